Context: an optimization exercise on an open-source flow, tuned for small area, a short achievable clock period and few clock cycles per item. The choices shown serve that exercise and are no tape-out recipe. Only simulation tests tie the RTL to the original design; equivalence was not proved. Order is by start time. A run may have started before the one above it ended, and the first run may already hold edits. The series may have gaps, and a smaller design here may also do less where the tests do not look. No driver is modelled on the clock port, so clocking that relies on it looks cheaper here than on a real chip. Power and IR drop assume default switching activity.

==> design.v <==
module lut #(
    parameter int ENTRIES = 16,
    parameter int ENTRY_WIDTH = 10
)(
    output logic [ENTRIES*ENTRY_WIDTH-1:0] o_values   
);
    localparam logic [ENTRIES*ENTRY_WIDTH-1:0] LUT_INIT = {
        10'b0000000001,
        10'b0000000110,
        10'b0000001101,
        10'b0000010110,
        10'b0000100011,
        10'b0000110010,
        10'b0001000011,
        10'b0001010010,
        10'b0001001000,
        10'b0001000000,
        10'b0001000001,
        10'b0001000011,
        10'b0000110010,
        10'b0000101000,
        10'b0000010101,
        10'b0000000011
    };
    assign o_values = LUT_INIT;
endmodule
module lse_add #(
    parameter int WIDTH          = 24,
    parameter int LUT_PRECISION  = 10,
    parameter int FRAC_BITS      = 10   
)(
    input  logic                         i_clk,
    input  logic                         i_rst,
    input  logic                         i_enable,
    input  logic [WIDTH-1:0]             i_operand_a,
    input  logic [WIDTH-1:0]             i_operand_b,
    input  logic [16*LUT_PRECISION-1:0]  i_clut_values,   
    input  logic [1:0]                   i_pe_mode,
    output logic [WIDTH-1:0]             o_result,
    output logic                         o_valid_out
);
    localparam logic [WIDTH-1:0] NEG_INF_VAL   = {1'b1, {(WIDTH-1){1'b0}}};
    localparam logic [WIDTH-1:0] POS_SAT_VAL   = {1'b0, {(WIDTH-1){1'b1}}};
    localparam int                INT_BITS     = WIDTH - FRAC_BITS;
    localparam int                CLUT_SIZE    = 16;
    localparam int                CLUT_ADDR_BITS  = 4;
    localparam int                CLUT_ADDR_SHIFT = (FRAC_BITS > CLUT_ADDR_BITS)
                                                    ? (FRAC_BITS - CLUT_ADDR_BITS)
                                                    : 0;
    logic [WIDTH-1:0] result_next;
    logic signed [WIDTH-1:0] x, y;
    logic signed [WIDTH:0] sub;
    logic signed [INT_BITS-1:0] I_yx;
    logic [FRAC_BITS-1:0] F_yx;
    logic [WIDTH-1:0] one_plus_frac;
    logic [WIDTH-1:0] f_tilde;
    logic [5:0] shift_amount;
    logic [FRAC_BITS-1:0] frac_part;
    logic [CLUT_ADDR_BITS:0] rounded_index;
    logic [CLUT_ADDR_BITS-1:0] clut_index;
    logic signed [LUT_PRECISION-1:0] clut_correction;
    logic signed [WIDTH:0] temp_result;
    logic signed [WIDTH:0] clut_extension;
    logic signed [WIDTH:0] x_ext;
    logic signed [WIDTH:0] f_tilde_ext;
    always_comb begin : lse_add_comb
        result_next = '0;
        x = '0;
        y = '0;
        sub = '0;
        I_yx = '0;
        F_yx = '0;
        one_plus_frac = '0;
        f_tilde = '0;
        shift_amount = '0;
        frac_part = '0;
        rounded_index = '0;
        clut_index = '0;
        clut_correction = '0;
        temp_result = '0;
        clut_extension = '0;
        x_ext = '0;
        f_tilde_ext = '0;
        unique case (i_pe_mode)
            2'b00: begin
                if (i_operand_a == NEG_INF_VAL || i_operand_b == NEG_INF_VAL) begin
                    if (i_operand_a == NEG_INF_VAL && i_operand_b == NEG_INF_VAL) begin
                        result_next = NEG_INF_VAL;
                    end else if (i_operand_a == NEG_INF_VAL) begin
                        result_next = i_operand_b;
                    end else begin
                        result_next = i_operand_a;
                    end
                end else begin
                    if ($signed(i_operand_a) >= $signed(i_operand_b)) begin
                        x = $signed(i_operand_a);
                        y = $signed(i_operand_b);
                    end else begin
                        x = $signed(i_operand_b);
                        y = $signed(i_operand_a);
                    end
                    sub = $signed({y[WIDTH-1], y}) - $signed({x[WIDTH-1], x});
                    I_yx = sub[WIDTH:FRAC_BITS];
                    F_yx = sub[FRAC_BITS-1:0];
                    one_plus_frac = {{(INT_BITS-1){1'b0}}, 1'b1, F_yx};
                    shift_amount = (-I_yx < 6'd24) ? -I_yx[5:0] : 6'd24;
                    f_tilde      = one_plus_frac >> shift_amount;
                    frac_part = f_tilde[FRAC_BITS-1:0];
                    if (CLUT_ADDR_SHIFT > 0) begin
                        rounded_index = (frac_part + (1 << (CLUT_ADDR_SHIFT-1))) >> CLUT_ADDR_SHIFT;
                    end else begin
                        rounded_index = {1'b0, frac_part[CLUT_ADDR_BITS-1:0]};
                    end
                    if (rounded_index[CLUT_ADDR_BITS]) begin
                        clut_index = {CLUT_ADDR_BITS{1'b1}};
                    end else begin
                        clut_index = rounded_index[CLUT_ADDR_BITS-1:0];
                    end
                    clut_correction = i_clut_values[clut_index*LUT_PRECISION +: LUT_PRECISION];
                    clut_extension = $signed({{(WIDTH-LUT_PRECISION+1){clut_correction[LUT_PRECISION-1]}}, clut_correction});
                    x_ext        = $signed({x[WIDTH-1], x});
                    f_tilde_ext  = $signed({1'b0, f_tilde});
                    temp_result  = x_ext + f_tilde_ext + clut_extension;
                    if (temp_result > $signed({1'b0, POS_SAT_VAL})) begin
                        result_next = POS_SAT_VAL;
                    end else begin
                        result_next = temp_result[WIDTH-1:0];
                    end
                end
            end
            default: begin
                result_next = i_operand_a + i_operand_b;
            end
        endcase
    end
    always_ff @(posedge i_clk) begin : lse_add_sync
        if (i_rst) begin
            o_result    <= '0;
            o_valid_out <= 1'b0;
        end else if (i_enable) begin
            o_result    <= result_next;
            o_valid_out <= 1'b1;
        end else begin
            o_valid_out <= 1'b0;
        end
    end
endmodule
module lse_add_pe (
    input  logic        i_clk,
    input  logic        i_rst,
    input  logic        i_enable,
    input  logic [1:0]  i_pe_mode,
    input  logic [23:0] i_operand_a,
    input  logic [23:0] i_operand_b,
    output logic [23:0] o_result,
    output logic        o_valid_out
);
    logic [16*10-1:0] clut_values;
    lut #(
        .ENTRIES(16),
        .ENTRY_WIDTH(10)
    ) u_lut (
        .o_values(clut_values)
    );
    lse_add #(
        .WIDTH(24),
        .LUT_PRECISION(10),
        .FRAC_BITS(10)
    ) u_add (
        .i_clk(i_clk),
        .i_rst(i_rst),
        .i_enable(i_enable),
        .i_operand_a(i_operand_a),
        .i_operand_b(i_operand_b),
        .i_clut_values(clut_values),
        .i_pe_mode(i_pe_mode),
        .o_result(o_result),
        .o_valid_out(o_valid_out)
    );
endmodule
==> run.sh <==
#!/bin/bash
# synth_recipe.tcl (not shown) runs the flow's synth.tcl, then flattens the netlist and writes it again
# the make line also repeats each setting of config.mk as NAME=value (left out here)
make -C /OpenROAD-flow-scripts/flow DESIGN_CONFIG=/design/flow/config.mk WORK_HOME=/design/flow/orfs CLKGATE_MAP_FILE= SYNTH_SCRIPT=/design/flow/synth_recipe.tcl finish
==> config.mk <==
export PLATFORM = sky130hd
export DESIGN_NAME = lse_add_pe
export DESIGN_NICKNAME = lse_add_pe
export VERILOG_FILES = /design/flow/design.v
export SDC_FILE = /design/flow/constraint.sdc
export NUM_CORES = 4
export LEC_CHECK = 0
export CAP_MARGIN = 20
export CORE_MARGIN = 2
export CORE_UTILIZATION = 40
export SLEW_MARGIN = 20
==> constraint.sdc <==
create_clock -name core_clock -period 13.0 [get_ports {i_clk}]
set_input_delay 2.6000 -clock core_clock [delete_from_list [all_inputs] [get_ports {i_clk}]]
set_output_delay 2.6000 -clock core_clock [all_outputs]
set_load 0.01 [all_outputs]
==> summary.md, run 1 <==
| Metric | Value |
|---|---|
| Status | no timing/DRC/antenna violations |
| Sw Pwr | 438 uW |
| R2R depth | 2 |
| Hold EP | u_add.o_result[20]$_SDFFE_PP0P_ |
| Count leader, synth | nor2_1 |
| Sequential Power Share | 0.097 |
| Initial antenna violation count | 0 |
| Maxcap violations | 0 |
| Max VDD drop | 77.9 uV |
| # fillers | 1,943 |
| Worst hold path depth | 2 |
| Buffers on Ports | 77 |
| # IOs | 78 |
| Int Pwr | 473 uW |
| Post-DRT Antenna Nets | 0 |
| Synth Flop Type | dfxtp_1 |
| Global placement routability congestion | 1.01 |
| Total CTS buffers | 3 |
| Leak | 5.31 nW |
| Crit path kind | input port to flop |
| Max-slew headroom | 0.380 |
| Min Tclk post-route | 12.58 ns |
| Via count | 10,700 |
| Worst path max stage delay | 0.57 ns |
| Startpoint Class | input port |
| Synth Cell Area | 0.00828 mm^2 |
| Area of the multi-input gates | 0.00774 mm^2 |
| Clk latency of the worst-skew pair | 0.26 ns |
| Period utilisation layout | 0.968 |
| First-pass GRT wire length | 54,000 um |
| Largest net degree at the start of global routing | 40 |
| Max H-tree Level | 1 |
| Clock Sinks | 25 |
| Clock Skew | 0 ns |
| Power share of the clock group | 0.076 |
| Clk root buf | clkbuf_16 |
| Synth area leaders | ha_1 (11%), dfxtp_1 (6.0%), nor2_1 (5.8%) |
| Comb power frac | 0.828 |
| Top cells by count, synth | nor2_1 (128), nand2_1 (102), a21oi_1 (95), inv_1 (78), ha_1 (70) |
| Site row count | 52 |
| Grt ovf | 0 |
| Core Region | 0.0203 mm^2 |
| Area Overhead vs Synth | 47.2% |
| Synth Instances | 1,195 |
| Post-synth cell types | 115 |
| Seq/Total Area, Yosys | 0.0604 |
| PwrDens | 74.7 mW/mm^2 |
| Flop2flop setup slack | 12.23 ns |
| Hold path start | u_add.o_result[20]$_SDFFE_PP0P_ |
| Die Span Y | 148 um |
| Final core utilization | 0.600 |
| Final Max Tran Viols | 0 |
| Yosys top cell area share | 0.106 |
| Initial Util | 0.408 |
| Number of global-route vias before repair | 9,941 |
| CTS tree | done |
| Final Power | 911 uW |
| Synth warnings | 1 |
| Pre-Repair DR Iteration Count | 7 |
| Worst reg2reg path startpoint | u_add.o_result[12]$_SDFFE_PP0P_ |
| CP dominant cell by count | buf_4 |
| Post-DR vias/cell | 5.96 |
| Initial DRC count | 913 |
| Routed WL | 35,900 um |
| Reg clk slew, reported paths | 0.06 ns |
| Final Hold Viols | 0 |
| Critical path endpoint category | flop |
| FF+latch count, synth | 25 |
| DIE WIDTH | 148 um |
| Ys async rst share | 0 |
| Req. time, crit path | 13.11 ns |
| Number of flops mapped to enable cells by yosys | 0 |
| FMAX | 0.0795 GHz |
| CP Data Arrival Time | 12.69 ns |
| Routed WL per cell | 19.9 um |
| Slowest cell on the critical path | o41ai_1 |
| Syn_area_per_cell | 6.93 um^2 |
| Post-DP HPWL | 29,000 um |
| Mapped Nets | 1,327 |
| Reg-to-reg endpoint | u_add.o_result[12]$_SDFFE_PP0P_ |
| Post-route DRC | 0 |
| Total track usage | 0.309 |
| Fraction of layout cells with a size suffix above 1 | 0.312 |
| FF/Latch Area | 500 um^2 |
| Actual slew at the worst max-slew pin | 0.927 ns |
| # diodes | 0 |
| Hold Path Class | flop to flop |
| Final net count | 1,666 |
| Hold buffer count at cts | 0 |
| Leading area contributor after synthesis | ha_1 |
| CP max FO | 6 |
| Final setup violation count | 0 |
| Die area | 0.0219 mm^2 |
| Maximum root-to-sink buffer count | 2 |
| Sw frac | 0.480 |
[cell usage in the layout, fill, tap and decap left out, types with 18 or more instances in the layout]
master and count:
nand2_1 100, o21ai_0 52, nor2_1 123, nand4_1 18
xnor2_1 40, dfxtp_1 25, inv_1 75, nand3_1 41
nor2b_1 21, ha_1 59, nor3_1 27, buf_4 314
a21oi_1 89, nor4_1 18, clkdlybuf4s50_1 75
[state kept, by name, summed over array words and instances, names as in the netlist]
signal and count:
u_add.o_result 24, u_add.o_valid_out 1
[routing by layer]
layer | wire length, um | global-route usage | share of wire
met1 | 16000 | 0.437 | 0.45
met2 | 16100 | 0.500 | 0.45
met3 | 2780 | 0.0287 | 0.077
met4 | 1060 | 0.0886 | 0.030
met5 | 0 | 0 | 0
[worst max-delay path, delay by kind of cell]
kind,cells,cell delay (ns)
xor gates and xnor gates,1,0.28
AOI/OAI and AO/OA,23,4.00
and+or+nand+nor,14,1.97
buffers and inverters,14,2.31
adders and majority gates,5,1.53
[power groups by stage]
stage / Sequential [mW] / Clock [mW] / Combinational (mW)
2_1_floorplan: 0.0934 / 0 / 0.375
3_3_place_gp: 0.0897 / 0 / 0.669
3_5_place_dp: 0.0899 / 0 / 0.671
4_1_cts: 0.0883 / 0.0699 / 0.686
5_1_grt: 0.0891 / 0.0746 / 0.807
6_report: 0.0882 / 0.0688 / 0.754
[kinds of logic (layout without fill, tap and decap cells)]
logic type / count (synthesis) / in the layout / synth area share
buf+inv: 147 / 484 / 0.0792
simple gates: 470 / 470 / 0.298
fa+ha+maj: 79 / 79 / 0.128
flops: 25 / 25 / 0.0604
mux: 19 / 19 / 0.0246
xor+xnor: 53 / 53 / 0.0561
compound gates: 402 / 403 / 0.354
[area by class of cell]
type / instances / area share
tap: 270 / 0.0277
sequential: 25 / 0.0411
timing repair buffer: 397 / 0.264
multi-input combinational: 1024 / 0.635
inverter: 83 / 0.0258
clock buffer: 3 / 0.00616
clock inverter: 1 / 0.000411
[per-stage QoR]
| stage | worst slack, ns | TNS [ns] | instances | instance area (um^2) | hold slack (ns) |
|---|---|---|---|---|---|
| final | 0.416 | 0 | 1803 | 12200 | 0.463 |
| after CTS | 0.00437 | 0 | 1790 | 11600 | 0.464 |
| after global routing | -0.0883 | -0.949 | 1803 | 12200 | 0.487 |
| after global placement | -0.469 | -8.08 | 1781 | 11400 | 0.450 |
| after floorplan | 0.00265 | 0 | 1195 | 8320 | 0.486 |
| after detailed placement | -0.666 | -12.99 | 1781 | 11400 | 0.456 |
[how the worst max path moves through the flow]
stage               slack, ns                               to            start  depth (start not counted)
floorplan               0.003  u_add.o_result[15]$_SDFFE_PP0P_  i_operand_b[21]                         61
detailed placement      -0.67  u_add.o_result[13]$_SDFFE_PP0P_   i_operand_b[4]                         53
CTS                     0.004  u_add.o_result[13]$_SDFFE_PP0P_   i_operand_b[6]                         55
global placement        -0.47  u_add.o_result[20]$_SDFFE_PP0P_   i_operand_b[4]                         53
finish                   0.42   u_add.o_result[0]$_SDFFE_PP0P_   i_operand_b[1]                         57
global route            -0.09  u_add.o_result[13]$_SDFFE_PP0P_   i_operand_b[5]                         56
[timing repair]
action / 4_1_cts / 5_1_grt
gates resized for setup: 25 / 100
gates cloned: 0 / 2
hold endpoints to repair: 0 / 0
endpoints found under the setup margin: 24 / 24
setup buffers: 5 / 11
pin swaps: 15 / 62
Testbench counts, summed over its fixed seeds: cycles 8,008, items 8,000.
==> run 2: changes to the inputs <==
==> design.v (replaced) <==
module lut (
    input  logic [4:0] i_frac_hi,
    output logic [6:0] o_value
);
    always_comb begin
        unique case (i_frac_hi)
            5'd0:                 o_value = 7'd3;    
            5'd1,  5'd2:          o_value = 7'd21;   
            5'd3,  5'd4:          o_value = 7'd40;   
            5'd5,  5'd6:          o_value = 7'd50;   
            5'd7,  5'd8:          o_value = 7'd67;   
            5'd9,  5'd10:         o_value = 7'd65;   
            5'd11, 5'd12:         o_value = 7'd64;   
            5'd13, 5'd14:         o_value = 7'd72;   
            5'd15, 5'd16:         o_value = 7'd82;   
            5'd17, 5'd18:         o_value = 7'd67;   
            5'd19, 5'd20:         o_value = 7'd50;   
            5'd21, 5'd22:         o_value = 7'd35;   
            5'd23, 5'd24:         o_value = 7'd22;   
            5'd25, 5'd26:         o_value = 7'd13;   
            5'd27, 5'd28:         o_value = 7'd6;    
            default:              o_value = 7'd1;    
        endcase
    end
endmodule
module lse_diff (
    input  logic [23:0] i_operand_a,
    input  logic [23:0] i_operand_bx,    
    input  logic        i_lse,           
    output logic [23:0] o_xs,            
    output logic [9:0]  o_frac,          
    output logic [3:0]  o_h_lo,          
    output logic        o_h_zero,        
    output logic        o_h_ones,        
    output logic        o_lo_nz,         
    output logic        o_ge             
);
    logic [24:0] s;
    logic [9:0]  lo_or;
    always_comb begin
        s = {i_operand_a[23], i_operand_a}
          + {i_operand_bx[23], i_operand_bx}
          + {24'd0, i_lse};
        o_ge = ~s[24];
        o_xs = !i_lse ? s[23:0] : (o_ge ? i_operand_a : ~i_operand_bx);
        lo_or[0] = 1'b0;
        for (int i = 1; i < 10; i++) lo_or[i] = lo_or[i-1] | s[i-1];
        o_frac = s[9:0] ^ ({10{o_ge}} & lo_or);
        o_h_lo   = s[13:10];
        o_h_zero = (s[23:14] == 10'd0);
        o_h_ones = (&s[23:14]);
        o_lo_nz  = |s[9:0];
    end
endmodule
module lse_corr (
    input  logic [9:0]  i_frac,
    input  logic [3:0]  i_h_lo,
    input  logic        i_h_zero,
    input  logic        i_h_ones,
    input  logic        i_lo_nz,
    input  logic        i_ge,
    input  logic        i_kill,          
    output logic [10:0] o_f,             
    output logic [6:0]  o_corr           
);
    logic [4:0]  sh_ge, sh_lt;
    logic        rng_ge, rng_lt;
    logic [3:0]  shift;
    logic [10:0] f;
    logic [6:0]  tab;
    lut u_lut (.i_frac_hi(f[9:5]), .o_value(tab));
    always_comb begin
        sh_ge  = {1'b0, i_h_lo} + {4'd0, i_lo_nz};
        sh_lt  = 5'd16 - {1'b0, i_h_lo};
        rng_ge = (i_h_zero && (sh_ge <= 5'd10)) || (i_h_ones && (&i_h_lo) && i_lo_nz);
        rng_lt = (i_h_ones && (i_h_lo != 4'd0) && (sh_lt <= 5'd10)) || (i_h_zero && (i_h_lo == 4'd0));
        shift  = i_ge ? (rng_ge ? sh_ge[3:0] : 4'hF)
                      : (rng_lt ? sh_lt[3:0] : 4'hF);
        f      = {1'b1, i_frac} >> shift;
        o_f    = i_kill ? 11'd0 : f;
        o_corr = i_kill ? 7'd0 : tab;
    end
endmodule
module lse_sum (
    input  logic [23:0] i_xs,
    input  logic [10:0] i_f,
    input  logic [6:0]  i_corr,
    output logic [23:0] o_result
);
    logic [11:0] fk, ck, cs_s, cs_c;
    logic [12:0] low;
    logic [11:0] hi;
    logic        sat;
    always_comb begin
        fk   = {1'b0, i_f};
        ck   = {5'd0, i_corr};
        cs_s = i_xs[11:0] ^ fk ^ ck;
        cs_c = (i_xs[11:0] & fk) | (i_xs[11:0] & ck) | (fk & ck);
        low  = {1'b0, cs_s} + {cs_c, 1'b0};
        hi   = low[12] ? i_xs[23:12] + 12'd1 : i_xs[23:12];
        sat  = ~i_xs[23] & (&i_xs[22:12]) & low[12];
        o_result = sat ? 24'h7FFFFF : {hi, low[11:0]};
    end
endmodule
module lse_add (
    input  logic [23:0] i_operand_a,
    input  logic [23:0] i_operand_b,
    input  logic [1:0]  i_pe_mode,
    output logic [23:0] o_result
);
    localparam logic [23:0] NEG_INF_VAL = 24'h800000;
    logic        lse, kill, h_zero, h_ones, lo_nz, ge;
    logic [23:0] bx, xs;
    logic [9:0]  frac;
    logic [3:0]  h_lo;
    logic [10:0] f;
    logic [6:0]  corr;
    always_comb begin
        lse  = (i_pe_mode == 2'b00);
        bx   = lse ? ~i_operand_b : i_operand_b;
        kill = !lse || (i_operand_a == NEG_INF_VAL) || (i_operand_b == NEG_INF_VAL);
    end
    lse_diff u_diff (
        .i_operand_a(i_operand_a), .i_operand_bx(bx), .i_lse(lse),
        .o_xs(xs), .o_frac(frac), .o_h_lo(h_lo), .o_h_zero(h_zero),
        .o_h_ones(h_ones), .o_lo_nz(lo_nz), .o_ge(ge)
    );
    lse_corr u_corr (
        .i_frac(frac), .i_h_lo(h_lo), .i_h_zero(h_zero),
        .i_h_ones(h_ones), .i_lo_nz(lo_nz), .i_ge(ge), .i_kill(kill),
        .o_f(f), .o_corr(corr)
    );
    lse_sum u_sum (
        .i_xs(xs), .i_f(f), .i_corr(corr),
        .o_result(o_result)
    );
endmodule
module lse_add_pe (
    input  logic        i_clk,
    input  logic        i_rst,
    input  logic        i_enable,
    input  logic [1:0]  i_pe_mode,
    input  logic [23:0] i_operand_a,
    input  logic [23:0] i_operand_b,
    output logic [23:0] o_result,
    output logic        o_valid_out
);
    localparam logic [23:0] NEG_INF_VAL = 24'h800000;
    logic        lse_d;
    logic [23:0] a_q, bx_q;
    logic        lse_q, kill1_q, v1_q;
    logic [23:0] xs_d, xs_q;
    logic [9:0]  frac_d, frac_q;
    logic [3:0]  h_lo_d, h_lo_q;
    logic        h_zero_d, h_zero_q, h_ones_d, h_ones_q;
    logic        lo_nz_d, lo_nz_q, ge_d, ge_q;
    logic        kill2_q, v2_q;
    logic [23:0] xs3_q;
    logic [10:0] f_d, f_q;
    logic [6:0]  corr_d, corr_q;
    logic        v3_q;
    logic [23:0] result_d;
    assign lse_d = (i_pe_mode == 2'b00);
    lse_diff u_diff (
        .i_operand_a(a_q), .i_operand_bx(bx_q), .i_lse(lse_q),
        .o_xs(xs_d), .o_frac(frac_d), .o_h_lo(h_lo_d), .o_h_zero(h_zero_d),
        .o_h_ones(h_ones_d), .o_lo_nz(lo_nz_d), .o_ge(ge_d)
    );
    lse_corr u_corr (
        .i_frac(frac_q), .i_h_lo(h_lo_q), .i_h_zero(h_zero_q),
        .i_h_ones(h_ones_q), .i_lo_nz(lo_nz_q), .i_ge(ge_q), .i_kill(kill2_q),
        .o_f(f_d), .o_corr(corr_d)
    );
    lse_sum u_sum (
        .i_xs(xs3_q), .i_f(f_q), .i_corr(corr_q),
        .o_result(result_d)
    );
    always_ff @(posedge i_clk) begin
        if (i_rst) begin
            v1_q        <= 1'b0;
            v2_q        <= 1'b0;
            v3_q        <= 1'b0;
            o_valid_out <= 1'b0;
        end else begin
            v1_q        <= i_enable;
            v2_q        <= v1_q;
            v3_q        <= v2_q;
            o_valid_out <= v3_q;
        end
        a_q      <= i_operand_a;
        bx_q     <= lse_d ? ~i_operand_b : i_operand_b;
        lse_q    <= lse_d;
        kill1_q  <= !lse_d || (i_operand_a == NEG_INF_VAL) || (i_operand_b == NEG_INF_VAL);
        xs_q     <= xs_d;
        frac_q   <= frac_d;
        h_lo_q   <= h_lo_d;
        h_zero_q <= h_zero_d;
        h_ones_q <= h_ones_d;
        lo_nz_q  <= lo_nz_d;
        ge_q     <= ge_d;
        kill2_q  <= kill1_q;
        xs3_q    <= xs_q;
        f_q      <= f_d;
        corr_q   <= corr_d;
        o_result <= result_d;
    end
endmodule
==> flow/run.sh (new file) <==
#!/bin/bash
# Layout flow: the standard flow (standard.sh) with its synthesis unchanged.
# Changes to the layout steps only:
#  - timing repair aims for setup slack well past the clock period, so that the
#    achieved period (clock period less worst slack) shrinks;
#  - the port buffers are buf_1 cells (repair resizes the ones on critical paths).
# Each step's output goes to its own log here; ORFS keeps per-stage logs under orfs/logs/.
set -euo pipefail
bash standard.sh synth > synth.log 2>&1
bash standard.sh SETUP_SLACK_MARGIN=9.5 \
  'BUFFER_PORTS_ARGS=-buffer_cell sky130_fd_sc_hd__buf_1' finish > layout.log 2>&1
==> standard.sh (new file) <==
#!/bin/bash
# synth_recipe.tcl (not shown) runs the flow's synth.tcl, then flattens the netlist and writes it again
# the make line also repeats each setting of config.mk as NAME=value (left out here)
make -C /OpenROAD-flow-scripts/flow DESIGN_CONFIG=/design/flow/config.mk WORK_HOME=/design/flow/orfs CLKGATE_MAP_FILE= SYNTH_SCRIPT=/design/flow/synth_recipe.tcl "${@:-finish}"
--- a/config.mk
+++ b/config.mk
@@ -7,5 +7,6 @@
 export LEC_CHECK = 0
 export CAP_MARGIN = 20
 export CORE_MARGIN = 2
-export CORE_UTILIZATION = 40
+export CORE_UTILIZATION = 65
+export CTS_BUF_LIST = sky130_fd_sc_hd__clkbuf_8
 export SLEW_MARGIN = 20
removed: run.sh
==> run 2 against run 1 <==
  * Global-route usage down 1.6 points
  * Critical path depth down 56
  * Wire length down 48%
  * Combinational power down 39%
  * Final area down 26%
  * Via count down 40%
  * Die area down 41%
  * Sequential cell count up 138
  * Power up 66%
  * Non-clock buffer count down 296
  * Worst hold slack worse by 0.14 ns
  * Critical endpoint is now o_result[19]
  * Largest power group is now registers
  * Highest routed layer unchanged
==> summary.md, run 2 <==
| Metric | Value |
|---|---|
| CP Data Arrival Time | 0.90 ns |
| FF+latch count, synth | 163 |
| Seq/Total Area, Yosys | 0.416 |
| Routed WL per cell | 17.6 um |
| Post-placement setup slack | 8.93 ns |
| Global placement routability congestion | 0.946 |
| Maximum root-to-sink buffer count | 2 |
| Max H-tree Level | 4 |
| Post-synth cell types | 72 |
| Delay-heaviest family, CP | flip-flops |
| Top cells by count, synth | dfxtp_1 (163), nand3_1 (59), nor2_1 (50), ha_1 (48), nand2_1 (42) |
| Startpoint Class | flop |
| Count leader, synth | dfxtp_1 |
| Reg clk slew, reported paths | 0.09 ns |
| CP Buf/Inv Count | 1 |
| Actual slew at the worst max-slew pin | 0.740 ns |
| Max VDD drop | 140 uV |
| Cell Chain, Critical Path | buf_2 |
| Pre-Repair DR Iteration Count | 7 |
| Number of global-route vias before repair | 6,093 |
| Total track usage | 0.293 |
| Core Region | 0.0119 mm^2 |
| Leak | 3.84 nW |
| Synth Instances | 824 |
| Clock Sinks | 163 |
| Mapped Nets | 935 |
| Most common cell after layout, fill and taps aside | dfxtp_1 |
| First-pass GRT wire length | 29,600 um |
| # IOs | 78 |
| Area Overhead vs Synth | 15.0% |
| Clk root buf | clkbuf_8 |
| FMAX | 0.286 GHz |
| # diodes | 0 |
| Syn_area_per_cell | 9.52 um^2 |
| Final net count | 1,018 |
| Setup Total Neg Slack | 0 ns |
| Slowest cell on the critical path | dfxtp_1 |
| CP max FO | 1 |
| Synth warnings | 5 |
| PwrDens | 168 mW/mm^2 |
| Final Power | 1.51 mW |
| Met1 Use GR | 0.368 |
| Hold path start | xs_q[23]$_DFF_P_ |
| Period utilisation layout | 0.269 |
| Final setup violation count | 0 |
| Worst path max stage delay | 0.32 ns |
| Commonest non-fill, non-tap cells in the layout | dfxtp_1 (150), nand3_1 (59), buf_1 (52) |
| Crit path kind | flop to output port |
| GR peak layer | met2 |
| Ys async rst share | 0 |
| Synth Cell Area | 0.00785 mm^2 |
| Die area | 0.0130 mm^2 |
| Via count | 6,497 |
| Fraction of layout cells with a size suffix above 1 | 0.159 |
| Yosys top cell area share | 0.416 |
| Synth Flop Type | dfxtp_1 |
| Clk latency of the worst-skew pair | 0.45 ns |
| # fillers | 856 |
| Initial DRC count | 578 |
| Maxcap violations | 0 |
| Hold Path Class | flop to flop |
| Clock Skew | 0.0115 ns |
| Hold buffer count at cts | 0 |
| Hold_ws | 0.323 ns |
| Status | no timing/DRC/antenna violations |
| Buffers on Ports | 77 |
| RSZ-0062 raised after global routing | true |
| Critical path endpoint category | output port |
| Site row count | 40 |
| Crit path from | o_result[19]$_SDFF_PP1_ |
| Req. time, crit path | 10.40 ns |
| Number of flops mapped to enable cells by yosys | 0 |
| DIE WIDTH | 114 um |
| Total CTS buffers | 17 |
| Post-route DRC | 0 |
| Die Span Y | 114 um |
| GR Util met3 | 0.0563 |
| Leading area contributor after synthesis | dfxtp_1 |
| Initial antenna violation count | 0 |
| Worst reg2reg path startpoint | h_lo_q[3]$_DFF_P_ |
| Grt ovf | 0 |
| Met2 usage | 0.498 |
| Max-slew headroom | 0.500 |
| Final Max Tran Viols | 0 |
| Min Tclk post-route | 3.50 ns |
| Final Hold Viols | 0 |
| Largest net degree at the start of global routing | 50 |
| Post-DP HPWL | 13,800 um |
| Post-DRT Antenna Nets | 0 |
| Routed WL | 18,800 um |
| Initial Util | 0.659 |
| Post-DR vias/cell | 6.09 |
| PnR worst setup slack | 9.50 ns |
| CTS tree | done |
| Synth area leaders | dfxtp_1 (42%), ha_1 (7.7%), xor2_1 (3.9%) |
[run 2: timing repair]
action,4_1_cts,5_1_grt
pin swaps,5,5
endpoints found under the setup margin,69,88
setup buffers,9,11
gates cloned,0,0
resized for setup,42,46
endpoints found under the hold margin,0,0
[run 2: kinds of logic (layout without fill, tap and decap cells)]
logic type / after synthesis / count (layout) / synth area share
xor+xnor: 64 / 64 / 0.0714
buf+inv: 66 / 162 / 0.0367
compound gates: 194 / 194 / 0.171
flops: 163 / 163 / 0.416
mux: 27 / 27 / 0.0362
simple gates: 252 / 252 / 0.167
fa+ha+maj: 58 / 58 / 0.102
[run 2: final timing paths]
path	endpoint	slack (ns)	cells after the start
setup reg to reg	corr_q[6]$_SDFF_PP0_	9.54	13
hold / removal	xs3_q[23]$_DFF_P_	0.32	0
setup / recovery	o_result[19]	9.50	1
hold reg to reg	xs3_q[23]$_DFF_P_	0.32	0
[run 2: layout make-up]
class / count / area [um^2] / share of cell area
repair buffers: 101 / 583 / 0.0646
inverters: 29 / 109 / 0.0121
flip-flops and latches: 163 / 3280 / 0.364
clock buffers: 18 / 248 / 0.0275
clock inverters: 14 / 151 / 0.0168
multi-input cells: 595 / 4470 / 0.495
well taps: 147 / 184 / 0.0204
[run 2: power breakdown]
part           internal [mW]  switching [mW]  total (mW)
registers              0.606          0.0827       0.689
clock network          0.178           0.185       0.364
logic                  0.210           0.252       0.462
[run 2: per-layer routing]
metal  part of all wire  wire length (um)
met3              0.059              1110
met4              0.030               561
met2               0.49              9190
met1               0.42              7940
met5                  0                 0
[run 2: metrics by stage]
step	utilization	cells	instance area [um^2]
finish	0.757	1067	9020
global placement	0.687	1015	8180
detailed placement	0.687	1015	8180
CTS	0.736	1056	8760
floorplan	-	824	7850
global route	0.757	1067	9020
Testbench counts for the RTL of run 2, summed over its fixed seeds: cycles 8,032, items 8,000.
==> run 3: changes to the inputs <==
--- a/config.mk
+++ b/config.mk
@@ -5,6 +5,7 @@
 export SDC_FILE = /design/flow/constraint.sdc
 export NUM_CORES = 4
 export LEC_CHECK = 0
+export ABC_AREA = 1
 export CAP_MARGIN = 20
 export CORE_MARGIN = 2
 export CORE_UTILIZATION = 65
==> run 3 against run 2 <==
  * Still clean on timing, DRC and antenna
  * Sequential power is 4.2% lower
  * Clock skew is 0.00068 ns higher
  * Register-to-register slack better by 0.16 ns
  * Non-clock buffer count is 22 lower
  * Clock power is 2% higher
  * Fmax is 0.38% higher
  * Via count is 1.5% lower
  * Synthesized cell count is 17% higher
  * Cell count is 13% higher
  * Worst hold slack better by 0.0078 ns
  * Worst setup slack better by 0.013 ns
  * Synthesized area is 1.4% higher
==> summary.md, run 3 <==
| Metric | Value |
|---|---|
| Top cells by count, synth | nand2_1 (201), dfxtp_1 (163), inv_1 (85), nor2_1 (64), xor2_1 (51) |
| Comb power frac | 0.271 |
| Synth warnings | 5 |
| Sequential Power Share | 0.466 |
| Ys async rst share | 0 |
| Maximum root-to-sink buffer count | 2 |
| Count leader, synth | nand2_1 |
| Actual slew at the worst max-slew pin | 0.497 ns |
| Leak | 4.11 nW |
| Post-route DRC | 0 |
| Final net count | 1,153 |
| Number of flops mapped to enable cells by yosys | 0 |
| Max-slew headroom | 0.665 |
| Simple-Gate Fraction of Synth Area | 0.248 |
| Total track usage | 0.258 |
| Period utilisation layout | 0.268 |
| Clock Sinks | 163 |
| Main combinational cell family by area after synthesis | simple AND/OR/NAND/NOR gates |
| Post-DRT Antenna Nets | 0 |
| Max H-tree Level | 4 |
| # IOs | 78 |
| Cell Chain, Critical Path | buf_6 |
| Clk latency of the worst-skew pair | 0.46 ns |
| Post-synth cell types | 52 |
| Mapped Nets | 1,073 |
| Total CTS buffers | 17 |
| DIE WIDTH | 115 um |
| Post-DR vias/cell | 5.32 |
| Min Tclk post-route | 3.49 ns |
| # diodes | 0 |
| Final Hold Viols | 0 |
| Req. time, crit path | 10.40 ns |
| Die Span Y | 115 um |
| Via count | 6,400 |
| Initial antenna violation count | 0 |
| Int Pwr | 938 uW |
| Synth Cell Area | 0.00796 mm^2 |
| Largest net degree at the start of global routing | 54 |
| Buffers on Ports | 77 |
| Post-DP HPWL | 12,800 um |
| Startpoint Class | flop |
| Max VDD drop | 88.8 uV |
| Routed WL per cell | 13.4 um |
| CP Buf/Inv Count | 1 |
| Syn_area_per_cell | 8.27 um^2 |
| Proportion of synthesized area in mux cells | 0 |
| Clock Skew | 0.0122 ns |
| Clk root buf | clkbuf_8 |
| Number of global-route vias before repair | 5,799 |
| Flop2flop setup slack | 9.70 ns |
| Slowest cell on the critical path | dfxtp_2 |
| Synth area leaders | dfxtp_1 (41%), nand2_1 (9.5%), ha_1 (7.5%) |
| # fillers | 983 |
| Leading area contributor after synthesis | dfxtp_1 |
| Commonest non-fill, non-tap cells in the layout | nand2_1 (201), dfxtp_1 (156), inv_1 (85) |
| Final Max Tran Viols | 0 |
| Final setup violation count | 0 |
| Routed WL | 16,100 um |
| First-pass GRT wire length | 26,500 um |
| Site row count | 40 |
| CP max FO | 1 |
| Core Region | 0.0120 mm^2 |
| Hold Path Class | flop to flop |
| Die area | 0.0131 mm^2 |
| Seq/Total Area, Yosys | 0.410 |
| Sw frac | 0.338 |
| Pre-Repair DR Iteration Count | 5 |
| Synthesized-area fraction occupied by adder cells | 0.101 |
| Initial Util | 0.665 |
| RSZ-0062 raised after global routing | true |
| CP Data Arrival Time | 0.89 ns |
| Setup Total Neg Slack | 0 ns |
| FMAX | 0.287 GHz |
| Status | no timing/DRC/antenna violations |
| Power share of the clock group | 0.263 |
| Reg clk slew, reported paths | 0.09 ns |
| Initial DRC count | 389 |
| Maxcap violations | 0 |
| Worst path max stage delay | 0.33 ns |
| Sw Pwr | 479 uW |
| Synth Instances | 962 |
| Post CTS Setup Buffer Count | 0 |
| Crit path kind | flop to output port |
| Yosys top cell area share | 0.410 |
| Fraction of layout cells with a size suffix above 1 | 0.123 |
| Critical path endpoint category | output port |
| Final Power | 1.42 mW |
| Global placement routability congestion | 0.936 |
| Compound-Gate Fraction of Synth Area | 0.111 |
| Synth Area in XOR/XNOR | 0.0690 |
| PwrDens | 160 mW/mm^2 |
| Area Overhead vs Synth | 11.1% |
| Most common cell after layout, fill and taps aside | nand2_1 |
| FF+latch count, synth | 163 |
| Synth Flop Type | dfxtp_1 |
| CTS tree | done |
| Delay-heaviest family, CP | flip-flops |
| Grt ovf | 0 |
run 3: path summary, 6_finish.rpt:
path	startpoint	to	depth (start not counted)
worst max register to register	lse_q$_DFF_P_	xs_q[9]$_DFF_P_	15
worst min register to register	xs_q[18]$_DFF_P_	xs3_q[18]$_DFF_P_	0
worst min-delay path	xs_q[18]$_DFF_P_	xs3_q[18]$_DFF_P_	0
worst max-delay path	o_result[4]$_SDFF_PP1_	o_result[4]	1
run 3: cell families after synthesis:
logic type / count (synthesis)
buffers and inverters: 113
AOI/OAI and AO/OA: 152
and+or+nand+nor: 415
adders and majority gates: 58
xor gates and xnor gates: 61
DFF: 163
run 3: area by class of cell:
cell class                      instances  area [um^2]  share of cell area
Multi-Input combinational cell        686         4220               0.478
Inverter                               95          362              0.0409
Clock buffer                           18          248              0.0280
Timing Repair Buffer                   79          379              0.0429
Tap cell                              147          184              0.0208
Sequential cell                       163         3270               0.370
Clock inverter                         14          170              0.0193
run 3: repair_timing:
item | in CTS | in global routing
gates resized for setup | 25 | 17
endpoints found under the setup margin | 25 | 37
gates cloned | 0 | 0
hold buffers | 0 | 0
run 3: layer usage:
metal / track usage / part of all wire / up-vias
li1: - / - / 3361
met1: 0.346 / 0.47 / 2853
met2: 0.411 / 0.46 / 162
met3: 0.0498 / 0.050 / 24
met4: 0.103 / 0.020 / 0
met5: 0 / 0 / -
run 3: through the flow:
stage               cells  hold WS, ns  cell area (um^2)   util  setup slack (ns)
detailed placement   1170        0.312              8330  0.696              9.42
global placement     1170        0.311              8330  0.696              9.40
CTS                  1202        0.333              8770  0.734              9.48
finish               1202        0.331              8840  0.739              9.51
floorplan             962        0.310              7960      -              9.55
global route         1202        0.337              8840  0.739              9.46
run 3: power groups by stage:
stage | Clock, mW | Combinational, mW | Sequential, mW
CTS | 0.380 | 0.373 | 0.655
global route | 0.403 | 0.438 | 0.671
detailed placement | 0 | 0.364 | 0.668
floorplan | 0 | 0.279 | 0.662
finish | 0.373 | 0.385 | 0.660
global placement | 0 | 0.359 | 0.665
==> run 4: changes to the inputs <==
--- a/design.v
+++ b/design.v
@@ -148,7 +148,7 @@
     localparam logic [23:0] NEG_INF_VAL = 24'h800000;
     logic        lse_d;
     logic [23:0] a_q, bx_q;
-    logic        lse_q, kill1_q, v1_q;
+    logic        lse_q, v1_q;
     logic [23:0] xs_d, xs_q;
     logic [9:0]  frac_d, frac_q;
     logic [3:0]  h_lo_d, h_lo_q;
@@ -190,7 +190,6 @@
         a_q      <= i_operand_a;
         bx_q     <= lse_d ? ~i_operand_b : i_operand_b;
         lse_q    <= lse_d;
-        kill1_q  <= !lse_d || (i_operand_a == NEG_INF_VAL) || (i_operand_b == NEG_INF_VAL);
         xs_q     <= xs_d;
         frac_q   <= frac_d;
         h_lo_q   <= h_lo_d;
@@ -198,7 +197,7 @@
         h_ones_q <= h_ones_d;
         lo_nz_q  <= lo_nz_d;
         ge_q     <= ge_d;
-        kill2_q  <= kill1_q;
+        kill2_q  <= !lse_q || (a_q == NEG_INF_VAL) || (bx_q == ~NEG_INF_VAL);
         xs3_q    <= xs_q;
         f_q      <= f_d;
         corr_q   <= corr_d;
==> flow/run.sh (replaced) <==
#!/bin/bash
# Layout flow: the standard flow (standard.sh) with its synthesis unchanged.
# Changes to the layout steps only:
#  - clock tree: flow/clock_tree.tcl builds a balanced two-level tree (port ->
#    2 clkbuf_16 -> 8 clkbuf_16 -> flip-flops) in place of TritonCTS's tree;
#  - timing repair aims for setup slack well past the clock period, so that the
#    achieved period (clock period less worst slack) shrinks;
#  - the port buffers are buf_1 cells (repair resizes the ones on critical paths).
# Each step's output goes to its own log here; ORFS keeps per-stage logs under orfs/logs/.
set -euo pipefail
here=$(pwd)
bash standard.sh synth > synth.log 2>&1
bash standard.sh SETUP_SLACK_MARGIN=9.75 \
  'BUFFER_PORTS_ARGS=-buffer_cell sky130_fd_sc_hd__buf_1' \
  "PRE_CTS_TCL=$here/flow/clock_tree.tcl" finish > layout.log 2>&1
==> flow/clock_tree.tcl (new file) <==
# Clock tree built by hand before ORFS's CTS step (sourced as PRE_CTS_TCL).
#
# Two buffer levels: the clock port drives two sky130_fd_sc_hd__clkbuf_16 roots;
# each root drives four clkbuf_16 leaves; each leaf drives the clock pins of one
# eighth of the flip-flops. The flip-flops are split by placement into eight
# clusters of equal size (bisection by x, then y, then x); every buffer sits at
# the centre of what it drives. All flip-flops are two equal buffer levels away
# from the port, so the tree is balanced, and its insertion delay is smaller than
# that of TritonCTS's deeper tree. The nets are left out of TritonCTS, which would
# otherwise add further levels; detailed placement later legalizes the buffers.
set block [ord::get_db_block]
set clknet [$block findNet i_clk]
set bufm [[ord::get_db] findMaster sky130_fd_sc_hd__clkbuf_16]

proc bisect {items idx} {
  set s [lsort -integer -index $idx $items]
  set h [expr {[llength $s] / 2}]
  return [list [lrange $s 0 [expr {$h - 1}]] [lrange $s $h end]]
}

proc centre {items} {
  set sx 0
  set sy 0
  foreach s $items {
    incr sx [lindex $s 1]
    incr sy [lindex $s 2]
  }
  return [list [expr {$sx / [llength $items]}] [expr {$sy / [llength $items]}]]
}

# a buffer named name at pos, driven by innet; returns the net it drives
proc add_buf {block master name innet pos} {
  set buf [odb::dbInst_create $block $master $name]
  set net [odb::dbNet_create $block "${name}_net"]
  $net setSigType CLOCK
  [$buf findITerm A] connect $innet
  [$buf findITerm X] connect $net
  $buf setLocation [lindex $pos 0] [lindex $pos 1]
  $buf setPlacementStatus PLACED
  return $net
}

set sinks {}
foreach it [$clknet getITerms] {
  lassign [[$it getInst] getLocation] x y
  lappend sinks [list $it $x $y]
}
puts "clock_tree.tcl: [llength $sinks] clock sinks"

set skip [list i_clk]
set r 0
foreach half [bisect $sinks 1] {
  set rnet [add_buf $block $bufm "clkbuf_root_$r" $clknet [centre $half]]
  lappend skip [$rnet getName]
  set l 0
  foreach q [bisect $half 2] {
    foreach g [bisect $q 1] {
      set lnet [add_buf $block $bufm "clkbuf_leaf_${r}_$l" $rnet [centre $g]]
      lappend skip [$lnet getName]
      foreach s $g {
        set it [lindex $s 0]
        $it disconnect
        $it connect $lnet
      }
      puts "clock_tree.tcl: clkbuf_leaf_${r}_$l drives [llength $g] sinks"
      incr l
    }
  }
  incr r
}

set_cts_config -skip_nets $skip
==> run 4 against run 3 <==
  * Worst hold slack lost 0.0022 ns
  * Power shrank 4.9%
  * Sequential share of layout area shrank 0.54 points
==> summary.md, run 4 <==
| Metric | Value |
|---|---|
| Clock Skew | 0.0199 ns |
| CP Buf/Inv Count | 1 |
| Fraction of layout cells with a size suffix above 1 | 0.113 |
| Maxcap violations | 0 |
| Slowest cell on the critical path | dfxtp_2 |
| Area of all placed cells without fillers | 0.00892 mm^2 |
| Final setup violation count | 0 |
| Routed WL | 17,600 um |
| Post-DP HPWL | 13,500 um |
| Core Region | 0.0120 mm^2 |
| Hold Path Class | flop to flop |
| Leading area contributor after synthesis | dfxtp_1 |
| Total track usage | 0.267 |
| Via count | 6,727 |
| Syn_area_per_cell | 8.06 um^2 |
| Synth Cell Area | 0.00801 mm^2 |
| Die area | 0.0132 mm^2 |
| Hold_ws | 0.329 ns |
| PwrDens | 151 mW/mm^2 |
| Min Tclk post-route | 3.34 ns |
| Die Span Y | 115 um |
| Crit path kind | flop to output port |
| Grt ovf | 0 |
| Max-slew headroom | 0.615 |
| Post-route DRC | 0 |
| Ys async rst share | 0 |
| # IOs | 78 |
| Number of global-route vias before repair | 6,134 |
| Final Max Tran Viols | 0 |
| Power share of the clock group | 0.207 |
| Sw Pwr | 444 uW |
| Final Hold Viols | 0 |
| Post-synth cell types | 50 |
| Leak | 4.14 nW |
| Sequential Power Share | 0.492 |
| Yosys top cell area share | 0.405 |
| Site row count | 40 |
| Sw frac | 0.329 |
| Reg clk slew, reported paths | 0.07 ns |
| RSZ-0062 raised after global routing | true |
| # fillers | 945 |
| Initial Util | 0.667 |
| Synth warnings | 5 |
| Startpoint Class | flop |
| Post-placement setup slack | 9.34 ns |
| Post-DR vias/cell | 5.52 |
| Commonest non-fill, non-tap cells in the layout | nand2_1 (194), dfxtp_1 (152), inv_1 (98) |
| Clk latency of the worst-skew pair | 0.32 ns |
| CP max FO | 1 |
| Critical path endpoint category | output port |
| Period utilisation layout | 0.257 |
| R2R depth | 13 |
| Worst path max stage delay | 0.32 ns |
| Buffers on Ports | 77 |
| Post-DRT Antenna Nets | 0 |
| Count leader, synth | nand2_1 |
| Synth Flop Type | dfxtp_1 |
| FF+latch count, synth | 162 |
| Routed WL per cell | 14.5 um |
| Pre-Repair DR Iteration Count | 5 |
| Area of the multi-input gates | 0.00430 mm^2 |
| Largest net degree at the start of global routing | 46 |
| First-pass GRT wire length | 28,900 um |
| Status | no timing/DRC/antenna violations |
| Comb power frac | 0.301 |
| Delay-heaviest family, CP | flip-flops |
| Cell Chain, Critical Path | buf_6 |
| Final Power | 1.35 mW |
| Top cells by count, synth | nand2_1 (195), dfxtp_1 (162), inv_1 (98), nand3_1 (75), nor2_1 (67) |
| Req. time, crit path | 10.40 ns |
| CP Data Arrival Time | 0.74 ns |
| Mapped Nets | 1,105 |
| CP Depth | 1 |
| Global placement routability congestion | 1.04 |
| FF/Latch Area | 0.00326 mm^2 |
| Most common cell after layout, fill and taps aside | nand2_1 |
| PnR worst setup slack | 9.66 ns |
| Hold buffer count at cts | 0 |
| Initial DRC count | 538 |
| Worst hold path depth | 0 |
| Int Pwr | 903 uW |
| Area Overhead vs Synth | 11.4% |
| Final net count | 1,183 |
| Synth Instances | 994 |
| Number of flops mapped to enable cells by yosys | 0 |
| Area post-placement | 0.00838 mm^2 |
| Synth area leaders | dfxtp_1 (40%), nand2_1 (9.1%), ha_1 (7.5%) |
| FMAX | 0.300 GHz |
| Setup Total Neg Slack | 0 ns |
| Max VDD drop | 136 uV |
| Seq/Total Area, Yosys | 0.405 |
| DIE WIDTH | 115 um |
| Actual slew at the worst max-slew pin | 0.577 ns |
| Initial antenna violation count | 2 |
==> run 4: changes by cell type in the layout (fill, tap and decap cells not counted), moves of 12 or more <==
cell      previous run  this run
o211ai_1            19         3
nand3_1             50        75
inv_1               85        98
clkbuf_8            18         0
nand4_1             12        24
o21ai_1             25        13
a21oi_1             37        56
==> run 4: metrics by stage <==
stage          std cells  utilization
2_1_floorplan        994            -
3_3_place_gp        1198        0.698
3_5_place_dp        1198        0.698
4_1_cts             1213        0.726
5_1_grt             1217        0.742
6_report            1219        0.743
==> run 4: metal layers <==
| layer | part of all wire | global-route usage | vias up |
|---|---|---|---|
| met5 | 0 | 0 | - |
| met2 | 0.47 | 0.467 | 252 |
| met4 | 0.024 | 0.0562 | 0 |
| met1 | 0.44 | 0.360 | 3014 |
| met3 | 0.066 | 0.0279 | 27 |
| li1 | - | - | 3434 |
==> run 4: cell families after synthesis <==
group	after synthesis	share of synthesized area
and+or+nand+nor	432	0.255
DFF	162	0.405
AOI/OAI and AO/OA	153	0.107
buffers and inverters	129	0.0667
xor gates and xnor gates	60	0.0656
adders and majority gates	58	0.100
==> run 4: final timing paths <==
path,start,end,slack (ns)
hold / removal,xs_q[23]$_DFF_P_,xs3_q[23]$_DFF_P_,0.33
setup reg to reg,lse_q$_DFF_P_,xs_q[12]$_DFF_P_,9.93
setup / recovery,o_result[1]$_SDFF_PP1_,o_result[1],9.66
hold reg to reg,xs_q[23]$_DFF_P_,xs3_q[23]$_DFF_P_,0.33
==> run 4: area by class of cell <==
type	count	area share
multi-input combinational	704	0.482
sequential	162	0.365
timing repair buffer	88	0.0592
inverter	106	0.0449
buffer	10	0.0281
tap	147	0.0206
antenna	2	0.000561
==> run 4: power groups by stage <==
stage / Clock, mW / Sequential, mW / Combinational (mW)
after floorplan: 0 / 0.661 / 0.280
after global placement: 0 / 0.667 / 0.367
after detailed placement: 0 / 0.670 / 0.372
after CTS: 0.229 / 0.671 / 0.380
after global routing: 0.304 / 0.676 / 0.459
final: 0.279 / 0.663 / 0.405
==> run 4: repair_timing <==
| action | CTS | global route |
|---|---|---|
| gates cloned | 1 | 0 |
| pin swaps | 2 | 2 |
| setup endpoints to repair | 48 | 57 |
| setup buffers | 4 | 4 |
| gates resized for setup | 7 | 82 |
Testbench counts for the RTL of run 4, summed over its fixed seeds: cycles 8,032, items 8,000.
==> run 5: changes to the inputs <==
--- a/flow/run.sh
+++ b/flow/run.sh
@@ -10,6 +10,6 @@
 set -euo pipefail
 here=$(pwd)
 bash standard.sh synth > synth.log 2>&1
-bash standard.sh SETUP_SLACK_MARGIN=9.75 \
+bash standard.sh SETUP_SLACK_MARGIN=9.68 \
   'BUFFER_PORTS_ARGS=-buffer_cell sky130_fd_sc_hd__buf_1' \
   "PRE_CTS_TCL=$here/flow/clock_tree.tcl" finish > layout.log 2>&1
==> run 5 against run 4 <==
  * Critical path depth did not move
  * First-iteration DRC count fell by 8.4%
  * Worst hold slack barely moved
  * Die area did not move
  * Final area fell by 0.73%
  * Critical path type unchanged
  * Largest power group unchanged
  * Still clean
  * Synthesized area did not move
  * Wire length fell by 1.5%
  * Register-to-register slack got worse by 0.05 ns
  * Clock skew rose by 0.0031 ns
  * Worst setup slack barely moved
==> summary.md, run 5 <==
| Metric | Value |
|---|---|
| Hold_ws | 0.329 ns |
| Slowest cell on the critical path | dfxtp_2 |
| Post-placement setup slack | 9.34 ns |
| Area of all placed cells without fillers | 0.00886 mm^2 |
| PwrDens | 152 mW/mm^2 |
| Cell Chain, Critical Path | buf_6 |
| Req. time, crit path | 10.40 ns |
| Die Span Y | 115 um |
| Final Power | 1.35 mW |
| Yosys top cell area share | 0.405 |
| Post-route DRC | 0 |
| Buffers on Ports | 77 |
| RSZ-0062 raised after global routing | true |
| FF+latch count, synth | 162 |
| Initial antenna violation count | 2 |
| Status | no timing/DRC/antenna violations |
| Reg clk slew, reported paths | 0.07 ns |
| Area Overhead vs Synth | 10.6% |
| FMAX | 0.300 GHz |
| Leading area contributor after synthesis | dfxtp_1 |
| Final Max Tran Viols | 0 |
| Site row count | 40 |
| CP max FO | 1 |
| Mapped Nets | 1,105 |
| Synth area leaders | dfxtp_1 (40%), nand2_1 (9.1%), ha_1 (7.5%) |
| Final setup violation count | 0 |
| Final net count | 1,179 |
| Delay-heaviest family, CP | flip-flops |
| Ys async rst share | 0 |
| Max VDD drop | 135 uV |
| Startpoint Class | flop |
| Synth Cell Area | 0.00801 mm^2 |
| Min Tclk post-route | 3.33 ns |
| Most common cell after layout, fill and taps aside | nand2_1 |
| Actual slew at the worst max-slew pin | 0.577 ns |
| Number of global-route vias before repair | 6,120 |
| Clock Skew | 0.0231 ns |
| Count leader, synth | nand2_1 |
| Core Region | 0.0120 mm^2 |
| Routed WL | 17,400 um |
| Synth Flop Type | dfxtp_1 |
| Final Hold Viols | 0 |
| Synth warnings | 5 |
| Seq/Total Area, Yosys | 0.405 |
| Critical path endpoint category | output port |
| Routed WL per cell | 14.3 um |
| First-pass GRT wire length | 28,800 um |
| Commonest non-fill, non-tap cells in the layout | nand2_1 (195), dfxtp_1 (152), inv_1 (98) |
| Largest net degree at the start of global routing | 46 |
| PnR worst setup slack | 9.67 ns |
| Area post-placement | 0.00838 mm^2 |
| Leak | 4.10 nW |
| Crit path kind | flop to output port |
| Number of flops mapped to enable cells by yosys | 0 |
| Max-slew headroom | 0.615 |
| Post-DP HPWL | 13,500 um |
| Fraction of layout cells with a size suffix above 1 | 0.108 |
| CP Buf/Inv Count | 1 |
| Post-synth cell types | 50 |
| Period utilisation layout | 0.257 |
| Grt ovf | 0 |
| Setup Total Neg Slack | 0 ns |
| Post-DRT Antenna Nets | 0 |
| Pre-Repair DR Iteration Count | 5 |
| Clk latency of the worst-skew pair | 0.32 ns |
| CP Data Arrival Time | 0.73 ns |
| Synth Instances | 994 |
| Worst path max stage delay | 0.32 ns |
| Global placement routability congestion | 1.04 |
| Maxcap violations | 0 |
| Top cells by count, synth | nand2_1 (195), dfxtp_1 (162), inv_1 (98), nand3_1 (75), nor2_1 (67) |
| Initial DRC count | 493 |
| Post-DR vias/cell | 5.49 |
| Syn_area_per_cell | 8.06 um^2 |
| Die area | 0.0132 mm^2 |
| Initial Util | 0.667 |
| Total track usage | 0.266 |
| DIE WIDTH | 115 um |
| Hold buffer count at cts | 0 |
| Via count | 6,673 |
| Hold Path Class | flop to flop |
| # IOs | 78 |
-- run 5: cell counts after synthesis --
No cell type changed its count.
-- run 5: kinds of logic (layout without fill, tap and decap cells) --
family                     after synthesis  in the layout  share of synthesized area
and+or+nand+nor                        432            433                      0.255
buffers and inverters                  129            200                     0.0667
adders and majority gates               58             58                      0.100
xor gates and xnor gates                60             60                     0.0656
other                                    0              2                          0
DFF                                    162            162                      0.405
AOI/OAI and AO/OA                      153            153                      0.107
-- run 5: final cells by class --
class	count	area, um^2
multi-input combinational	704	4270
sequential	162	3260
fill	954	3160
timing repair buffer	84	487
inverter	106	400
buffer	10	250
tap	147	184
antenna	2	5.00
-- run 5: what timing repair did --
| item | in CTS | in global routing |
|---|---|---|
| setup buffers | 4 | 0 |
| pin swaps | 2 | 0 |
| gates cloned | 1 | 0 |
| gates resized for setup | 4 | 77 |
| endpoints found under the setup margin | 40 | 57 |
| hold endpoints to repair | 0 | 0 |
-- run 5: report_power, final --
part | total (mW) | switching, mW | leakage, nW | internal (mW)
combinational | 0.404 | 0.241 | 2.62 | 0.163
clock | 0.279 | 0.141 | 0.123 | 0.138
sequential | 0.663 | 0.0607 | 1.36 | 0.602
total | 1.35 | 0.443 | 4.10 | 0.903
-- run 5: final timing paths --
check	startpoint	end	slack (ns)	depth (start not counted)
worst max-delay path	o_result[1]$_SDFF_PP1_	o_result[1]	9.67	1
worst min-delay path	xs_q[23]$_DFF_P_	xs3_q[23]$_DFF_P_	0.33	0
worst max register to register	lse_q$_DFF_P_	xs_q[12]$_DFF_P_	9.88	13
worst min register to register	xs_q[23]$_DFF_P_	xs3_q[23]$_DFF_P_	0.33	0
-- run 5: worst register-to-register path, stage by stage, from the launching register on --
cell and delay [ns]:
dfxtp_1 0.30, buf_4 0.25, fa_2 0.48, fa_1 0.41, inv_1 0.11, o21ai_2 0.09
nand2_1 0.08, nand2_1 0.14, nand3_1 0.13, nand4_1 0.26, buf_6 0.30, nand3_1 0.12
nand2_1 0.05, o22ai_1 0.28
-- run 5: layer usage --
layer,share of wire,track usage,up-vias
met4,0.022,0.0514,0
met5,0,0,-
li1,-,-,3420
met1,0.44,0.359,2987
met2,0.47,0.468,236
met3,0.065,0.0248,30
-- run 5: stage by stage --
step	std cells	utilization
finish	1215	0.737
global route	1213	0.737
CTS	1213	0.726
detailed placement	1198	0.698
global placement	1198	0.698
floorplan	994	-
==> run 6: changes to the inputs <==
--- a/flow/run.sh
+++ b/flow/run.sh
@@ -10,6 +10,6 @@
 set -euo pipefail
 here=$(pwd)
 bash standard.sh synth > synth.log 2>&1
-bash standard.sh SETUP_SLACK_MARGIN=9.68 \
+bash standard.sh SETUP_SLACK_MARGIN=9.6 \
   'BUFFER_PORTS_ARGS=-buffer_cell sky130_fd_sc_hd__buf_1' \
   "PRE_CTS_TCL=$here/flow/clock_tree.tcl" finish > layout.log 2>&1
==> run 6 against run 5 <==
  * Critical path type unchanged
  * Power shrank 1.9%
  * Sequential share of layout area up 0.64 points
  * Sequential cell count did not move
  * Still clean
  * Critical endpoint is now o_result[18]
  * Synthesized area stayed put
  * Largest cell class unchanged
  * Worst hold slack worse by 0.0029 ns
==> summary.md, run 6 <==
| Metric | Value |
|---|---|
| Synth Flop Type | dfxtp_1 |
| Period utilisation layout | 0.258 |
| PwrDens | 152 mW/mm^2 |
| Area Overhead vs Synth | 8.28% |
| Initial antenna violation count | 0 |
| Status | no timing/DRC/antenna violations |
| FMAX | 0.298 GHz |
| Crit path from | o_result[18]$_SDFF_PP1_ |
| Post-DR vias/cell | 5.47 |
| Initial DRC count | 513 |
| Synth area leaders | dfxtp_1 (40%), nand2_1 (9.1%), ha_1 (7.5%) |
| Yosys top cell area share | 0.405 |
| Maxcap violations | 0 |
| Crit path kind | flop to output port |
| Count leader, synth | nand2_1 |
| Setup Total Neg Slack | 0 ns |
| Power share of the clock group | 0.209 |
| Clk latency of the worst-skew pair | 0.31 ns |
| Critical path endpoint category | output port |
| Post-DP HPWL | 13,500 um |
| Grt ovf | 0 |
| Actual slew at the worst max-slew pin | 0.561 ns |
| Seq/Total Area, Yosys | 0.405 |
| Final Hold Viols | 0 |
| Sequential Power Share | 0.498 |
| CP Buf/Inv Count | 1 |
| Sw frac | 0.331 |
| Core Region | 0.0120 mm^2 |
| Hold path start | xs_q[13]$_DFF_P_ |
| Post-route DRC | 0 |
| Leak | 4.01 nW |
| Req. time, crit path | 10.40 ns |
| Post-placement setup slack | 9.58 ns |
| Clock Skew | 0.0173 ns |
| PnR worst setup slack | 9.64 ns |
| Max VDD drop | 131 uV |
| # diodes | 0 |
| Syn_area_per_cell | 8.06 um^2 |
| Fraction of layout cells with a size suffix above 1 | 0.0791 |
| Max-slew headroom | 0.625 |
| Ys async rst share | 0 |
| Reg clk slew, reported paths | 0.07 ns |
| RSZ-0062 raised after global routing | false |
| Number of global-route vias before repair | 6,135 |
| Cell Chain, Critical Path | buf_1 |
| Worst path max stage delay | 0.31 ns |
| Min Tclk post-route | 3.36 ns |
| First-pass GRT wire length | 28,300 um |
| Non-Filler Instances | 1,209 |
| Final Power | 1.32 mW |
| Site row count | 40 |
| Die area | 0.0132 mm^2 |
| Mapped Nets | 1,105 |
| Routed WL | 17,100 um |
| Most common cell after layout, fill and taps aside | nand2_1 |
| Sw Pwr | 437 uW |
| Number of flops mapped to enable cells by yosys | 0 |
| Routed WL per cell | 14.1 um |
| Synth Instances | 994 |
| Via count | 6,613 |
| CTS resizes | 3 |
| Commonest non-fill, non-tap cells in the layout | nand2_1 (195), dfxtp_1 (162), inv_1 (98) |
| Total track usage | 0.260 |
| Post-synth cell types | 50 |
| CP Data Arrival Time | 0.76 ns |
| Slowest cell on the critical path | dfxtp_1 |
| Dpl cells | 1,199 |
| Post CTS Setup Buffer Count | 0 |
| Buffers on Ports | 77 |
| Delay-heaviest family, CP | flip-flops |
| Leading area contributor after synthesis | dfxtp_1 |
| Initial Util | 0.667 |
| FF+latch count, synth | 162 |
| Die Span Y | 115 um |
| Final Max Tran Viols | 0 |
| Pre-Repair DR Iteration Count | 7 |
| Global placement routability congestion | 1.01 |
| Comb power frac | 0.293 |
| Worst reg2reg path startpoint | lse_q$_DFF_P_ |
| Synth Cell Area | 0.00801 mm^2 |
| DIE WIDTH | 115 um |
| Hold_ws | 0.326 ns |
| Startpoint Class | flop |
| Post-DRT Antenna Nets | 0 |
| Largest net degree at the start of global routing | 46 |
| # IOs | 78 |
| Hold Path Class | flop to flop |
| Hold buffer count at cts | 0 |
| Int Pwr | 883 uW |
| Top cells by count, synth | nand2_1 (195), dfxtp_1 (162), inv_1 (98), nand3_1 (75), nor2_1 (67) |
| Final setup violation count | 0 |
| Synth warnings | 5 |
| CP max FO | 1 |
| Final net count | 1,175 |
## run 6: cell counts after synthesis
Identical to the previous run, type by type.
## run 6: power groups by stage
stage          sequential (mW)  clock (mW)  combinational [mW]
2_1_floorplan            0.661           0               0.280
3_3_place_gp             0.666           0               0.368
3_5_place_dp             0.668           0               0.375
4_1_cts                  0.669       0.229               0.378
5_1_grt                  0.669       0.303               0.439
6_report                 0.657       0.277               0.386
## run 6: final cells by class
type / instances / area (um^2)
Buffer: 10 / 250
Fill cell: 988 / 3340
Tap cell: 147 / 184
Multi-Input combinational cell: 703 / 4240
Inverter: 106 / 400
Sequential cell: 162 / 3240
Timing Repair Buffer: 81 / 350
## run 6: through the flow
stage / utilization / cell area, um^2
6_report: 0.722 / 8670
5_1_grt: 0.722 / 8670
2_1_floorplan: - / 8010
3_5_place_dp: 0.698 / 8380
3_3_place_gp: 0.698 / 8380
4_1_cts: 0.720 / 8640
## run 6: path summary, 6_finish.rpt
kind	cells after the start	end	slack, ns
hold / removal	0	xs3_q[13]$_DFF_P_	0.33
setup reg to reg	13	xs_q[12]$_DFF_P_	9.74
hold reg to reg	0	xs3_q[13]$_DFF_P_	0.33
setup / recovery	1	o_result[18]	9.64
## run 6: cells by family (layout without fill, tap and decap cells)
logic type / Yosys count / after routing / share of synthesized area
and+or+nand+nor: 432 / 432 / 0.255
DFF: 162 / 162 / 0.405
AOI/OAI and AO/OA: 153 / 153 / 0.107
buffers and inverters: 129 / 197 / 0.0667
xor gates and xnor gates: 60 / 60 / 0.0656
adders and majority gates: 58 / 58 / 0.100
## run 6: layer usage
metal  vias to the layer above  global-route usage  wire [um]
met5                         -                   0          0
met4                         0              0.0586        368
met3                        26              0.0221       1020
met2                       235               0.458       7980
met1                      2942               0.349       7690
li1                       3410                   -          -
==> run 7: changes to the inputs <==
--- a/flow/run.sh
+++ b/flow/run.sh
@@ -2,7 +2,7 @@
 # Layout flow: the standard flow (standard.sh) with its synthesis unchanged.
 # Changes to the layout steps only:
 #  - clock tree: flow/clock_tree.tcl builds a balanced two-level tree (port ->
-#    2 clkbuf_16 -> 8 clkbuf_16 -> flip-flops) in place of TritonCTS's tree;
+#    2 clkbuf_8 -> 8 clkbuf_8 -> flip-flops) in place of TritonCTS's tree;
 #  - timing repair aims for setup slack well past the clock period, so that the
 #    achieved period (clock period less worst slack) shrinks;
 #  - the port buffers are buf_1 cells (repair resizes the ones on critical paths).
--- a/flow/clock_tree.tcl
+++ b/flow/clock_tree.tcl
@@ -1,7 +1,7 @@
 # Clock tree built by hand before ORFS's CTS step (sourced as PRE_CTS_TCL).
 #
-# Two buffer levels: the clock port drives two sky130_fd_sc_hd__clkbuf_16 roots;
-# each root drives four clkbuf_16 leaves; each leaf drives the clock pins of one
+# Two buffer levels: the clock port drives two sky130_fd_sc_hd__clkbuf_8 roots;
+# each root drives four clkbuf_8 leaves; each leaf drives the clock pins of one
 # eighth of the flip-flops. The flip-flops are split by placement into eight
 # clusters of equal size (bisection by x, then y, then x); every buffer sits at
 # the centre of what it drives. All flip-flops are two equal buffer levels away
@@ -10,7 +10,7 @@
 # otherwise add further levels; detailed placement later legalizes the buffers.
 set block [ord::get_db_block]
 set clknet [$block findNet i_clk]
-set bufm [[ord::get_db] findMaster sky130_fd_sc_hd__clkbuf_16]
+set bufm [[ord::get_db] findMaster sky130_fd_sc_hd__clkbuf_8]
 
 proc bisect {items idx} {
   set s [lsort -integer -index $idx $items]
==> run 7 against run 6 <==
  * Still clean
  * Clock skew up 0.019 ns
  * Synthesized area did not move
  * Wire length decreased by 1.1%
  * Sequential share of layout area grew 0.35 points
  * Die area did not move
  * Global-route usage fell by 0.40 points
  * Cell count is the same
  * Core utilization fell by 0.50 points
  * Via count decreased by 1.1%
  * Worst hold slack improved by 0.0030 ns
==> summary.md, run 7 <==
| Metric | Value |
|---|---|
| Period utilisation layout | 0.259 |
| Commonest non-fill, non-tap cells in the layout | nand2_1 (195), dfxtp_1 (156), inv_1 (98) |
| Final core utilization | 0.717 |
| Simple-Gate Fraction of Synth Area | 0.255 |
| Slowest cell on the critical path | dfxtp_1 |
| CP Buf/Inv Count | 1 |
| DIE WIDTH | 115 um |
| Req. time, crit path | 10.40 ns |
| Synth Cell Area | 0.00801 mm^2 |
| Final net count | 1,175 |
| Area of all placed cells without fillers | 0.00861 mm^2 |
| Buffers on Ports | 77 |
| Final setup violation count | 0 |
| Ys async rst share | 0 |
| Global placement routability congestion | 1.01 |
| Leading area contributor after synthesis | dfxtp_1 |
| Main combinational cell family by area after synthesis | simple AND/OR/NAND/NOR gates |
| Flop2flop setup slack | 9.74 ns |
| Initial Util | 0.667 |
| Top cells by count, synth | nand2_1 (195), dfxtp_1 (162), inv_1 (98), nand3_1 (75), nor2_1 (67) |
| Routed WL per cell | 14.0 um |
| Post-DRT Antenna Nets | 0 |
| Max-slew headroom | 0.633 |
| # IOs | 78 |
| Actual slew at the worst max-slew pin | 0.550 ns |
| Reg-to-reg endpoint | xs_q[12]$_DFF_P_ |
| Site row count | 40 |
| Pre-Repair DR Iteration Count | 5 |
| CP Data Arrival Time | 0.77 ns |
| Post-synth cell types | 50 |
| Max VDD drop | 107 uV |
| # diodes | 0 |
| Final Max Tran Viols | 0 |
| Cell Chain, Critical Path | clkbuf_2 |
| Post-route DRC | 0 |
| Area post-placement | 0.00838 mm^2 |
| Worst reg2reg path startpoint | lse_q$_DFF_P_ |
| Setup Total Neg Slack | 0 ns |
| Worst hold path depth | 0 |
| Compound-Gate Fraction of Synth Area | 0.107 |
| FF+latch count, synth | 162 |
| Via count | 6,540 |
| Post CTS Setup Buffer Count | 0 |
| Synth Area in XOR/XNOR | 0.0656 |
| Reg clk slew, reported paths | 0.11 ns |
| FMAX | 0.297 GHz |
| Count leader, synth | nand2_1 |
| Worst path max stage delay | 0.33 ns |
| Synth warnings | 5 |
| PwrDens | 146 mW/mm^2 |
| Largest net degree at the start of global routing | 46 |
| Leak | 4.01 nW |
| Synthesized-area fraction occupied by adder cells | 0.100 |
| Final Power | 1.26 mW |
| Delay-heaviest family, CP | flip-flops |
| Critical path endpoint category | output port |
| Die area | 0.0132 mm^2 |
| Maxcap violations | 0 |
| Proportion of synthesized area in mux cells | 0 |
| R2R depth | 13 |
| Number of flops mapped to enable cells by yosys | 0 |
| Grt ovf | 0 |
| Hold Path Class | flop to flop |
| RSZ-0062 raised after global routing | true |
| Most common cell after layout, fill and taps aside | nand2_1 |
| Synth area leaders | dfxtp_1 (40%), nand2_1 (9.1%), ha_1 (7.5%) |
| Seq/Total Area, Yosys | 0.405 |
| Clk latency of the worst-skew pair | 0.35 ns |
| Synth Flop Type | dfxtp_1 |
| Hold EP | xs3_q[13]$_DFF_P_ |
| Hold_ws | 0.329 ns |
| Mapped Nets | 1,105 |
| Post-DR vias/cell | 5.41 |
| Die Span Y | 115 um |
| Initial DRC count | 404 |
| CP Depth | 1 |
| Fraction of layout cells with a size suffix above 1 | 0.0970 |
| Total track usage | 0.256 |
| Hold path start | xs_q[13]$_DFF_P_ |
| Crit path kind | flop to output port |
| Synth Instances | 994 |
| Min Tclk post-route | 3.37 ns |
| Yosys top cell area share | 0.405 |
| Startpoint Class | flop |
| Final Hold Viols | 0 |
| Post-DP HPWL | 13,500 um |
| CP max FO | 1 |
| Area Overhead vs Synth | 7.53% |
| First-pass GRT wire length | 27,900 um |
| Number of global-route vias before repair | 6,065 |
| Core Region | 0.0120 mm^2 |
| Routed WL | 16,900 um |
| Syn_area_per_cell | 8.06 um^2 |
| Clock Skew | 0.0365 ns |
| Initial antenna violation count | 0 |
| Status | no timing/DRC/antenna violations |
run 7: worst max-delay path by stage:
stage                                 start               end  slack, ns
floorplan                      i_pe_mode[1]  bx_q[10]$_DFF_P_       9.60
global placement               i_pe_mode[1]  bx_q[19]$_DFF_P_       9.63
detailed placement             i_pe_mode[1]   bx_q[0]$_DFF_P_       9.58
CTS                            i_pe_mode[1]   bx_q[0]$_DFF_P_       9.65
global route        o_result[15]$_SDFF_PP1_      o_result[15]       9.57
finish              o_result[14]$_SDFF_PP1_      o_result[14]       9.63
run 7: where the power goes:
group	leakage, nW	internal [mW]	switching [mW]
combinational	2.58	0.155	0.240
sequential	1.36	0.601	0.0579
clock	0.0719	0.0705	0.131
total	4.01	0.827	0.429
run 7: cell families after synthesis:
kind of cell / Yosys count
flip-flops: 162
adder cells (fa/ha/maj): 58
AND/OR/NAND/NOR: 432
AO/OA/AOI/OAI: 153
XOR/XNOR: 60
buffers and inverters: 129
run 7: layout make-up:
type | count | area, um^2
multi-input cells | 703 | 4240
fillers | 1000 | 3400
flip-flops and latches | 162 | 3250
inverters | 106 | 400
repair buffers | 81 | 395
well taps | 147 | 184
plain buffers | 10 | 138
run 7: through the flow:
step	cells	setup slack [ns]
detailed placement	1199	9.58
floorplan	994	9.60
CTS	1209	9.65
global placement	1199	9.63
global route	1209	9.57
finish	1209	9.63
run 7: timing repair:
action | 4_1_cts | 5_1_grt
setup endpoints to repair | 4 | 33
resized for setup | 1 | 61
hold buffers | 0 | 0
run 7: layer usage:
metal  global-route usage  part of all wire  vias up
li1                     -                 -     3406
met1                0.347              0.45     2895
met2                0.449              0.46      215
met3               0.0200             0.061       24
met4               0.0570             0.021        0
met5                    0                 0        -
==> run 8: changes to the inputs <==
--- a/flow/run.sh
+++ b/flow/run.sh
@@ -2,7 +2,7 @@
 # Layout flow: the standard flow (standard.sh) with its synthesis unchanged.
 # Changes to the layout steps only:
 #  - clock tree: flow/clock_tree.tcl builds a balanced two-level tree (port ->
-#    2 clkbuf_8 -> 8 clkbuf_8 -> flip-flops) in place of TritonCTS's tree;
+#    2 clkbuf_16 -> 16 clkbuf_4 -> flip-flops) in place of TritonCTS's tree;
 #  - timing repair aims for setup slack well past the clock period, so that the
 #    achieved period (clock period less worst slack) shrinks;
 #  - the port buffers are buf_1 cells (repair resizes the ones on critical paths).
--- a/flow/clock_tree.tcl
+++ b/flow/clock_tree.tcl
@@ -1,16 +1,17 @@
 # Clock tree built by hand before ORFS's CTS step (sourced as PRE_CTS_TCL).
 #
-# Two buffer levels: the clock port drives two sky130_fd_sc_hd__clkbuf_8 roots;
-# each root drives four clkbuf_8 leaves; each leaf drives the clock pins of one
-# eighth of the flip-flops. The flip-flops are split by placement into eight
-# clusters of equal size (bisection by x, then y, then x); every buffer sits at
+# Two buffer levels: the clock port drives two sky130_fd_sc_hd__clkbuf_16 roots;
+# each root drives eight clkbuf_4 leaves; each leaf drives the clock pins of one
+# sixteenth of the flip-flops. The flip-flops are split by placement into sixteen
+# clusters of equal size (bisection by x, then y, x, y); every buffer sits at
 # the centre of what it drives. All flip-flops are two equal buffer levels away
 # from the port, so the tree is balanced, and its insertion delay is smaller than
 # that of TritonCTS's deeper tree. The nets are left out of TritonCTS, which would
 # otherwise add further levels; detailed placement later legalizes the buffers.
 set block [ord::get_db_block]
 set clknet [$block findNet i_clk]
-set bufm [[ord::get_db] findMaster sky130_fd_sc_hd__clkbuf_8]
+set rootm [[ord::get_db] findMaster sky130_fd_sc_hd__clkbuf_16]
+set leafm [[ord::get_db] findMaster sky130_fd_sc_hd__clkbuf_4]
 
 proc bisect {items idx} {
   set s [lsort -integer -index $idx $items]
@@ -50,20 +51,22 @@
 set skip [list i_clk]
 set r 0
 foreach half [bisect $sinks 1] {
-  set rnet [add_buf $block $bufm "clkbuf_root_$r" $clknet [centre $half]]
+  set rnet [add_buf $block $rootm "clkbuf_root_$r" $clknet [centre $half]]
   lappend skip [$rnet getName]
   set l 0
   foreach q [bisect $half 2] {
-    foreach g [bisect $q 1] {
-      set lnet [add_buf $block $bufm "clkbuf_leaf_${r}_$l" $rnet [centre $g]]
-      lappend skip [$lnet getName]
-      foreach s $g {
-        set it [lindex $s 0]
-        $it disconnect
-        $it connect $lnet
+    foreach e [bisect $q 1] {
+      foreach g [bisect $e 2] {
+        set lnet [add_buf $block $leafm "clkbuf_leaf_${r}_$l" $rnet [centre $g]]
+        lappend skip [$lnet getName]
+        foreach s $g {
+          set it [lindex $s 0]
+          $it disconnect
+          $it connect $lnet
+        }
+        puts "clock_tree.tcl: clkbuf_leaf_${r}_$l drives [llength $g] sinks"
+        incr l
       }
-      puts "clock_tree.tcl: clkbuf_leaf_${r}_$l drives [llength $g] sinks"
-      incr l
     }
   }
   incr r
==> run 8 against run 7 <==
  * Still clean on timing, DRC and antenna
  * Combinational power fell by 2%
  * Cell count increased by 0.66%
  * Critical path depth stayed put
  * Synthesized area is the same
  * Clock skew is 0.0018 ns higher
  * Fmax rose by 0.35%
  * Worst hold slack got worse by 0.0048 ns
  * Core utilization about the same
  * Wire length grew 0.74%
  * Largest cell class unchanged
==> summary.md, run 8 <==
| Metric | Value |
|---|---|
| Power share of the clock group | 0.176 |
| Die Span Y | 115 um |
| Leak | 4.02 nW |
| Post-synth cell types | 50 |
| Status | no timing/DRC/antenna violations |
| Hold Path Class | flop to flop |
| Worst hold path depth | 0 |
| Post-placement setup slack | 9.58 ns |
| Hold_ws | 0.324 ns |
| PnR worst setup slack | 9.64 ns |
| # fillers | 1,010 |
| Sw frac | 0.342 |
| Max-slew headroom | 0.634 |
| # IOs | 78 |
| Req. time, crit path | 10.40 ns |
| Fraction of layout cells with a size suffix above 1 | 0.104 |
| Slowest cell on the critical path | dfxtp_2 |
| Commonest non-fill, non-tap cells in the layout | nand2_1 (195), dfxtp_1 (156), inv_1 (98) |
| Post-DR vias/cell | 5.45 |
| Number of flops mapped to enable cells by yosys | 0 |
| R2R depth | 13 |
| Site row count | 40 |
| CP max FO | 1 |
| Global placement routability congestion | 1.01 |
| PwrDens | 148 mW/mm^2 |
| Reg-to-reg endpoint | xs_q[12]$_DFF_P_ |
| Grt ovf | 0 |
| Sw Pwr | 434 uW |
| Delay-heaviest family, CP | flip-flops |
| Post-DP HPWL | 13,500 um |
| Clk latency of the worst-skew pair | 0.34 ns |
| Clock Skew | 0.0384 ns |
| Reg clk slew, reported paths | 0.10 ns |
| Setup Total Neg Slack | 0 ns |
| Area post-placement | 0.00838 mm^2 |
| Seq/Total Area, Yosys | 0.405 |
| Final Power | 1.27 mW |
| Max VDD drop | 106 uV |
| Final Max Tran Viols | 0 |
| Initial DRC count | 486 |
| First-pass GRT wire length | 28,100 um |
| Non-Filler Instances | 1,217 |
| CP Buf/Inv Count | 1 |
| Worst reg2reg path startpoint | lse_q$_DFF_P_ |
| DIE WIDTH | 115 um |
| Comb power frac | 0.306 |
| Yosys top cell area share | 0.405 |
| Count leader, synth | nand2_1 |
| FMAX | 0.298 GHz |
| Int Pwr | 836 uW |
| Startpoint Class | flop |
| Cell Chain, Critical Path | buf_2 |
| RSZ-0062 raised after global routing | true |
| Worst path max stage delay | 0.32 ns |
| CP Data Arrival Time | 0.76 ns |
| Final setup violation count | 0 |
| Initial antenna violation count | 0 |
| Final net count | 1,183 |
| Hold buffer count at cts | 0 |
| Ys async rst share | 0 |
| Syn_area_per_cell | 8.06 um^2 |
| Synth Cell Area | 0.00801 mm^2 |
| Crit path from | o_result[14]$_SDFF_PP1_ |
| Actual slew at the worst max-slew pin | 0.547 ns |
| Final Hold Viols | 0 |
| Maxcap violations | 0 |
| Routed WL per cell | 14.0 um |
| Number of global-route vias before repair | 6,127 |
| Sequential Power Share | 0.518 |
| CP Depth | 1 |
| Core Region | 0.0120 mm^2 |
| Pre-Repair DR Iteration Count | 5 |
| Synth Flop Type | dfxtp_1 |
| Post-DRT Antenna Nets | 0 |
| FF+latch count, synth | 162 |
| Final core utilization | 0.717 |
| Area of all placed cells without fillers | 0.00861 mm^2 |
| CP endpoint | o_result[14] |
| Post-route DRC | 0 |
| Synth area leaders | dfxtp_1 (40%), nand2_1 (9.1%), ha_1 (7.5%) |
| Period utilisation layout | 0.258 |
| Dpl cells | 1,199 |
| Buffers on Ports | 77 |
| Area Overhead vs Synth | 7.55% |
| Leading area contributor after synthesis | dfxtp_1 |
| Routed WL | 17,000 um |
| Initial Util | 0.667 |
| Critical path endpoint category | output port |
| Crit path kind | flop to output port |
| Flop2flop setup slack | 9.71 ns |
| Synth warnings | 5 |
| Min Tclk post-route | 3.36 ns |
| Synth Instances | 994 |
| # diodes | 0 |
| Mapped Nets | 1,105 |
| Top cells by count, synth | nand2_1 (195), dfxtp_1 (162), inv_1 (98), nand3_1 (75), nor2_1 (67) |
| Largest net degree at the start of global routing | 46 |
| Die area | 0.0132 mm^2 |
| Most common cell after layout, fill and taps aside | nand2_1 |
| Via count | 6,631 |
| Total track usage | 0.258 |
run 8: worst min-delay path by stage:
stage / endpoint / from
CTS: xs3_q[20]$_DFF_P_ / xs_q[20]$_DFF_P_
global route: xs3_q[18]$_DFF_P_ / xs_q[18]$_DFF_P_
detailed placement: xs3_q[20]$_DFF_P_ / xs_q[20]$_DFF_P_
global placement: xs3_q[9]$_DFF_P_ / xs_q[9]$_DFF_P_
floorplan: xs3_q[0]$_DFF_P_ / xs_q[0]$_DFF_P_
finish: xs3_q[13]$_DFF_P_ / xs_q[13]$_DFF_P_
run 8: metal layers:
metal	vias to the layer above	share of wire	GRT usage
met5	-	0	0
met3	32	0.068	0.0248
met1	2925	0.45	0.349
met4	0	0.025	0.0651
li1	3425	-	-
met2	249	0.46	0.447
run 8: repair_timing:
item	in CTS	in global routing
resized for setup	1	46
setup buffers	0	0
endpoints found under the setup margin	4	30
cloned	0	0
run 8: layout make-up:
type                       instances  area, um^2  area share
tap                              147         184      0.0214
inverter                         106         400      0.0465
multi-input combinational        703        4240       0.493
sequential                       162        3250       0.377
timing repair buffer              81         364      0.0423
buffer                            18         170      0.0198
run 8: cells by family (layout without fill, tap and decap cells):
kind of cell,Yosys count,after routing,share of synthesized area
AOI/OAI and AO/OA,153,153,0.107
adders and majority gates,58,58,0.100
DFF,162,162,0.405
buffers and inverters,129,205,0.0667
xor gates and xnor gates,60,60,0.0656
and+or+nand+nor,432,432,0.255
run 8: power by group through the flow:
stage | Clock, mW | Combinational, mW | Sequential (mW)
after floorplan | 0 | 0.280 | 0.661
after global placement | 0 | 0.368 | 0.666
after detailed placement | 0 | 0.375 | 0.668
after CTS | 0.170 | 0.377 | 0.668
after global routing | 0.253 | 0.442 | 0.669
final | 0.224 | 0.389 | 0.658
==> run 9: changes to the inputs <==
==> flow/run.sh (replaced) <==
#!/bin/bash
# Layout flow: the standard flow (standard.sh) with its synthesis unchanged.
# Changes to the layout steps only:
#  - clock tree: flow/clock_tree.tcl builds a balanced two-level tree (port ->
#    2 clkbuf_16 -> 8 clkbuf_16 -> flip-flops) in place of TritonCTS's tree;
#  - timing repair aims for setup slack well past the clock period, so that the
#    achieved period (clock period less worst slack) shrinks;
#  - the port buffers are buf_1 cells (repair resizes the ones on critical paths).
# Each step's output goes to its own log here; ORFS keeps per-stage logs under orfs/logs/.
set -euo pipefail
here=$(pwd)
bash standard.sh synth > synth.log 2>&1
bash standard.sh SETUP_SLACK_MARGIN=9.5 \
  'BUFFER_PORTS_ARGS=-buffer_cell sky130_fd_sc_hd__buf_1' \
  "PRE_CTS_TCL=$here/flow/clock_tree.tcl" finish > layout.log 2>&1
==> flow/clock_tree.tcl (replaced) <==
# Clock tree built by hand before ORFS's CTS step (sourced as PRE_CTS_TCL).
#
# Two buffer levels: the clock port drives two sky130_fd_sc_hd__clkbuf_16 roots;
# each root drives four clkbuf_16 leaves; each leaf drives the clock pins of one
# eighth of the flip-flops. The flip-flops are split by placement into eight
# clusters of equal size (bisection by x, then y, then x); every buffer sits at
# the centre of what it drives. All flip-flops are two equal buffer levels away
# from the port, so the tree is balanced, and its insertion delay is smaller than
# that of TritonCTS's deeper tree. The nets are left out of TritonCTS, which would
# otherwise add further levels; detailed placement later legalizes the buffers.
set block [ord::get_db_block]
set clknet [$block findNet i_clk]
set bufm [[ord::get_db] findMaster sky130_fd_sc_hd__clkbuf_16]

proc bisect {items idx} {
  set s [lsort -integer -index $idx $items]
  set h [expr {[llength $s] / 2}]
  return [list [lrange $s 0 [expr {$h - 1}]] [lrange $s $h end]]
}

proc centre {items} {
  set sx 0
  set sy 0
  foreach s $items {
    incr sx [lindex $s 1]
    incr sy [lindex $s 2]
  }
  return [list [expr {$sx / [llength $items]}] [expr {$sy / [llength $items]}]]
}

# a buffer named name at pos, driven by innet; returns the net it drives
proc add_buf {block master name innet pos} {
  set buf [odb::dbInst_create $block $master $name]
  set net [odb::dbNet_create $block "${name}_net"]
  $net setSigType CLOCK
  [$buf findITerm A] connect $innet
  [$buf findITerm X] connect $net
  $buf setLocation [lindex $pos 0] [lindex $pos 1]
  $buf setPlacementStatus PLACED
  return $net
}

set sinks {}
foreach it [$clknet getITerms] {
  lassign [[$it getInst] getLocation] x y
  lappend sinks [list $it $x $y]
}
puts "clock_tree.tcl: [llength $sinks] clock sinks"

set skip [list i_clk]
set r 0
foreach half [bisect $sinks 1] {
  set rnet [add_buf $block $bufm "clkbuf_root_$r" $clknet [centre $half]]
  lappend skip [$rnet getName]
  set l 0
  foreach q [bisect $half 2] {
    foreach g [bisect $q 1] {
      set lnet [add_buf $block $bufm "clkbuf_leaf_${r}_$l" $rnet [centre $g]]
      lappend skip [$lnet getName]
      foreach s $g {
        set it [lindex $s 0]
        $it disconnect
        $it connect $lnet
      }
      puts "clock_tree.tcl: clkbuf_leaf_${r}_$l drives [llength $g] sinks"
      incr l
    }
  }
  incr r
}

set_cts_config -skip_nets $skip
==> run 9 against run 8 <==
  * Worst hold slack improved by 0.0024 ns
  * Via count fell by 1.1%
  * Sequential power barely moved
  * Core utilization rose by 0.15 points
  * Global-route usage rose by 0.095 points
  * Critical path depth did not move
  * Die area did not move
  * Critical endpoint is now o_result[18]
==> summary.md, run 9 <==
| Metric | Value |
|---|---|
| Int Pwr | 879 uW |
| Yosys top cell area share | 0.405 |
| Sw frac | 0.331 |
| Synth Instances | 994 |
| Leading area contributor after synthesis | dfxtp_1 |
| Clk latency of the worst-skew pair | 0.32 ns |
| Grt ovf | 0 |
| DIE WIDTH | 115 um |
| Via count | 6,557 |
| # diodes | 0 |
| PwrDens | 152 mW/mm^2 |
| Core Region | 0.0120 mm^2 |
| CP Data Arrival Time | 0.76 ns |
| Comb power frac | 0.290 |
| Most common cell after layout, fill and taps aside | nand2_1 |
| Ys async rst share | 0 |
| Startpoint Class | flop |
| FF/Latch Area | 0.00324 mm^2 |
| Total track usage | 0.259 |
| CP max FO | 1 |
| Routed WL per cell | 14.0 um |
| Post-DRT Antenna Nets | 0 |
| Crit path kind | flop to output port |
| Die area | 0.0132 mm^2 |
| RSZ-0062 raised after global routing | false |
| Die Span Y | 115 um |
| Worst path max stage delay | 0.31 ns |
| Top cells by count, synth | nand2_1 (195), dfxtp_1 (162), inv_1 (98), nand3_1 (75), nor2_1 (67) |
| Crit path from | o_result[18]$_SDFF_PP1_ |
| # fillers | 993 |
| Synth Flop Type | dfxtp_1 |
| Pre-Repair DR Iteration Count | 5 |
| Seq/Total Area, Yosys | 0.405 |
| Setup Total Neg Slack | 0 ns |
| Buffers on Ports | 77 |
| Count leader, synth | nand2_1 |
| Period utilisation layout | 0.258 |
| Syn_area_per_cell | 8.06 um^2 |
| Min Tclk post-route | 3.36 ns |
| Initial Util | 0.667 |
| Req. time, crit path | 10.40 ns |
| Leak | 3.97 nW |
| Commonest non-fill, non-tap cells in the layout | nand2_1 (195), dfxtp_1 (162), inv_1 (98) |
| Max VDD drop | 131 uV |
| First-pass GRT wire length | 28,200 um |
| Final setup violation count | 0 |
| Site row count | 40 |
| Hold Path Class | flop to flop |
| Sw Pwr | 436 uW |
| Sequential Power Share | 0.500 |
| FMAX | 0.298 GHz |
| Post CTS Setup Buffer Count | 0 |
| Number of global-route vias before repair | 6,123 |
| Routed WL | 17,000 um |
| Post-route DRC | 0 |
| Area post-placement | 0.00838 mm^2 |
| CP Buf/Inv Count | 1 |
| Area of all placed cells without fillers | 0.00863 mm^2 |
| Cell Chain, Critical Path | buf_1 |
| Clock Skew | 0.0194 ns |
| Slowest cell on the critical path | dfxtp_1 |
| Synth area leaders | dfxtp_1 (40%), nand2_1 (9.1%), ha_1 (7.5%) |
| Hold buffer count at cts | 0 |
| Initial antenna violation count | 0 |
| Largest net degree at the start of global routing | 46 |
| # IOs | 78 |
| Synth warnings | 5 |
| Post-DR vias/cell | 5.42 |
| Final Max Tran Viols | 0 |
| Post-synth cell types | 50 |
| Actual slew at the worst max-slew pin | 0.560 ns |
| Max-slew headroom | 0.625 |
| Area of the multi-input gates | 0.00423 mm^2 |
| Power share of the clock group | 0.210 |
| Final Hold Viols | 0 |
| Initial DRC count | 500 |
| Number of flops mapped to enable cells by yosys | 0 |
| Global placement routability congestion | 1.01 |
| Hold path start | xs_q[13]$_DFF_P_ |
| Final net count | 1,175 |
| Post-DP HPWL | 13,500 um |
| Delay-heaviest family, CP | flip-flops |
| Area Overhead vs Synth | 7.76% |
| Mapped Nets | 1,105 |
| Status | no timing/DRC/antenna violations |
| Maxcap violations | 0 |
| CTS resizes | 0 |
| Critical path endpoint category | output port |
| Synth Cell Area | 0.00801 mm^2 |
| Reg clk slew, reported paths | 0.07 ns |
| Worst reg2reg path startpoint | lse_q$_DFF_P_ |
| FF+latch count, synth | 162 |
| Fraction of layout cells with a size suffix above 1 | 0.0678 |
## run 9: cell types whose count changed in the layout (fill, tap and decap cells not counted), sizes merged
cell / previous run / this run
buf: 67 / 81
clkbuf: 32 / 10
## run 9: layout make-up
cell class / instances / area share
well taps: 147 / 0.0213
plain buffers: 10 / 0.0290
flip-flops and latches: 162 / 0.376
repair buffers: 81 / 0.0370
multi-input cells: 703 / 0.491
inverters: 106 / 0.0464
## run 9: worst paths after layout
path | depth (start not counted) | slack (ns) | to
max | 1 | 9.64 | o_result[18]
max reg2reg | 13 | 9.75 | xs_q[12]$_DFF_P_
min | 0 | 0.33 | xs3_q[13]$_DFF_P_
min reg2reg | 0 | 0.33 | xs3_q[13]$_DFF_P_
## run 9: kinds of logic (layout without fill, tap and decap cells)
logic type	Yosys count	count (layout)	share of synthesized area
AOI/OAI and AO/OA	153	153	0.107
xor gates and xnor gates	60	60	0.0656
adders and majority gates	58	58	0.100
buffers and inverters	129	197	0.0667
DFF	162	162	0.405
and+or+nand+nor	432	432	0.255
## run 9: through the flow
| step | std cells | hold WS [ns] | util | total power, mW | setup WS, ns |
|---|---|---|---|---|---|
| after floorplan | 994 | 0.310 | - | 0.941 | 9.60 |
| after global placement | 1199 | 0.311 | 0.698 | 1.03 | 9.63 |
| after detailed placement | 1199 | 0.312 | 0.698 | 1.04 | 9.58 |
| after CTS | 1209 | 0.312 | 0.719 | 1.27 | 9.51 |
| after global routing | 1209 | 0.327 | 0.719 | 1.41 | 9.56 |
| final | 1209 | 0.326 | 0.719 | 1.32 | 9.64 |
## run 9: power groups by stage
stage          Sequential (mW)  Clock, mW  Combinational (mW)
2_1_floorplan            0.661          0               0.280
3_3_place_gp             0.666          0               0.368
3_5_place_dp             0.668          0               0.375
4_1_cts                  0.669      0.229               0.378
5_1_grt                  0.668      0.303               0.434
6_report                 0.657      0.277               0.381
## run 9: layer usage
metal,part of all wire,up-vias,global-route usage
li1,-,3406,-
met2,0.47,231,0.455
met4,0.021,0,0.0610
met5,0,-,0
met3,0.063,25,0.0216
met1,0.45,2895,0.349
==> run 10: changes to the inputs <==
--- a/flow/run.sh
+++ b/flow/run.sh
@@ -10,6 +10,6 @@
 set -euo pipefail
 here=$(pwd)
 bash standard.sh synth > synth.log 2>&1
-bash standard.sh SETUP_SLACK_MARGIN=9.5 \
+bash standard.sh SETUP_SLACK_MARGIN=9.3 \
   'BUFFER_PORTS_ARGS=-buffer_cell sky130_fd_sc_hd__buf_1' \
   "PRE_CTS_TCL=$here/flow/clock_tree.tcl" finish > layout.log 2>&1
==> run 10 against run 9 <==
  * Wire length down 1.7%
  * Worst hold slack worse by 0.0014 ns
  * Global-route usage down 0.36 points
  * Final area unchanged
  * Fmax up 0.11%
  * Critical endpoint is now o_result[19]
==> summary.md, run 10 <==
| Metric | Value |
|---|---|
| FF+latch count, synth | 162 |
| CP max FO | 1 |
| Syn_area_per_cell | 8.06 um^2 |
| Site row count | 40 |
| Buffers on Ports | 77 |
| R2R depth | 13 |
| Hold path start | xs_q[22]$_DFF_P_ |
| Routed met1 length | 7500 um |
| Highest routed layer | met4 |
| Initial Util | 0.667 |
| Initial DRC count | 513 |
| # diodes | 0 |
| Synth Instances | 994 |
| Cell Chain, Critical Path | buf_1 |
| DIE WIDTH | 115 um |
| First-pass GRT wire length | 27,800 um |
| Post-DRT Antenna Nets | 0 |
| Fraction of layout cells with a size suffix above 1 | 0.0678 |
| Post-route DRC | 0 |
| Met3 WL | 1070 um |
| PnR worst setup slack | 9.65 ns |
| Global placement routability congestion | 1.01 |
| RSZ-0062 raised after global routing | false |
| Yosys top cell area share | 0.405 |
| Maxcap violations | 0 |
| Status | no timing/DRC/antenna violations |
| Critical path endpoint category | output port |
| Post CTS Setup Buffer Count | 0 |
| Post-DR vias/cell | 5.44 |
| Reg clk slew, reported paths | 0.07 ns |
| Worst hold path depth | 0 |
| Slowest cell on the critical path | dfxtp_1 |
| Commonest non-fill, non-tap cells in the layout | nand2_1 (195), dfxtp_1 (162), inv_1 (98) |
| Number of flops mapped to enable cells by yosys | 0 |
| Hold buffer count at cts | 0 |
| # fillers | 987 |
| Mapped Nets | 1,105 |
| Most common cell after layout, fill and taps aside | nand2_1 |
| Post-placement setup slack | 9.61 ns |
| Flop2flop setup slack | 9.74 ns |
| Startpoint Class | flop |
| CP Data Arrival Time | 0.75 ns |
| Routed WL | 16,700 um |
| Post-synth cell types | 50 |
| CP Buf/Inv Count | 1 |
| Reg-to-reg endpoint | xs_q[14]$_DFF_P_ |
| Largest net degree at the start of global routing | 46 |
| Routed WL per cell | 13.8 um |
| Delay-heaviest family, CP | flip-flops |
| Final net count | 1,175 |
| Number of global-route vias before repair | 6,003 |
| Leak | 3.97 nW |
| Clock Skew | 0.0241 ns |
| Worst path max stage delay | 0.31 ns |
| Via count | 6,578 |
| Leading area contributor after synthesis | dfxtp_1 |
| Pre-Repair DR Iteration Count | 5 |
| Die area | 0.0132 mm^2 |
| FMAX | 0.298 GHz |
| Area Overhead vs Synth | 7.76% |
| # IOs | 78 |
| Top cells by count, synth | nand2_1 (195), dfxtp_1 (162), inv_1 (98), nand3_1 (75), nor2_1 (67) |
| CTS resizes | 0 |
| Grt ovf | 0 |
| Max VDD drop | 130 uV |
| Post-DP HPWL | 13,200 um |
| Synth area leaders | dfxtp_1 (40%), nand2_1 (9.1%), ha_1 (7.5%) |
| Req. time, crit path | 10.40 ns |
| Final Hold Viols | 0 |
| Seq/Total Area, Yosys | 0.405 |
| Period utilisation layout | 0.258 |
| Actual slew at the worst max-slew pin | 0.548 ns |
| Die Span Y | 115 um |
| Synth warnings | 5 |
| Max-slew headroom | 0.634 |
| Synth Flop Type | dfxtp_1 |
| Core Region | 0.0120 mm^2 |
| Hold Path Class | flop to flop |
| Final Max Tran Viols | 0 |
| Initial antenna violation count | 0 |
| Met2 wire length | 7720 um |
| Min Tclk post-route | 3.35 ns |
| Count leader, synth | nand2_1 |
| Setup Total Neg Slack | 0 ns |
| Hold_ws | 0.325 ns |
| Clk latency of the worst-skew pair | 0.32 ns |
| Crit path kind | flop to output port |
| Ys async rst share | 0 |
| Worst reg2reg path startpoint | lse_q$_DFF_P_ |
| Synth Cell Area | 0.00801 mm^2 |
| Hold EP | xs3_q[22]$_DFF_P_ |
| Final Power | 1.31 mW |
| Final setup violation count | 0 |
| PwrDens | 152 mW/mm^2 |
| Total track usage | 0.256 |
-- run 10: worst max-delay path by stage --
stage | from | endpoint | slack (ns) | cells past startpoint
4_1_cts | i_pe_mode[1] | bx_q[23]$_DFF_P_ | 9.57 | 4
2_1_floorplan | i_pe_mode[1] | bx_q[14]$_DFF_P_ | 9.32 | 3
5_1_grt | o_result[8]$_SDFF_PP1_ | o_result[8] | 9.57 | 1
6_report | o_result[19]$_SDFF_PP1_ | o_result[19] | 9.65 | 1
3_3_place_gp | i_pe_mode[1] | bx_q[19]$_DFF_P_ | 9.63 | 4
3_5_place_dp | i_pe_mode[1] | bx_q[0]$_DFF_P_ | 9.61 | 4
-- run 10: stage by stage --
| step | std cells | area, um^2 | utilization |
|---|---|---|---|
| after floorplan | 994 | 8010 | - |
| after global placement | 1199 | 8380 | 0.698 |
| after detailed placement | 1199 | 8380 | 0.698 |
| after CTS | 1209 | 8630 | 0.719 |
| after global routing | 1209 | 8630 | 0.719 |
| final | 1209 | 8630 | 0.719 |
-- run 10: final cells by class --
| type | instances | area (um^2) | share of cell area |
|---|---|---|---|
| Tap cell | 147 | 184 | 0.0213 |
| Sequential cell | 162 | 3240 | 0.376 |
| Multi-Input combinational cell | 703 | 4230 | 0.491 |
| Timing Repair Buffer | 81 | 319 | 0.0370 |
| Inverter | 106 | 400 | 0.0464 |
| Buffer | 10 | 250 | 0.0290 |
-- run 10: cell families after synthesis --
family,share of synthesized area
XOR/XNOR,0.0656
adder cells (fa/ha/maj),0.100
flip-flops,0.405
AND/OR/NAND/NOR,0.255
buffers and inverters,0.0667
AO/OA/AOI/OAI,0.107
-- run 10: power breakdown --
| part | switching [mW] | internal [mW] |
|---|---|---|
| logic | 0.236 | 0.142 |
| clock network | 0.139 | 0.138 |
| registers | 0.0570 | 0.600 |
| total | 0.432 | 0.880 |
-- run 10: worst register-to-register path, delay by kind of cell, from the launching register on --
| kind | cells | cell delay (ns) |
|---|---|---|
| buf+inv | 3 | 0.71 |
| compound gates | 3 | 0.51 |
| flops | 1 | 0.30 |
| fa+ha+maj | 2 | 0.99 |
| simple gates | 5 | 0.62 |
-- run 10: per-layer routing --
metal | GRT usage | vias up
met5 | 0 | -
met4 | 0.0474 | 0
met3 | 0.0248 | 26
met2 | 0.442 | 215
met1 | 0.352 | 2939
li1 | - | 3398
==> run 11: changes to the inputs <==
--- a/flow/run.sh
+++ b/flow/run.sh
@@ -10,6 +10,6 @@
 set -euo pipefail
 here=$(pwd)
 bash standard.sh synth > synth.log 2>&1
-bash standard.sh SETUP_SLACK_MARGIN=9.3 \
+bash standard.sh SETUP_SLACK_MARGIN=9.4 \
   'BUFFER_PORTS_ARGS=-buffer_cell sky130_fd_sc_hd__buf_1' \
   "PRE_CTS_TCL=$here/flow/clock_tree.tcl" finish > layout.log 2>&1
==> run 11 against run 10 <==
  * Critical path type unchanged
  * Still clean
  * Sequential cell count unchanged
  * Fmax is essentially flat
  * Synthesized area did not move
  * Sequential share of layout area barely moved
  * Sequential power is essentially flat
==> summary.md, run 11 <==
| Metric | Value |
|---|---|
| Commonest non-fill, non-tap cells in the layout | nand2_1 (195), dfxtp_1 (162), inv_1 (98) |
| Post-route DRC | 0 |
| Actual slew at the worst max-slew pin | 0.541 ns |
| Number of global-route vias before repair | 6,059 |
| CP Buf/Inv Count | 1 |
| Synth area leaders | dfxtp_1 (40%), nand2_1 (9.1%), ha_1 (7.5%) |
| Min Tclk post-route | 3.35 ns |
| Dpl cells | 1,199 |
| # diodes | 0 |
| Post-DRT Antenna Nets | 0 |
| Post-placement setup slack | 9.36 ns |
| Seq/Total Area, Yosys | 0.405 |
| Clk latency of the worst-skew pair | 0.31 ns |
| Buffers on Ports | 77 |
| Hold Path Class | flop to flop |
| Synth warnings | 5 |
| Syn_area_per_cell | 8.06 um^2 |
| Synth Flop Type | dfxtp_1 |
| Worst reg2reg path startpoint | lse_q$_DFF_P_ |
| Die Span Y | 115 um |
| Critical path endpoint category | output port |
| Routed WL per cell | 13.9 um |
| Ys async rst share | 0 |
| Mapped Nets | 1,105 |
| Post-DP HPWL | 13,500 um |
| Fraction of layout cells with a size suffix above 1 | 0.0678 |
| PnR worst setup slack | 9.65 ns |
| Synth Cell Area | 0.00801 mm^2 |
| FF+latch count, synth | 162 |
| Reg clk slew, reported paths | 0.07 ns |
| Final Max Tran Viols | 0 |
| Final Hold Viols | 0 |
| RSZ-0062 raised after global routing | false |
| Hold path start | xs_q[19]$_DFF_P_ |
| Routed WL | 16,800 um |
| Global placement routability congestion | 1.00 |
| Period utilisation layout | 0.258 |
| Count leader, synth | nand2_1 |
| First-pass GRT wire length | 27,800 um |
| Clock Skew | 0.0179 ns |
| Initial antenna violation count | 0 |
| Final setup violation count | 0 |
| Leading area contributor after synthesis | dfxtp_1 |
| Final Power | 1.31 mW |
| Initial Util | 0.667 |
| Crit path kind | flop to output port |
| Setup Total Neg Slack | 0 ns |
| Leak | 3.97 nW |
| Post-synth cell types | 50 |
| Pre-Repair DR Iteration Count | 5 |
| Yosys top cell area share | 0.405 |
| Max VDD drop | 120 uV |
| DIE WIDTH | 115 um |
| Die area | 0.0132 mm^2 |
| PwrDens | 152 mW/mm^2 |
| Flop2flop setup slack | 9.73 ns |
| Worst path max stage delay | 0.31 ns |
| Initial DRC count | 432 |
| Top cells by count, synth | nand2_1 (195), dfxtp_1 (162), inv_1 (98), nand3_1 (75), nor2_1 (67) |
| Startpoint Class | flop |
| Hold_ws | 0.326 ns |
| Largest net degree at the start of global routing | 46 |
| Core Region | 0.0120 mm^2 |
| Delay-heaviest family, CP | flip-flops |
| Maxcap violations | 0 |
| Req. time, crit path | 10.40 ns |
| Status | no timing/DRC/antenna violations |
| Post-DR vias/cell | 5.44 |
| FMAX | 0.298 GHz |
| # IOs | 78 |
| Cell Chain, Critical Path | buf_1 |
| Site row count | 40 |
| Area Overhead vs Synth | 7.81% |
| CP max FO | 1 |
| Max-slew headroom | 0.638 |
| Number of flops mapped to enable cells by yosys | 0 |
| Non-Filler Instances | 1,209 |
| Most common cell after layout, fill and taps aside | nand2_1 |
| Crit path from | o_result[15]$_SDFF_PP1_ |
| Synth Instances | 994 |
| Via count | 6,577 |
| Final net count | 1,175 |
| CP Data Arrival Time | 0.75 ns |
| Grt ovf | 0 |
| Slowest cell on the critical path | dfxtp_1 |
| Total track usage | 0.255 |
[run 11: through the flow]
step | cell area (um^2) | util
final | 8630 | 0.719
after global routing | 8630 | 0.719
after CTS | 8630 | 0.719
after detailed placement | 8380 | 0.698
after global placement | 8380 | 0.698
after floorplan | 8010 | -
[run 11: cell type report]
cell class                 instances  area, um^2
fill                             994        3380
timing repair buffer              81         323
tap                              147         184
buffer                            10         250
inverter                         106         400
sequential                       162        3240
multi-input combinational        703        4230
[run 11: final timing paths]
path / cells after the start / to
setup / recovery: 1 / o_result[15]
hold / removal: 0 / xs3_q[19]$_DFF_P_
setup reg to reg: 13 / xs_q[14]$_DFF_P_
hold reg to reg: 0 / xs3_q[19]$_DFF_P_
[run 11: where the power goes]
part | total (mW) | leakage [nW] | internal, mW | switching (mW)
registers | 0.657 | 1.36 | 0.600 | 0.0569
clock network | 0.276 | 0.123 | 0.138 | 0.138
logic | 0.378 | 2.49 | 0.142 | 0.236
[run 11: kinds of logic (layout without fill, tap and decap cells)]
group,count (synthesis),count (layout),share of synthesized area
simple gates,432,432,0.255
xor+xnor,60,60,0.0656
buf+inv,129,197,0.0667
compound gates,153,153,0.107
fa+ha+maj,58,58,0.100
flops,162,162,0.405
[run 11: what timing repair did]
item | CTS | global route
hold buffers | 0 | 0
buffers inserted | 0 | 0
endpoints found under the setup margin | 19 | 0
gates resized for setup | 1 | 0
[run 11: metal layers]
layer | up-vias | GRT usage | wire [um]
met2 | 259 | 0.447 | 7830
met1 | 2879 | 0.344 | 7340
li1 | 3412 | - | -
met3 | 27 | 0.0221 | 1230
met5 | - | 0 | 0
met4 | 0 | 0.0554 | 371

[static timing again, ports no longer ideal]
No port has a modelled driver above. Below, the same layouts with a new extraction and two added sets of constraints. Step 1, drivers: a clkbuf_16 drives i_clk and a buf_2 each remaining input, both assumed. Step 2 adds t to the input delays and takes it off the output delays; t is the mean of the earliest and latest rising clock arrival at the registers after step 1. Input paths then give back, and output paths get back, about the clock's delay inside the block. Slacks: ideal ports / drivers / drivers and shift; pairs: ideal ports / drivers.
run | t, ns | slack for setup (ns) | worst setup path after step 2 | slew at the worst register clock pin (ns)
run 1 | 0.294 | 0.416 / 0.422 / 0.128 | input to register | 0.06 / 0.06
run 2 | 0.479 | 9.498 / 9.464 / 9.116 | input to register | 0.09 / 0.09
run 3 | 0.485 | 9.511 / 9.477 / 9.412 | input to register | 0.09 / 0.09
run 4 | 0.363 | 9.665 / 9.607 / 9.700 | input to register | 0.09 / 0.09
run 5 | 0.364 | 9.665 / 9.607 / 9.685 | input to register | 0.09 / 0.09
run 6 | 0.361 | 9.644 / 9.587 / 9.642 | input to register | 0.08 / 0.08
run 7 | 0.382 | 9.630 / 9.582 / 9.674 | input to register | 0.12 / 0.12
run 8 | 0.382 | 9.642 / 9.584 / 9.670 | input to register | 0.11 / 0.11
run 9 | 0.362 | 9.644 / 9.587 / 9.532 | input to register | 0.08 / 0.08
run 10 | 0.364 | 9.648 / 9.589 / 9.592 | input to register | 0.09 / 0.09
run 11 | 0.362 | 9.648 / 9.589 / 9.444 | input to register | 0.08 / 0.08
After both steps every run listed still meets setup and hold. The setup slack of run 2, which loses most, moves by -0.034 ns with the drivers and by -0.382 ns with both steps.
